Source: an optimization exercise on an open RTL-to-GDS flow (aim: small area). Production flows keep margins and buffers that such runs may drop. At most, simulation tests tie the RTL to the original design; equivalence was not proved. The runs stand in the order in which they began. Some may have run side by side, so a run need not build on the results above it, and the first need not be the original design. The series may have gaps, and a smaller design here may also do less where the tests do not look. The RTL of run 5 was laid out without a check of its function. The clock port is modelled as an ideal driver; clocking choices that lean on that would not hold on a real chip. No activity file was given, so power comes from the tool's default toggle rates.

### flow/design.v
`timescale 1ns / 1ps
module SelectionOfAvatar(
	input [1:0] mode,
	input [5:0] userID,
	input [1:0] candidate,  
	input CLK,
	input rst,  
	output reg [1:0] ballotBoxId,
	output reg [5:0] numberOfRegisteredVoters,
	output reg [5:0] numberOfVotesWinner,  
	output reg [1:0] WinnerId,
	output reg AlreadyRegistered,
	output reg AlreadyVoted,
	output reg NotRegistered,
	output reg VotingHasNotStarted,
	output reg RegistrationHasEnded
	);
    reg [5:0] registered [0:63];
    reg [5:0] voted [0:63];
    integer i, clock, registeredNum, votedNum;
    integer airV, fireV, waterV, earthV;
	always @(posedge CLK)
	begin
	if (rst) begin
        clock = 0;
		registeredNum = 0;
		votedNum = 0;
		airV = 0;
		fireV = 0;
		waterV = 0;
		earthV = 0;
		for(i=0; i<64; i = i+1) begin
            registered[i]=6'b000000;
            voted[i]=6'b000000;
        end
        ballotBoxId =0;
        numberOfRegisteredVoters=0;
        numberOfVotesWinner=0;
        WinnerId=0;
        AlreadyRegistered=0;
        AlreadyVoted=0;
        NotRegistered=0;
        VotingHasNotStarted=0;
        RegistrationHasEnded=0;
	end
	else begin
		clock=clock+1;
        ballotBoxId =0;
        numberOfRegisteredVoters=0;
        numberOfVotesWinner=0;
        WinnerId=0;
        AlreadyRegistered=0;
        AlreadyVoted=0;
        NotRegistered=0;
        VotingHasNotStarted=0;
        RegistrationHasEnded=0;
        if(clock<=100) begin
            ballotBoxId=userID[5:4];
            if(mode==1) begin
                VotingHasNotStarted=1;
            end
            if(mode==0) begin
                if(registered[userID]==0) begin
                    registered[userID]=1;
                    ballotBoxId=userID[5:4];
                    registeredNum=registeredNum+1;
                end
                else begin 
                    AlreadyRegistered=1;
                    ballotBoxId=userID[5:4];
                end
            end
            numberOfRegisteredVoters=registeredNum;
        end
        else if(clock<=200) begin
            ballotBoxId=userID[5:4];
            numberOfRegisteredVoters=registeredNum;
            if(mode==0) begin
                RegistrationHasEnded=1;
            end
            if(mode==1) begin
                if(registered[userID]==1) begin
                    if(voted[userID]==0)begin
                        voted[userID]=1;
                        if(candidate==0)begin
                            airV=airV+1;
                        end
                        if(candidate==1)begin
                            fireV=fireV+1;
                        end
                        if(candidate==2)begin
                            waterV=waterV+1;
                        end
                        if(candidate==3)begin
                            earthV=earthV+1;
                        end
                    end 
                    else begin
                        AlreadyVoted=1;
                    end   
                end
                else begin
                    NotRegistered=1;
                end
            end    
        end
        else if(clock>200) begin
            numberOfRegisteredVoters=registeredNum;
            numberOfVotesWinner=airV;
            WinnerId=2'b0;
            if (fireV > numberOfVotesWinner) begin
				numberOfVotesWinner = fireV;
				WinnerId = 2'b01;
			end
			if (waterV > numberOfVotesWinner) begin
				numberOfVotesWinner = waterV;
				WinnerId = 2'b10;
			end
			if (earthV> numberOfVotesWinner) begin
				numberOfVotesWinner = earthV;
				WinnerId = 2'b11;
			end
        end
	end
	end
endmodule
### flow/run.sh
#!/bin/bash
# synth_recipe.tcl (not shown) runs the flow's synth.tcl, then flattens the netlist and writes it again
# the make line also repeats each setting of config.mk as NAME=value (left out here)
make -C /OpenROAD-flow-scripts/flow DESIGN_CONFIG=/design/flow/config.mk WORK_HOME=/design/flow/orfs CLKGATE_MAP_FILE= SYNTH_SCRIPT=/design/flow/synth_recipe.tcl finish
### flow/config.mk
export PLATFORM = sky130hd
export DESIGN_NAME = SelectionOfAvatar
export DESIGN_NICKNAME = SelectionOfAvatar
export VERILOG_FILES = /design/flow/design.v
export SDC_FILE = /design/flow/constraint.sdc
export NUM_CORES = 4
export LEC_CHECK = 0
export CAP_MARGIN = 20
export CORE_MARGIN = 2
export CORE_UTILIZATION = 40
export SLEW_MARGIN = 20
### flow/constraint.sdc
create_clock -name core_clock -period 6.0 [get_ports {CLK}]
set_input_delay 1.2000 -clock core_clock [delete_from_list [all_inputs] [get_ports {CLK}]]
set_output_delay 1.2000 -clock core_clock [all_outputs]
set_load 0.01 [all_outputs]
==> results of run 1 <==
==> placed cells by master (no fill, tap or decap), types with 19 or more instances in the layout <==
cell type and n:
nand4_1 44, xnor2_1 19, or4_1 45, o31ai_1 34, mux2_2 30, a21oi_1 43, ha_1 25, inv_1 59
dfxtp_1 289, nor3_1 22, clkbuf_16 37, nand2_1 201, o2bb2ai_1 63, or2_2 37, o311ai_0 22, and3_1 24
buf_4 31, nor2_1 129, o211ai_1 35, nor4_1 47, nor2b_1 34, o41ai_1 60, clkdlybuf4s50_1 31, nand3_1 69
mux2i_1 27
==> worst max-delay path, cell delays in order (launching register included) <==
cell	delay (ns)
dfxtp_1	0.38
inv_1	0.09
ha_1	0.29
nor2b_1	0.12
o21ai_0	0.09
a21oi_1	0.18
a211oi_1	0.08
o21ai_2	0.37
mux2_2	0.41
inv_1	0.06
ha_1	0.23
nor2b_1	0.13
o21a_1	0.16
o21ai_0	0.19
nand2b_1	0.08
a211oi_1	0.29
o21ai_2	0.20
mux2i_1	0.26
ha_1	0.29
nor2b_1	0.14
o21a_1	0.16
o21a_1	0.15
o21ai_0	0.15
nand2b_1	0.08
a21oi_1	0.14
o21ai_1	0.27
or2_2	0.37
a21oi_1	0.13
==> power groups by stage <==
stage / clock network (uW) / logic (uW) / registers [uW]
after floorplan: 0 / 136 / 1970
after global placement: 0 / 213 / 1970
after detailed placement: 0 / 214 / 1970
after CTS: 2250 / 214 / 1930
after global routing: 2310 / 233 / 1930
final: 2200 / 216 / 1930
==> cells by family after synthesis <==
group                    synth area share
AND/OR/NAND/NOR                     0.266
AO/OA/AOI/OAI                       0.204
flip-flops                          0.386
buffers and inverters              0.0573
multiplexers                       0.0466
XOR/XNOR                           0.0187
adder cells (fa/ha/maj)            0.0209
==> sequential cells by signal (all words and copies together), names as in the netlist <==
| signal | cells |
|---|---|
| NotRegistered | 1 |
| WinnerId | 2 |
| numberOfRegisteredVoters | 6 |
| registeredNum | 6 |
| earthV | 32 |
| AlreadyRegistered | 1 |
| RegistrationHasEnded | 1 |
| ballotBoxId | 2 |
| voted | 64 |
| registered | 64 |
| waterV | 32 |
| fireV | 32 |
| VotingHasNotStarted | 1 |
| airV | 6 |
| clock | 32 |
| numberOfVotesWinner | 6 |
| AlreadyVoted | 1 |
==> cell type report <==
cell class | instances | area, um2 | area share
inverters | 60 | 230 | 0.0137
multi-input cells | 1264 | 8340 | 0.497
flip-flops and latches | 289 | 5790 | 0.345
clock buffers | 55 | 1090 | 0.0651
repair buffers | 67 | 643 | 0.0383
well taps | 468 | 586 | 0.0349
clock inverters | 6 | 105 | 0.00626
==> worst max-delay path by stage <==
stage                        endpoint
6_report       numberOfVotesWinner[1]
5_1_grt        numberOfVotesWinner[4]
4_1_cts        numberOfVotesWinner[1]
3_5_place_dp   numberOfVotesWinner[0]
3_3_place_gp   numberOfVotesWinner[0]
2_1_floorplan  numberOfVotesWinner[1]
==> synthesized netlist by cell type, types with 15 or more instances <==
master | count | area share
nor2_1 | 129 | 0.032
nand2_1 | 201 | 0.050
and3_1 | 24 | 0.010
nand3_1 | 69 | 0.023
inv_1 | 59 | 0.015
o211ai_1 | 35 | 0.018
a21oi_1 | 43 | 0.014
nor4_1 | 47 | 0.020
mux2_2 | 30 | 0.023
o2bb2ai_1 | 63 | 0.037
buf_2 | 16 | 0.0053
o311ai_0 | 22 | 0.013
o21ai_0 | 19 | 0.0063
xnor2_1 | 19 | 0.011
o41ai_1 | 60 | 0.035
or4_1 | 46 | 0.023
nor3_1 | 22 | 0.0074
clkbuf_1 | 122 | 0.031
mux2i_1 | 27 | 0.018
or3_1 | 19 | 0.0079
nand4_1 | 44 | 0.018
o31ai_1 | 34 | 0.017
ha_1 | 25 | 0.021
and4_1 | 15 | 0.0088
nor2b_1 | 34 | 0.014
or2_2 | 37 | 0.015
dfxtp_1 | 289 | 0.39
==> metal layers <==
metal  global-route usage  part of all wire  wire length, um  up-vias
li1                     -                 -                -     6553
met1                0.290              0.48            19300     6451
met2                0.330              0.45            18300      299
met3               0.0314             0.049             2000       71
met4               0.0632             0.025             1010        0
met5                    0                 0                0        -
==> stage by stage <==
step	total power [uW]	util	hold WS, ns	cell area, um2	setup TNS [ns]
after floorplan	2100	-	0.411	15000	0
after global placement	2180	0.424	0.427	15600	0
after detailed placement	2180	0.424	0.430	15600	-0.461
after CTS	4390	0.456	0.448	16800	0
after global routing	4470	0.456	0.471	16800	0
final	4340	0.456	0.449	16800	0
==> timing repair <==
| action | in CTS | in global routing |
|---|---|---|
| pin swaps | 0 | 1 |
| gates resized for setup | 1 | 2 |
| gates cloned | 0 | 0 |
| setup endpoints to repair | 6 | 8 |
==> run summary, run 1 <==
- Via/cell ratio: 6.05
- Synth-to-layout area growth: 12.1%
- First-pass detailed-route iteration total: 6
- First-pass GRT wire length: 67300 um
- Die height: 198 um
- Crit Reg-Reg Endpoint: numberOfVotesWinner[1]
- Width of the die: 198 um
- Total CTS buffers: 35
- Die footprint: 39000 um2
- Cells on Worst Hold Path: 2
- DRT antenna net count: 0
- Largest net degree at the start of global routing: 118
- Worst-Skew Late Latency: 0.52 ns
- Async set-or-reset flop fraction in the synthesized netlist: 0
- Req. time, crit path: 6.44 ns
- R2r worst-path depth: 27
- Logic pwr share: 0.050
- Synth Net Count: 1805
- Clock Tree Buf Depth: 3
- Clk network pwr share: 0.506
- Ys flop type: dfxtp_1
- Final setup margin: 0.426 ns
- Hold EP: voted[34][0]
- Fin cells: 2209
- Pwr per Cell Area: 259 nW/um2
- Fin crit period: 5.57 ns
- Reg clk slew, reported paths: 0.06 ns
- # IOs: 33
- Pre-CTS worst setup slack: -0.106 ns
- Row cnt: 70
- Synthesized area per cell: 8.47 um2
- Post-CTS Hold Fix Bufs: 0
- FF+latch count, synth: 289
- Hold crit path type: reg2reg
- Total GRT Usage: 0.208
- WP data arrival: 6.01 ns
- Vias post-DR: 13400
- Port Buf Inserts: 32
- Worst vdd ir: 197 uV
- Lkg Pwr: 0.00572 uW
- Core Area: 36800 um2
- Cell Area, Synth: 15000 um2
- Fillers: 3567
- Avg WL per Cell: 18.4 um
- Dpl hpwl: 25800 um
- Switching share of power: 0.227
- Vias in the first global route: 12700
- Placed insts: 2148
- HP Start: voted[34][0]
- Int Pwr: 3360 uW
- Initial Utilization: 0.407
- EDFF count, synth: 0
- Post-CTS setup repair buffer count: 0
- Root buffer cell: clkbuf_16
- Share of layout cells above drive strength 1: 0.103
- Initial DRC Count: 953
- Setup Crit Path Kind: reg2reg
- Worst setup SP type: register
- Syn Inst Count: 1768
- MaxCap Viol Count: 0
- R2R setup slack: 0.43 ns
- Htree depth: 2
- Clk sinks: 289
- Grt total ovfl: 0
- Post-Route WL: 40700 um
- Antenna violations before repair: 0
- Crit. End Element: register
- Reg2reg start: airV[1]
- Setup violations, final: 0
- Sequential fraction of design power: 0.444
- DRC errors left: 0
- CP max FO: 13
- Slew margin rel.: 0.270
- Pins Over Slew Limit: 0
- Max Freq: 179 MHz
- CP startpoint: airV[1]
- Warnings from Yosys: 3
- CTS tree: built
- Synth cell types: 79
- Final hold viol count: 0
- Worst-margin pin slew: 1.10 ns
- Outcome: complete, no violations
- Post-Route Skew: 0.0292 ns
- Final #Nets: 1754
- GP Congestion: 0.848
- RSZ-0062 raised after global routing: no
- Switching power: 985 uW
- Sequential area share after synthesis: 0.386
- ANT cells: 0
- Final period util: 0.929
==> inputs of run 2 (changes only) <==
==> flow/design.v (replaced) <==
`timescale 1ns / 1ps
module SelectionOfAvatar(
	input [1:0] mode,
	input [5:0] userID,
	input [1:0] candidate,
	input CLK,
	input rst,  
	output reg [1:0] ballotBoxId,
	output reg [5:0] numberOfRegisteredVoters,
	output reg [5:0] numberOfVotesWinner,
	output reg [1:0] WinnerId,
	output reg AlreadyRegistered,
	output reg AlreadyVoted,
	output reg NotRegistered,
	output reg VotingHasNotStarted,
	output reg RegistrationHasEnded
	);
    reg [63:0] registered;
    reg [63:0] voted;
    reg [6:0] cnt;       
    reg [1:0] ph;        
    reg [6:0] v0, v1, v2, v3;
    wire last = (cnt == 7'd100);
    wire inReg  = (ph == 2'd0) & ~last;
    wire inVote = ((ph == 2'd0) & last) | ((ph == 2'd1) & ~last);
    wire inRes  = ~inReg & ~inVote;
    wire isReg = registered[userID];
    wire isVoted = voted[userID];
    wire doReg  = inReg & (mode == 2'd0) & ~isReg;
    wire doVote = inVote & (mode == 2'd1) & isReg & ~isVoted;
    wire        g01 = v1 > v0;
    wire [6:0]  m01 = g01 ? v1 : v0;
    wire        g23 = v3 > v2;
    wire [6:0]  m23 = g23 ? v3 : v2;
    wire        gf  = m23 > m01;
    wire [6:0]  wv  = gf ? m23 : m01;
    wire [1:0]  wid = gf ? {1'b1, g23} : {1'b0, g01};
    always @(posedge CLK) begin
        if (rst) begin
            registered <= 64'd0;
            voted <= 64'd0;
            cnt <= 7'd0;
            ph <= 2'd0;
            v0 <= 7'd0; v1 <= 7'd0; v2 <= 7'd0; v3 <= 7'd0;
            ballotBoxId <= 2'd0;
            numberOfRegisteredVoters <= 6'd0;
            numberOfVotesWinner <= 6'd0;
            WinnerId <= 2'd0;
            AlreadyRegistered <= 1'b0;
            AlreadyVoted <= 1'b0;
            NotRegistered <= 1'b0;
            VotingHasNotStarted <= 1'b0;
            RegistrationHasEnded <= 1'b0;
        end else begin
            cnt <= last ? 7'd1 : cnt + 7'd1;
            if (inVote) ph <= 2'd1;
            if (inRes) ph <= 2'd2;
            if (doReg) begin
                registered[userID] <= 1'b1;
                numberOfRegisteredVoters <= numberOfRegisteredVoters + 6'd1;
            end
            if (doVote) begin
                voted[userID] <= 1'b1;
                case (candidate)
                    2'd0: v0 <= v0 + 7'd1;
                    2'd1: v1 <= v1 + 7'd1;
                    2'd2: v2 <= v2 + 7'd1;
                    2'd3: v3 <= v3 + 7'd1;
                endcase
            end
            ballotBoxId <= inRes ? 2'd0 : userID[5:4];
            VotingHasNotStarted <= inReg & (mode == 2'd1);
            AlreadyRegistered <= inReg & (mode == 2'd0) & isReg;
            RegistrationHasEnded <= inVote & (mode == 2'd0);
            NotRegistered <= inVote & (mode == 2'd1) & ~isReg;
            AlreadyVoted <= inVote & (mode == 2'd1) & isReg & isVoted;
            numberOfVotesWinner <= inRes ? wv[5:0] : 6'd0;
            WinnerId <= inRes ? wid : 2'd0;
        end
    end
endmodule
==> run summary, run 2 <==
- Outcome: complete, no violations (unchanged)
- Synth-to-layout area growth: 12.3% (was 12.1%)
- Worst-margin pin slew: 1.07 ns (was 1.10 ns)
- Yosys top cell by area: dfxtp_1 (unchanged)
- Synth cell types: 67 (was 79)
- Reg clk slew, reported paths: 0.07 ns (was 0.06 ns)
- Synthesized area per cell: 8.96 um2 (was 8.47 um2)
- GR Util met2: 0.322 (was 0.330)
- Die height: 155 um (was 198 um)
- Met3 GRT Util: 0.0333 (was 0.0314)
- Htree depth: 4 (was 2)
- First-pass GRT wire length: 39600 um (was 67300 um)
- Post-Route Skew: 0.0152 ns (was 0.0292 ns)
- Req. time, crit path: 6.33 ns (was 6.44 ns)
- Hold WS: 0.456 ns (was 0.449 ns)
- Post-synth top cells: dfxtp_1, inv_1, nor2_1, o22ai_1, a31oi_1 (was dfxtp_1, nand2_1, nor2_1, clkbuf_1, nand3_1)
- Antenna violations before repair: 0 (unchanged)
- Cell Area, Synth: 9080 um2 (was 15000 um2)
- Warnings from Yosys: 1 (was 3)
- Share of layout cells above drive strength 1: 0.0938 (was 0.103)
- Fin crit period: 4.75 ns (was 5.57 ns)
- # IOs: 33 (unchanged)
- Initial DRC Count: 495 (was 953)
- Fillers: 2200 (was 3567)
- Post-CTS Hold Fix Bufs: 0 (unchanged)
- CP peak stage delay: 0.80 ns (was 0.41 ns)
- Design Area, Final: 10200 um2 (was 16800 um2)
- Avg WL per Cell: 18.8 um (was 18.4 um)
- Cells along the critical path: clkdlybuf4s50_1 > or3b_1 > o221ai_1 > a21oi_1 > a2111oi_4 > a22o_1 > buf_4 > nand3_2 > o41ai_1
- Post-route setup TNS: 0 ns (unchanged)
- Pins Over Slew Limit: 0 (unchanged)
- CP startpoint: userID[1] (was airV[1])
- Total GRT Usage: 0.209 (was 0.208)
- Dpl hpwl: 16900 um (was 25800 um)
- DRC errors left: 0 (unchanged)
- Async set-or-reset flop fraction in the synthesized netlist: 0 (unchanged)
- Largest net degree at the start of global routing: 80 (was 118)
- Worst setup SP type: input pin (was register)
- Final period util: 0.792 (was 0.929)
- Pre-CTS worst setup slack: 0.852 ns (was -0.106 ns)
- Final hold viol count: 0 (unchanged)
- WP data arrival: 5.08 ns (was 6.01 ns)
- Pwr per Cell Area: 252 nW/um2 (was 259 nW/um2)
- Sequential area share after synthesis: 0.410 (was 0.386)
- Post-Route WL: 24600 um (was 40700 um)
- First-pass detailed-route iteration total: 5 (was 6)
- Setup Crit Path Kind: in2reg (was reg2reg)
- DRT antenna net count: 0 (unchanged)
- Area contributors post-synth: dfxtp_1, mux4_2, ha_1, inv_1, nor2_1 (was dfxtp_1, nand2_1, o2bb2ai_1, o41ai_1, nor2_1)
- Setup violations, final: 0 (unchanged)
- Synth Net Count: 1058 (was 1805)
- Slew margin rel.: 0.284 (was 0.270)
- Worst path slowest cell: clkdlybuf4s50_1 (was mux2_2)
- Worst vdd ir: 177 uV (was 197 uV)
- Post-CTS setup repair buffer count: 0 (unchanged)
- Final setup margin: 1.25 ns (was 0.426 ns)
- CP max FO: 23 (was 13)
- EDFF count, synth: 0 (unchanged)
- ANT cells: 0 (unchanged)
- FF+latch count, synth: 186 (was 289)
- Port Buf Inserts: 32 (unchanged)
- Most common cell after layout, fill and taps aside: dfxtp_1 (unchanged)
- Final design utilization: 0.455 (was 0.456)
- CTS tree: built (unchanged)
- Syn Inst Count: 1014 (was 1768)
- Ys flop type: dfxtp_1 (unchanged)
- Root buffer cell: clkbuf_16 (unchanged)
- Max Freq: 210 MHz (was 179 MHz)
- Crit path buf inv count: 2 (unchanged)
- Combined area of the multi-input logic cells: 4660 um2 (was 8340 um2)
- Worst-Skew Late Latency: 0.44 ns (was 0.52 ns)
- Clk sinks: 186 (was 289)
- Grt total ovfl: 0 (unchanged)
- MaxCap Viol Count: 0 (unchanged)
- Post-CTS sizing: 0 (was 1)
- Reg area: 3720 um2 (was 5790 um2)
- Width of the die: 155 um (was 198 um)
- Post-synth top area share: 0.410 (was 0.386)
- Reg2reg start: v2[4] (was airV[1])
- Initial Utilization: 0.405 (was 0.407)
- Crit. End Element: register (unchanged)
- Vias post-DR: 7655 (was 13400)
- Total CTS buffers: 17 (was 35)
- Clock Tree Buf Depth: 2 (was 3)
- Vias in the first global route: 7181 (was 12700)
- Row cnt: 55 (was 70)
- Via/cell ratio: 5.85 (was 6.05)
- Lkg Pwr: 0.00360 uW (was 0.00572 uW)
- Placed cell areas: 9590 um2 (was 15600 um2)
- M1 GR Usage: 0.288 (was 0.290)
- HP Start: voted[47] (was voted[34][0])
- RSZ-0062 raised after global routing: no (unchanged)
- Cell family with most CP delay: compound AO/OA/AOI/OAI gates (unchanged)
- Top-count cell post-synth: dfxtp_1 (unchanged)
- Commonest cells after routing, fill and taps aside: dfxtp_1, inv_1, nor2_1 (was dfxtp_1, nand2_1, nor2_1)
- Core Area: 22400 um2 (was 36800 um2)
- GP Congestion: 0.919 (was 0.848)
- Final #Nets: 1054 (was 1754)
- Hold crit path type: reg2reg (unchanged)
- GR peak layer: met2 (unchanged)
- Die footprint: 23900 um2 (was 39000 um2)
## run 2: worst paths after layout
path / endpoint / slack, ns / cells past startpoint
worst max-delay path: voted[60] / 1.25 / 9
worst min-delay path: voted[47] / 0.46 / 2
worst max register to register: WinnerId[0] / 2.16 / 16
worst min register to register: voted[47] / 0.46 / 2
## run 2: where the power goes
group / total, uW / switching [uW] / internal (uW)
Combinational: 178 / 125 / 52.8
Clock: 1150 / 553 / 599
Sequential: 1240 / 3.90 / 1240
## run 2: layout make-up
class,count,area share
Sequential cell,186,0.365
Timing Repair Buffer,52,0.0458
Inverter,102,0.0375
Multi-Input combinational cell,651,0.457
Clock inverter,14,0.0174
Tap cell,285,0.0350
Clock buffer,18,0.0421
## run 2: metal layers
| layer | up-vias | wire, um |
|---|---|---|
| met3 | 57 | 1180 |
| met2 | 229 | 11200 |
| met4 | 0 | 932 |
| li1 | 3683 | - |
| met5 | - | 0 |
| met1 | 3686 | 11300 |
## run 2: through the flow
stage,power (uW),std cells
after floorplan,1390,1014
after global placement,1450,1276
after detailed placement,1450,1276
after CTS,2590,1308
after global routing,2650,1308
final,2570,1308
## run 2: cells by family after synthesis
group,after synthesis,synth area share
and+or+nand+nor,298,0.170
AOI/OAI and AO/OA,247,0.187
DFF,186,0.410
buffers and inverters,177,0.0767
muxes,62,0.101
adders and majority gates,32,0.0441
xor gates and xnor gates,12,0.0116
## run 2: tightest hold or removal path, stage by stage (launching register included)
cell     delay (ns)
dfxtp_1        0.31
inv_1          0.05
o32ai_1        0.05
==> inputs of run 3 (changes only) <==
==> flow/design.v (replaced) <==
`timescale 1ns / 1ps
module SelectionOfAvatar(
	input [1:0] mode,
	input [5:0] userID,
	input [1:0] candidate,
	input CLK,
	input rst,  
	output reg [1:0] ballotBoxId,
	output reg [5:0] numberOfRegisteredVoters,
	output [5:0] numberOfVotesWinner,
	output [1:0] WinnerId,
	output reg AlreadyRegistered,
	output reg AlreadyVoted,
	output reg NotRegistered,
	output reg VotingHasNotStarted,
	output reg RegistrationHasEnded
	);
    reg [63:0] registered;
    reg [63:0] voted;
    reg [6:0] lfsr;
    reg pv, pr;
    reg [5:0] v0, v1, v2, v3;
    reg [1:0] lead;
    wire last = (lfsr == 7'd22);    
    wire inReg  = ~pv & ~last;
    wire inVote = (~pv & last) | (pv & ~pr & ~last);
    wire inRes  = pr | (pv & last);
    wire isReg = registered[userID];
    wire isVoted = voted[userID];
    wire doReg  = inReg & (mode == 2'd0) & ~isReg;
    wire doVote = inVote & (mode == 2'd1) & isReg & ~isVoted;
    reg [5:0] vsel, vlead;
    always @* case (candidate)
        2'd0: vsel = v0;
        2'd1: vsel = v1;
        2'd2: vsel = v2;
        default: vsel = v3;
    endcase
    always @* case (lead)
        2'd0: vlead = v0;
        2'd1: vlead = v1;
        2'd2: vlead = v2;
        default: vlead = v3;
    endcase
    wire [5:0] vinc = vsel + 6'd1;
    wire take = {vinc, candidate < lead} > {vlead, 1'b0};
    assign numberOfVotesWinner = pr ? vlead : 6'd0;
    assign WinnerId = pr ? lead : 2'd0;
    wire nrst = ~rst;
    wire [7:0] col = 8'd1 << userID[2:0];
    wire [7:0] row = 8'd1 << userID[5:3];
    wire setR = nrst & inReg & (mode == 2'd0);
    wire setV = nrst & inVote & (mode == 2'd1);
    wire [7:0] rowR = row & {8{setR}};
    wire [7:0] rowV = row & {8{setV}};
    genvar gi;
    generate for (gi = 0; gi < 64; gi = gi + 1) begin : tbl
        always @(posedge CLK) begin
            registered[gi] <= (registered[gi] & nrst) | (rowR[gi/8] & col[gi%8]);
            voted[gi] <= (voted[gi] & nrst) | (rowV[gi/8] & col[gi%8]);
        end
    end endgenerate
    always @(posedge CLK) begin
        if (rst) begin
            lfsr <= 7'd0;
            pv <= 1'b0;
            pr <= 1'b0;
            v0 <= 6'd0; v1 <= 6'd0; v2 <= 6'd0; v3 <= 6'd0;
            lead <= 2'd0;
            ballotBoxId <= 2'd0;
            numberOfRegisteredVoters <= 6'd0;
            AlreadyRegistered <= 1'b0;
            AlreadyVoted <= 1'b0;
            NotRegistered <= 1'b0;
            VotingHasNotStarted <= 1'b0;
            RegistrationHasEnded <= 1'b0;
        end else begin
            lfsr <= last ? 7'd1 : {lfsr[5:0], ~(lfsr[6] ^ lfsr[5])};
            if (last) pv <= 1'b1;
            if (inRes) pr <= 1'b1;
            if (doReg) begin
                numberOfRegisteredVoters <= numberOfRegisteredVoters + 6'd1;
            end
            if (doVote) begin
                if (take) lead <= candidate;
                case (candidate)
                    2'd0: v0 <= vinc;
                    2'd1: v1 <= vinc;
                    2'd2: v2 <= vinc;
                    2'd3: v3 <= vinc;
                endcase
            end
            ballotBoxId <= inRes ? 2'd0 : userID[5:4];
            VotingHasNotStarted <= inReg & (mode == 2'd1);
            AlreadyRegistered <= inReg & (mode == 2'd0) & isReg;
            RegistrationHasEnded <= inVote & (mode == 2'd0);
            NotRegistered <= inVote & (mode == 2'd1) & ~isReg;
            AlreadyVoted <= inVote & (mode == 2'd1) & isReg & isVoted;
        end
    end
endmodule
==> run summary, run 3 <==
- Outcome: complete, no violations (unchanged)
- Lkg Pwr: 0.00302 uW (was 0.00360 uW)
- Post-route setup TNS: 0 ns (unchanged)
- Clk network pwr share: 0.465 (was 0.448)
- R2R setup slack: 3.20 ns (was 2.16 ns)
- Slew margin rel.: 0.304 (was 0.284)
- Cell Area, Synth: 7670 um2 (was 9080 um2)
- CTS tree: built (unchanged)
- Die footprint: 20300 um2 (was 23900 um2)
- Die height: 142 um (was 155 um)
- Area contributors post-synth: dfxtp_1, mux4_2, o22ai_1, inv_1, mux2i_1 (was dfxtp_1, mux4_2, ha_1, inv_1, nor2_1)
- Commonest cells after routing, fill and taps aside: dfxtp_1, inv_1, o22ai_1 (was dfxtp_1, inv_1, nor2_1)
- Crit Reg-Reg Endpoint: lead[1] (was WinnerId[0])
- Initial DRC Count: 455 (was 495)
- HP Start: lfsr[1] (was voted[47])
- Warnings from Yosys: 1 (unchanged)
- Clock Tree Buf Depth: 2 (unchanged)
- First-pass GRT wire length: 29100 um (was 39600 um)
- Post-Route WL: 17900 um (was 24600 um)
- Synth Net Count: 800 (was 1058)
- Most common cell after layout, fill and taps aside: dfxtp_1 (unchanged)
- Setup Crit Path Kind: in2reg (unchanged)
- Final period util: 0.704 (was 0.792)
- Core Area: 18800 um2 (was 22400 um2)
- Worst-Skew Late Latency: 0.43 ns (was 0.44 ns)
- CP peak stage delay: 0.89 ns (was 0.80 ns)
- Yosys top cell by area: dfxtp_1 (unchanged)
- Via/cell ratio: 5.39 (was 5.85)
- Row cnt: 50 (was 55)
- Final setup margin: 1.78 ns (was 1.25 ns)
- Final hold viol count: 0 (unchanged)
- Share of layout cells above drive strength 1: 0.111 (was 0.0938)
- Total CTS buffers: 17 (unchanged)
- First-pass detailed-route iteration total: 5 (unchanged)
- Fillers: 1839 (was 2200)
- Post-CTS Hold Fix Bufs: 0 (unchanged)
- EDFF count, synth: 0 (unchanged)
- Initial Utilization: 0.409 (was 0.405)
- Post-Route Skew: 0.00836 ns (was 0.0152 ns)
- Dpl hpwl: 10900 um (was 16900 um)
- Max Freq: 237 MHz (was 210 MHz)
- Post-synth top cells: dfxtp_1, inv_1, o22ai_1, mux2i_1, nand2b_1 (was dfxtp_1, inv_1, nor2_1, o22ai_1, a31oi_1)
- Post-synth top area share: 0.459 (was 0.410)
- Avg WL per Cell: 17.4 um (was 18.8 um)
- Sequential area share after synthesis: 0.459 (was 0.410)
- Ys flop type: dfxtp_1 (unchanged)
- Switching share of power: 0.237 (was 0.265)
- Worst vdd ir: 191 uV (was 177 uV)
- MaxCap Viol Count: 0 (unchanged)
- Worst setup SP type: input pin (unchanged)
- Grt total ovfl: 0 (unchanged)
- CP max FO: 12 (was 23)
- Worst-margin pin slew: 1.04 ns (was 1.07 ns)
- RSZ-0062 raised after global routing: no (unchanged)
- Pre-CTS worst setup slack: 1.32 ns (was 0.852 ns)
- Reg clk slew, reported paths: 0.07 ns (about the same)
- # IOs: 33 (unchanged)
- Design Area, Final: 8670 um2 (was 10200 um2)
- Post-CTS sizing: 0 (unchanged)
- WP data arrival: 4.54 ns (was 5.08 ns)
- Req. time, crit path: 6.32 ns (was 6.33 ns)
- Hold EP: lfsr[2] (was voted[47])
- GP Congestion: 0.772 (was 0.919)
- Hold crit path type: reg2reg (unchanged)
- Switching power: 573 uW (was 683 uW)
- Largest net degree at the start of global routing: 105 (was 80)
- R2r worst-path depth: 10 (was 16)
- Reg2reg start: lead[0] (was v2[4])
- Fin crit period: 4.22 ns (was 4.75 ns)
- Port Buf Inserts: 32 (unchanged)
- Crit. End Element: register (unchanged)
- Pins Over Slew Limit: 0 (unchanged)
- Syn Inst Count: 779 (was 1014)
- Cells on Worst Hold Path: 1 (was 2)
- Synth-to-layout area growth: 13.0% (was 12.3%)
- Synthesized area per cell: 9.84 um2 (was 8.96 um2)
- DRT antenna net count: 0 (unchanged)
- Antenna violations before repair: 0 (unchanged)
- Htree depth: 4 (unchanged)
- Setup violations, final: 0 (unchanged)
- Worst path slowest cell: clkdlybuf4s50_1 (unchanged)
- Async set-or-reset flop fraction in the synthesized netlist: 0 (unchanged)
- Vias post-DR: 5537 (was 7655)
- Cell mode on critical path: o21a_1
- Vias in the first global route: 5336 (was 7181)
- FF+latch count, synth: 176 (was 186)
- DRC errors left: 0 (unchanged)
- Top-count cell post-synth: dfxtp_1 (unchanged)
- Int Pwr: 1850 uW (was 1890 uW)
- Synth cell types: 51 (was 67)
- Final #Nets: 802 (was 1054)
- ANT cells: 0 (unchanged)
- Cells along the critical path: clkdlybuf4s50_1 > mux4_2 > ha_1 > ha_1 > nor2b_1 > o21a_1 > o21a_1 > o21a_1 > o21a_1 > o211a_1 > mux2i_1 (was clkdlybuf4s50_1 > or3b_1 > o221ai_1 > a21oi_1 > a2111oi_4 > a22o_1 > buf_4 > nand3_2 > o41ai_1)
- Total GRT Usage: 0.185 (was 0.209)
- Placed cell areas: 8070 um2 (was 9590 um2)
- Sequential fraction of design power: 0.486 (was 0.483)
- Pwr per Cell Area: 279 nW/um2 (was 252 nW/um2)
- Post-CTS setup repair buffer count: 0 (unchanged)
- Width of the die: 142 um (was 155 um)
- Root buffer cell: clkbuf_16 (unchanged)
- Clk sinks: 176 (was 186)
- Logic pwr share: 0.049 (was 0.069)
## run 3: per-stage QoR
step / utilization / hold WS, ns / instances / total power (uW)
final: 0.462 / 0.446 / 1028 / 2420
after global placement: 0.430 / 0.429 / 996 / 1320
after detailed placement: 0.430 / 0.437 / 996 / 1320
after global routing: 0.462 / 0.475 / 1028 / 2500
after CTS: 0.461 / 0.448 / 1028 / 2440
after floorplan: - / 0.421 / 779 / 1280
## run 3: worst max path at each step
stage                     slack (ns)    startpoint  endpoint
after floorplan                 2.06  candidate[0]   lead[0]
after global placement          1.33  candidate[0]   lead[0]
after detailed placement        1.32  candidate[0]   lead[1]
after CTS                       1.75  candidate[0]   lead[1]
after global routing            1.58  candidate[0]   lead[1]
final                           1.78  candidate[0]   lead[1]
## run 3: area by class of cell
class	count	area [um2]	area share
Clock buffer	19	443	0.0511
Sequential cell	176	3520	0.407
Tap cell	234	293	0.0338
Multi-Input combinational cell	415	3410	0.394
Timing Repair Buffer	35	330	0.0381
Inverter	136	510	0.0589
Clock inverter	13	153	0.0176
## run 3: power groups by stage
stage	registers, uW	clock network (uW)	logic, uW
floorplan	1200	0	81.5
global placement	1200	0	120
detailed placement	1200	0	120
CTS	1180	1140	120
global route	1180	1190	129
finish	1180	1130	120
## run 3: cell families after synthesis
logic type	synth area share
simple gates	0.112
buf+inv	0.0961
compound gates	0.136
mux	0.172
flops	0.459
xor+xnor	0.00914
fa+ha+maj	0.0147
## run 3: critical path, delay by kind of cell
| family | cells | cell delay, ns |
|---|---|---|
| mux | 2 | 0.77 |
| buf+inv | 1 | 0.89 |
| simple gates | 1 | 0.13 |
| fa+ha+maj | 2 | 0.65 |
| compound gates | 5 | 0.90 |
## run 3: layer usage
layer / wire length, um / up-vias / GRT usage
met5: 0 / - / 0
met4: 157 / 0 / 0.0537
met3: 752 / 14 / 0.0326
met2: 8430 / 130 / 0.293
met1: 8550 / 2657 / 0.260
li1: - / 2736 / -
==> inputs of run 4 (changes only) <==
--- a/flow/design.v
+++ b/flow/design.v
@@ -15,8 +15,8 @@
 	output reg VotingHasNotStarted,
 	output reg RegistrationHasEnded
 	);
-    reg [63:0] registered;
-    reg [63:0] voted;
+    reg [63:0] nregistered;
+    reg [63:0] nvoted;
     reg [6:0] lfsr;
     reg pv, pr;
     reg [5:0] v0, v1, v2, v3;
@@ -25,8 +25,8 @@
     wire inReg  = ~pv & ~last;
     wire inVote = (~pv & last) | (pv & ~pr & ~last);
     wire inRes  = pr | (pv & last);
-    wire isReg = registered[userID];
-    wire isVoted = voted[userID];
+    wire isReg = ~nregistered[userID];
+    wire isVoted = ~nvoted[userID];
     wire doReg  = inReg & (mode == 2'd0) & ~isReg;
     wire doVote = inVote & (mode == 2'd1) & isReg & ~isVoted;
     reg [5:0] vsel, vlead;
@@ -56,8 +56,8 @@
     genvar gi;
     generate for (gi = 0; gi < 64; gi = gi + 1) begin : tbl
         always @(posedge CLK) begin
-            registered[gi] <= (registered[gi] & nrst) | (rowR[gi/8] & col[gi%8]);
-            voted[gi] <= (voted[gi] & nrst) | (rowV[gi/8] & col[gi%8]);
+            nregistered[gi] <= (nregistered[gi] | rst) & ~(rowR[gi/8] & col[gi%8]);
+            nvoted[gi] <= (nvoted[gi] | rst) & ~(rowV[gi/8] & col[gi%8]);
         end
     end endgenerate
     always @(posedge CLK) begin
==> flow/flow/run.sh (new file) <==
#!/bin/bash
# Layout flow: the standard ORFS flow (standard.sh) with changes that only
# affect cell area:
#  - synthesis maps the logic with an area-oriented ABC script (flow/abc.script)
#    instead of ORFS's delay-oriented one; everything else in synthesis,
#    including the registers, is the standard synthesis;
#  - the port buffers are buf_1 cells;
#  - clock tree synthesis uses clkbuf_8 buffers and no dummy loads.
# Each tool's output is in standard.log and in ORFS's own logs under orfs/logs.
set -euo pipefail
W=$(pwd)
rm -rf "$W/scripts_abc"
cp -r "$FLOW_HOME/scripts" "$W/scripts_abc"
cp "$W/flow/abc.script" "$W/scripts_abc/abc_speed.script"
bash "$W/standard.sh" \
  "SCRIPTS_DIR=$W/scripts_abc" \
  "BUFFER_PORTS_ARGS=-buffer_cell sky130_fd_sc_hd__buf_1" \
  "CTS_ARGS=-sink_clustering_enable -repair_clock_nets -dont_use_dummy_load -buf_list sky130_fd_sc_hd__clkbuf_8" \
  finish > "$W/standard.log" 2>&1
==> flow/flow/abc.script (new file) <==
&get -n
&st
&deepsyn -T 60
&dch -f
&nf -R 1000
&put
==> flow/standard.sh (new file) <==
#!/bin/bash
# synth_recipe.tcl (not shown) runs the flow's synth.tcl, then flattens the netlist and writes it again
# the make line also repeats each setting of config.mk as NAME=value (left out here)
make -C /OpenROAD-flow-scripts/flow DESIGN_CONFIG=/design/flow/config.mk WORK_HOME=/design/flow/orfs CLKGATE_MAP_FILE= SYNTH_SCRIPT=/design/flow/synth_recipe.tcl "${@:-finish}"
removed: flow/run.sh
==> run summary, run 4 <==
- Final hold viol count: 0 (unchanged)
- Pins Over Slew Limit: 0 (unchanged)
- Post-route setup TNS: 0 ns (unchanged)
- Vias in the first global route: 5773 (was 5336)
- Synth Net Count: 735 (was 800)
- Commonest cells after routing, fill and taps aside: dfxtp_1, nor2_1, a21oi_1 (was dfxtp_1, inv_1, o22ai_1)
- Clock Tree Buf Depth: 2 (unchanged)
- Setup violations, final: 0 (unchanged)
- Max Freq: 222 MHz (was 237 MHz)
- ANT cells: 0 (unchanged)
- Post-CTS Hold Fix Bufs: 0 (unchanged)
- Syn Inst Count: 714 (was 779)
- DRC errors left: 0 (unchanged)
- Total CTS buffers: 17 (unchanged)
- Antenna violations before repair: 0 (unchanged)
- Most common cell after layout, fill and taps aside: dfxtp_1 (unchanged)
- Dpl hpwl: 12300 um (was 10900 um)
- Post-CTS sizing: 0 (unchanged)
- Worst vdd ir: 130 uV (was 191 uV)
- Largest net degree at the start of global routing: 78 (was 105)
- Synthesized area per cell: 9.43 um2 (was 9.84 um2)
- CP max FO: 10 (was 12)
- Hold EP: lfsr[2] (unchanged)
- Row cnt: 47 (was 50)
- Clk sinks: 176 (unchanged)
- Root buffer cell: clkbuf_8 (was clkbuf_16)
- Ys flop type: dfxtp_1 (unchanged)
- RSZ-0062 raised after global routing: no (unchanged)
- Post-synth top area share: 0.523 (was 0.459)
- Vias post-DR: 5917 (was 5537)
- WP data arrival: 4.83 ns (was 4.54 ns)
- First-pass GRT wire length: 29700 um (was 29100 um)
- Avg WL per Cell: 18.8 um (was 17.4 um)
- Initial DRC Count: 665 (was 455)
- Area contributors post-synth: dfxtp_1, o22a_1, nor2_1, a21oi_1, a222oi_1 (was dfxtp_1, mux4_2, o22ai_1, inv_1, mux2i_1)
- EDFF count, synth: 0 (unchanged)
- DRT antenna net count: 0 (unchanged)
- Synth-to-layout area growth: 10.3% (was 13.0%)
- Fin crit period: 4.50 ns (was 4.22 ns)
- Worst path slowest cell: nor2b_1 (was clkdlybuf4s50_1)
- Pwr per Cell Area: 258 nW/um2 (was 279 nW/um2)
- Reg clk slew, reported paths: 0.09 ns (was 0.07 ns)
- GP Congestion: 0.876 (was 0.772)
- Reg2reg start: v1[0] (was lead[0])
- Top-count cell post-synth: dfxtp_1 (unchanged)
- FF+latch count, synth: 176 (unchanged)
- Slew margin rel.: 0.279 (was 0.304)
- Initial Utilization: 0.408 (was 0.409)
- Yosys top cell by area: dfxtp_1 (unchanged)
- Pre-CTS worst setup slack: 1.06 ns (was 1.32 ns)
- CP peak stage delay: 0.84 ns (was 0.89 ns)
- Outcome: complete, no violations (unchanged)
- R2r worst-path depth: 15 (was 10)
- HP Start: lfsr[1] (unchanged)
- Post-synth top cells: dfxtp_1, nor2_1, a21oi_1, o22a_1, nand2_1 (was dfxtp_1, inv_1, o22ai_1, mux2i_1, nand2b_1)
- Req. time, crit path: 6.33 ns (was 6.32 ns)
- Htree depth: 4 (unchanged)
- Post-Route WL: 18600 um (was 17900 um)
- Setup Crit Path Kind: in2reg (unchanged)
- Worst-margin pin slew: 1.07 ns (was 1.04 ns)
- First-pass detailed-route iteration total: 7 (was 5)
- Hold crit path type: reg2reg (unchanged)
- Cells on Worst Hold Path: 1 (unchanged)
- # IOs: 33 (unchanged)
- Final #Nets: 794 (was 802)
- Post-Route Skew: 0.0275 ns (was 0.00836 ns)
- Crit Reg-Reg Endpoint: lead[1] (unchanged)
- Worst setup SP type: input pin (unchanged)
- Final setup margin: 1.50 ns (was 1.78 ns)
- Total GRT Usage: 0.210 (was 0.185)
- MaxCap Viol Count: 0 (unchanged)
- Async set-or-reset flop fraction in the synthesized netlist: 0 (unchanged)
- Die footprint: 17900 um2 (was 20300 um2)
- CTS tree: built (unchanged)
- R2R setup slack: 2.40 ns (was 3.20 ns)
- Worst-Skew Late Latency: 0.46 ns (was 0.43 ns)
- Crit. End Element: register (unchanged)
- Synth cell types: 39 (was 51)
- Core Area: 16500 um2 (was 18800 um2)
- Grt total ovfl: 0 (unchanged)
- Sequential area share after synthesis: 0.523 (was 0.459)
- Post-CTS setup repair buffer count: 0 (unchanged)
- Cells along the critical path: buf_1 > nor2b_1 > buf_4 > a222oi_1 > and3_1 > a21oi_1 > nand4_1 > a31oi_1 > buf_4 > nor2b_1 > and2_0 > and4_1 > and3_1 > nor3_1 (was clkdlybuf4s50_1 > mux4_2 > ha_1 > ha_1 > nor2b_1 > o21a_1 > o21a_1 > o21a_1 > o21a_1 > o211a_1 > mux2i_1)
- Warnings from Yosys: 1 (unchanged)
- Final period util: 0.751 (was 0.704)
- Lkg Pwr: 0.00255 uW (was 0.00302 uW)
- Via/cell ratio: 5.97 (was 5.39)
- Share of layout cells above drive strength 1: 0.0337 (was 0.111)
- Cell Area, Synth: 6740 um2 (was 7670 um2)
- Port Buf Inserts: 32 (unchanged)
- Width of the die: 134 um (was 142 um)
- Die height: 134 um (was 142 um)
-- run 4: changes by cell type in the layout (fill, tap and decap cells not counted), sizes merged, moves of 20 or more --
cell,previous run,this run
nand2b,40,11
a21oi,5,86
o22a,1,64
nor2,19,121
a222oi,0,20
buf,6,39
mux2i,43,3
clkdlybuf4s50,29,0
mux4,37,0
inv,142,0
o21ai,3,30
o22ai,128,23
-- run 4: cells by family (layout without fill, tap and decap cells) --
| group | count (synthesis) | in the layout | synth area share |
|---|---|---|---|
| buffers and inverters | 8 | 65 | 0.00446 |
| multiplexers | 7 | 7 | 0.0111 |
| AND/OR/NAND/NOR | 246 | 246 | 0.169 |
| XOR/XNOR | 5 | 5 | 0.00650 |
| adder cells (fa/ha/maj) | 9 | 9 | 0.0167 |
| AO/OA/AOI/OAI | 263 | 263 | 0.269 |
| flip-flops | 176 | 176 | 0.523 |
-- run 4: worst max path at each step --
| stage | start | endpoint | slack, ns | cells past startpoint |
|---|---|---|---|---|
| floorplan | candidate[0] | lead[0] | 1.70 | 16 |
| global placement | userID[1] | numberOfRegisteredVoters[5] | 1.11 | 14 |
| detailed placement | userID[0] | numberOfRegisteredVoters[5] | 1.06 | 16 |
| CTS | userID[0] | numberOfRegisteredVoters[5] | 1.56 | 16 |
| global route | userID[3] | numberOfRegisteredVoters[5] | 1.19 | 16 |
| finish | userID[1] | numberOfRegisteredVoters[5] | 1.50 | 14 |
-- run 4: per-stage QoR --
step                      cell area, um2  hold WS, ns   util  total power [uW]  cells
after floorplan                     6740        0.422      -              1260    714
after global placement              7200        0.433  0.435              1330    974
after detailed placement            7200        0.448  0.435              1330    974
after CTS                           7430        0.469  0.450              1930    991
after global routing                7430        0.486  0.450              1990    991
final                               7430        0.473  0.450              1920    991
-- run 4: layer usage --
layer / vias up / track usage / share of wire
met5: - / 0 / 0
met4: 0 / 0.0910 / 0.019
met1: 2881 / 0.266 / 0.44
li1: 2806 / - / -
met3: 29 / 0.0446 / 0.052
met2: 201 / 0.348 / 0.49
-- run 4: power by group --
part | switching, uW | internal [uW]
Sequential | 2.78 | 1170
Clock | 364 | 251
Combinational | 93.9 | 34.0
Total | 461 | 1460
-- run 4: layout make-up --
cell class	instances	area [um2]
fillers	1603	9090
flip-flops and latches	176	3520
multi-input cells	530	3180
well taps	220	275
clock buffers	17	234
repair buffers	40	184
inverters	8	30.0
-- run 4: worst max-delay path: cells and delay by family --
family | cells | cell delay, ns
AOI/OAI and AO/OA | 3 | 0.54
buffers and inverters | 3 | 0.76
and+or+nand+nor | 8 | 2.31
==> inputs of run 5 (changes only) <==
--- a/flow/design.v
+++ b/flow/design.v
@@ -25,8 +25,16 @@
     wire inReg  = ~pv & ~last;
     wire inVote = (~pv & last) | (pv & ~pr & ~last);
     wire inRes  = pr | (pv & last);
-    wire isReg = ~nregistered[userID];
-    wire isVoted = ~nvoted[userID];
+    wire [7:0] colr = 8'd1 << userID[2:0];
+    wire [7:0] rowr = 8'd1 << userID[5:3];
+    wire [7:0] rr, vr;
+    genvar gr;
+    generate for (gr = 0; gr < 8; gr = gr + 1) begin : rd
+        assign rr[gr] = |(~nregistered[gr*8 +: 8] & colr);
+        assign vr[gr] = |(~nvoted[gr*8 +: 8] & colr);
+    end endgenerate
+    wire isReg = |(rr & rowr);
+    wire isVoted = |(vr & rowr);
     wire doReg  = inReg & (mode == 2'd0) & ~isReg;
     wire doVote = inVote & (mode == 2'd1) & isReg & ~isVoted;
     reg [5:0] vsel, vlead;
==> run summary, run 5 <==
- Post-route setup TNS: 0 ns (unchanged)
- Req. time, crit path: 6.37 ns (was 6.33 ns)
- Crit. End Element: register (unchanged)
- Async set-or-reset flop fraction in the synthesized netlist: 0 (unchanged)
- Clk sinks: 176 (unchanged)
- Crit Reg-Reg Endpoint: lead[0] (was lead[1])
- DRT antenna net count: 0 (unchanged)
- Initial DRC Count: 536 (was 665)
- Final hold viol count: 0 (unchanged)
- Worst-Skew Late Latency: 0.46 ns (about the same)
- Vias in the first global route: 5051 (was 5773)
- Clk network pwr share: 0.325 (was 0.320)
- Row cnt: 46 (was 47)
- GP Congestion: 0.896 (was 0.876)
- Setup Crit Path Kind: in2reg (unchanged)
- Cell Area, Synth: 6590 um2 (was 6740 um2)
- Area contributors post-synth: dfxtp_1, o22a_1, o22ai_1, nand2_1, ha_1 (was dfxtp_1, o22a_1, nor2_1, a21oi_1, a222oi_1)
- Lkg Pwr: 0.00235 uW (was 0.00255 uW)
- Avg WL per Cell: 17.9 um (was 18.8 um)
- Worst-margin pin slew: 0.932 ns (was 1.07 ns)
- Setup violations, final: 0 (unchanged)
- R2r worst-path depth: 14 (was 15)
- Post-CTS Hold Fix Bufs: 0 (unchanged)
- WP data arrival: 4.91 ns (was 4.83 ns)
- Via/cell ratio: 6.08 (was 5.97)
- Top Metal Used: met4 (unchanged)
- Syn Inst Count: 624 (was 714)
- Commonest cells after routing, fill and taps aside: dfxtp_1, o22a_1, o22ai_1 (was dfxtp_1, nor2_1, a21oi_1)
- Post-synth top cells: dfxtp_1, o22a_1, o22ai_1, nand2_1, nor2_1 (was dfxtp_1, nor2_1, a21oi_1, o22a_1, nand2_1)
- Synth cell types: 42 (was 39)
- Switching share of power: 0.225 (was 0.240)
- First-pass GRT wire length: 26300 um (was 29700 um)
- Final period util: 0.757 (was 0.751)
- Post-CTS setup repair buffer count: 0 (unchanged)
- Total GRT Usage: 0.188 (was 0.210)
- Wl on met1: 7470 um (was 8200 um)
- Post-synth top area share: 0.535 (was 0.523)
- Pwr per Cell Area: 255 nW/um2 (was 258 nW/um2)
- EDFF count, synth: 0 (unchanged)
- Design Area, Final: 7320 um2 (was 7430 um2)
- R2R setup slack: 2.72 ns (was 2.40 ns)
- CP max FO: 19 (was 10)
- RSZ-0062 raised after global routing: no (unchanged)
- Sequential area share after synthesis: 0.535 (was 0.523)
- Vias post-DR: 5486 (was 5917)
- Width of the die: 132 um (was 134 um)
- Dpl hpwl: 10600 um (was 12300 um)
- Post-CTS sizing: 0 (unchanged)
- Worst vdd ir: 151 uV (was 130 uV)
- Overall power: 1860 uW (was 1920 uW)
- Synthesized area per cell: 10.6 um2 (was 9.43 um2)
- Antenna violations before repair: 0 (unchanged)
- Hold crit path type: reg2reg (unchanged)
- Max Freq: 220 MHz (was 222 MHz)
- Pins Over Slew Limit: 0 (unchanged)
- Warnings from Yosys: 1 (unchanged)
- Crit path capture: v3[1] (was numberOfRegisteredVoters[5])
- Fin crit period: 4.54 ns (was 4.50 ns)
- Reg2reg start: v2[1] (was v1[0])
- # IOs: 33 (unchanged)
- Slew margin rel.: 0.379 (was 0.279)
- Metal3 WL: 685 um (was 970 um)
- Int Pwr: 1440 uW (was 1460 uW)
- FF+latch count, synth: 176 (unchanged)
- Logic pwr share: 0.045 (was 0.067)
- Root buffer cell: clkbuf_8 (unchanged)
- Htree depth: 4 (unchanged)
- CP startpoint: userID[2] (was userID[1])
- CTS tree: built (unchanged)
- Die height: 132 um (was 134 um)
- Ys flop type: dfxtp_1 (unchanged)
- Synth Net Count: 644 (was 735)
- Most common cell after layout, fill and taps aside: dfxtp_1 (unchanged)
- Post-Route Skew: 0.0248 ns (was 0.0275 ns)
- Clock Tree Buf Depth: 2 (unchanged)
- Total CTS buffers: 17 (unchanged)
- Initial Utilization: 0.412 (was 0.408)
- Synth-to-layout area growth: 11.0% (was 10.3%)
- Post-Route WL: 16100 um (was 18600 um)
- Placed cell areas: 7080 um2 (was 7200 um2)
- Outcome: complete, no violations (unchanged)
- MaxCap Viol Count: 0 (unchanged)
- DRC errors left: 0 (unchanged)
- Yosys top cell by area: dfxtp_1 (unchanged)
- First-pass detailed-route iteration total: 9 (was 7)
- Worst setup SP type: input pin (unchanged)
- Sequential fraction of design power: 0.631 (was 0.613)
- Final #Nets: 708 (was 794)
- Die footprint: 17500 um2 (was 17900 um2)
- Reg clk slew, reported paths: 0.08 ns (was 0.09 ns)
- Grt total ovfl: 0 (unchanged)
- Core Area: 16000 um2 (was 16500 um2)
- Port Buf Inserts: 32 (unchanged)
- Switching power: 420 uW (was 461 uW)
- Detail Route met2 WL: 7620 um (was 9070 um)
- Share of layout cells above drive strength 1: 0.0452 (was 0.0337)
- Largest net degree at the start of global routing: 72 (was 78)
- ANT cells: 0 (unchanged)
- Top-count cell post-synth: dfxtp_1 (unchanged)
==> run 5: how the worst min path moves through the flow <==
stage	cells past startpoint	start	slack (ns)	end
CTS	1	lfsr[2]	0.46	lfsr[3]
finish	1	lfsr[2]	0.46	lfsr[3]
detailed placement	1	lfsr[2]	0.45	lfsr[3]
global route	1	lfsr[3]	0.49	lfsr[4]
global placement	1	lfsr[1]	0.43	lfsr[2]
floorplan	1	lfsr[1]	0.42	lfsr[2]
==> run 5: metrics by stage <==
| step | util | worst slack (ns) | instances | hold slack (ns) |
|---|---|---|---|---|
| final | 0.457 | 1.46 | 902 | 0.457 |
| after global routing | 0.457 | 1.10 | 902 | 0.494 |
| after CTS | 0.457 | 1.45 | 902 | 0.460 |
| after detailed placement | 0.443 | 0.990 | 885 | 0.449 |
| after global placement | 0.443 | 1.05 | 885 | 0.434 |
| after floorplan | - | 1.98 | 624 | 0.422 |
==> run 5: power groups by stage <==
stage          Combinational [uW]  Clock, uW  Sequential [uW]
2_1_floorplan                36.1          0             1200
3_3_place_gp                 81.0          0             1200
3_5_place_dp                 83.0          0             1200
4_1_cts                      83.1        624             1170
5_1_grt                      91.4        672             1180
6_report                     83.3        605             1170
==> run 5: cell families after synthesis <==
kind of cell               synth area share
muxes                               0.00304
buffers and inverters               0.00512
adders and majority gates            0.0152
xor gates and xnor gates            0.00532
AOI/OAI and AO/OA                     0.312
and+or+nand+nor                       0.125
DFF                                   0.535
==> run 5: critical path: stages <==
cell	delay (ns)
buf_1	0.22
or3b_1	0.70
buf_4	0.35
o22ai_1	0.10
nor4_1	0.52
o22ai_1	0.17
or3_1	0.50
nand3_1	0.17
clkinv_1	0.20
and2_0	0.25
nor2_1	0.33
nand2_1	0.09
o21ai_0	0.09
==> run 5: final cells by class <==
class / instances / area [um2]
Clock buffer: 17 / 234
Fill cell: 1579 / 8680
Inverter: 9 / 33.8
Multi-Input combinational cell: 439 / 3030
Sequential cell: 176 / 3520
Tap cell: 216 / 270
Timing Repair Buffer: 45 / 221
==> run 5: routing by layer <==
layer,up-vias,GRT usage
li1,2629,-
met1,2682,0.248
met2,149,0.300
met3,26,0.0434
met4,0,0.0717
met5,-,0
==> inputs of run 6 (changes only) <==
==> flow/design.v (replaced) <==
`timescale 1ns / 1ps
module SelectionOfAvatar(
	input [1:0] mode,
	input [5:0] userID,
	input [1:0] candidate,  
	input CLK,
	input rst,  
	output reg [1:0] ballotBoxId,
	output reg [5:0] numberOfRegisteredVoters,
	output [5:0] numberOfVotesWinner,  
	output [1:0] WinnerId,
	output reg AlreadyRegistered,
	output reg AlreadyVoted,
	output reg NotRegistered,
	output reg VotingHasNotStarted,
	output reg RegistrationHasEnded
	);
    wire nrst = ~rst;
    reg [6:0] lfsr;
    reg pv, pr;
    wire last = (lfsr == 7'd22);
    wire inReg  = ~pv & ~last;
    wire inVote = (~pv & last) | (pv & ~pr & ~last);
    wire inRes  = pr | (pv & last);
    wire [6:0] lfsr_step = {lfsr[5:0], ~(lfsr[6] ^ lfsr[5])};
    always @(posedge CLK) begin
        lfsr <= {7{nrst}} & (last ? 7'd1 : lfsr_step);
        pv <= nrst & (pv | last);
        pr <= nrst & inRes;
    end
    reg [63:0] nregistered;
    reg [63:0] nvoted;
    wire [7:0] col = 8'd1 << userID[2:0];
    wire [7:0] row = 8'd1 << userID[5:3];
    wire [7:0] rr, vr;
    genvar gr;
    generate for (gr = 0; gr < 8; gr = gr + 1) begin : rd
        assign rr[gr] = |(~nregistered[gr*8 +: 8] & col);
        assign vr[gr] = |(~nvoted[gr*8 +: 8] & col);
    end endgenerate
    wire isReg = |(rr & row);
    wire isVoted = |(vr & row);
    wire m0 = (mode == 2'd0);
    wire m1 = (mode == 2'd1);
    wire doReg  = inReg & m0 & ~isReg;
    wire doVote = inVote & m1 & isReg & ~isVoted;
    wire [7:0] rowR = row & {8{nrst & inReg & m0}};
    wire [7:0] rowV = row & {8{nrst & inVote & m1}};
    genvar gi;
    generate for (gi = 0; gi < 64; gi = gi + 1) begin : tbl
        always @(posedge CLK) begin
            nregistered[gi] <= (nregistered[gi] | rst) & ~(rowR[gi/8] & col[gi%8]);
            nvoted[gi] <= (nvoted[gi] | rst) & ~(rowV[gi/8] & col[gi%8]);
        end
    end endgenerate
    wire [5:0] rt = {rt[4:0] & numberOfRegisteredVoters[4:0], doReg};
    always @(posedge CLK)
        numberOfRegisteredVoters <= {6{nrst}} & (numberOfRegisteredVoters ^ rt);
    reg [5:0] v0, v1, v2, v3;
    reg [1:0] lead;
    wire [3:0] ch = 4'd1 << candidate;
    wire [3:0] lh = 4'd1 << lead;
    wire [5:0] vsel = ({6{ch[0]}} & v0) | ({6{ch[1]}} & v1) | ({6{ch[2]}} & v2) | ({6{ch[3]}} & v3);
    wire [5:0] vlead = ({6{lh[0]}} & v0) | ({6{lh[1]}} & v1) | ({6{lh[2]}} & v2) | ({6{lh[3]}} & v3);
    wire [5:0] vc = {vc[4:0] & vsel[4:0], 1'b1};
    wire [5:0] vinc = vsel ^ vc;
    wire take = {vinc, candidate < lead} > {vlead, 1'b0};
    wire [3:0] vwe = {4{nrst & doVote}} & ch;
    wire [3:0] vkeep = {4{nrst}} & ~vwe;
    wire lwe = nrst & doVote & take;
    wire lkeep = nrst & ~lwe;
    always @(posedge CLK) begin
        v0 <= (v0 & {6{vkeep[0]}}) | (vinc & {6{vwe[0]}});
        v1 <= (v1 & {6{vkeep[1]}}) | (vinc & {6{vwe[1]}});
        v2 <= (v2 & {6{vkeep[2]}}) | (vinc & {6{vwe[2]}});
        v3 <= (v3 & {6{vkeep[3]}}) | (vinc & {6{vwe[3]}});
        lead <= (lead & {2{lkeep}}) | (candidate & {2{lwe}});
    end
    assign numberOfVotesWinner = {6{pr}} & vlead;
    assign WinnerId = {2{pr}} & lead;
    always @(posedge CLK) begin
        ballotBoxId <= {2{nrst & ~inRes}} & userID[5:4];
        VotingHasNotStarted <= nrst & inReg & m1;
        AlreadyRegistered <= nrst & inReg & m0 & isReg;
        RegistrationHasEnded <= nrst & inVote & m0;
        NotRegistered <= nrst & inVote & m1 & ~isReg;
        AlreadyVoted <= nrst & inVote & m1 & isReg & isVoted;
    end
endmodule
==> flow/flow/abc.script (replaced) <==
&get -n
&st
&dch -f
&nf -R 1000
&put
==> run summary, run 6 <==
- Fin crit period: 4.77 ns (was 4.54 ns)
- Share of layout cells above drive strength 1: 0.0613 (was 0.0452)
- Post-CTS sizing: 0 (unchanged)
- Design Area, Final: 7280 um2 (was 7320 um2)
- Hold crit path type: reg2reg (unchanged)
- Worst-Skew Late Latency: 0.45 ns (was 0.46 ns)
- Yosys top cell by area: dfxtp_1 (unchanged)
- Ys flop type: dfxtp_1 (unchanged)
- Hold EP: lfsr[1] (was lfsr[3])
- Dpl hpwl: 10400 um (was 10600 um)
- Logic pwr share: 0.045 (about the same)
- Final period util: 0.795 (was 0.757)
- Pins Over Slew Limit: 0 (unchanged)
- Final setup margin: 1.23 ns (was 1.46 ns)
- Initial DRC Count: 496 (was 536)
- Clock Tree Buf Depth: 2 (unchanged)
- Area contributors post-synth: dfxtp_1, o22a_1, o22ai_1, a22o_1, ha_1 (was dfxtp_1, o22a_1, o22ai_1, nand2_1, ha_1)
- Initial Utilization: 0.409 (was 0.412)
- R2r worst-path depth: 14 (unchanged)
- Vias post-DR: 5277 (was 5486)
- Worst path slowest cell: a21boi_0 (was or3b_1)
- Die height: 131 um (was 132 um)
- GP Congestion: 0.909 (was 0.896)
- Setup violations, final: 0 (unchanged)
- RSZ-0062 raised after global routing: no (unchanged)
- Pwr per Cell Area: 256 nW/um2 (was 255 nW/um2)
- Cells along the critical path: buf_1 > nor2_1 > a222oi_1 > a21boi_0 > clkinv_1 > ha_1 > ha_1 > ha_1 > ha_1 > xor2_1 > ha_1 > nand2_1 > nor3_1 > nor3_1 > nor2_1 > a22o_1 (was buf_1 > or3b_1 > buf_4 > o22ai_1 > nor4_1 > o22ai_1 > or3_1 > nand3_1 > clkinv_1 > and2_0 > nor2_1 > nand2_1 > o21ai_0)
- Req. time, crit path: 6.32 ns (was 6.37 ns)
- Vias in the first global route: 5057 (was 5051)
- Post-CTS Hold Fix Bufs: 0 (unchanged)
- Warnings from Yosys: 1 (unchanged)
- R2R setup slack: 2.22 ns (was 2.72 ns)
- Largest net degree at the start of global routing: 67 (was 72)
- HP Start: lfsr[0] (was lfsr[2])
- Total CTS buffers: 17 (unchanged)
- Synth cell types: 34 (was 42)
- Placed cell areas: 7050 um2 (was 7080 um2)
- MaxCap Viol Count: 0 (unchanged)
- # IOs: 33 (unchanged)
- WP data arrival: 5.09 ns (was 4.91 ns)
- Width of the die: 131 um (was 132 um)
- FF+latch count, synth: 176 (unchanged)
- Max Freq: 210 MHz (was 220 MHz)
- Pre-CTS worst setup slack: 0.842 ns (was 0.990 ns)
- Htree depth: 4 (unchanged)
- Root buffer cell: clkbuf_8 (unchanged)
- Post-route setup TNS: 0 ns (unchanged)
- Clk network pwr share: 0.324 (was 0.325)
- Antenna violations before repair: 0 (unchanged)
- Cells on Worst Hold Path: 1 (unchanged)
- Post-synth top area share: 0.542 (was 0.535)
- Post-Route WL: 15500 um (was 16100 um)
- EDFF count, synth: 0 (unchanged)
- Top-count cell post-synth: dfxtp_1 (unchanged)
- Async set-or-reset flop fraction in the synthesized netlist: 0 (unchanged)
- Commonest cells after routing, fill and taps aside: dfxtp_1, o22a_1, o22ai_1 (unchanged)
- ANT cells: 0 (unchanged)
- Worst setup SP type: input pin (unchanged)
- Synthesized area per cell: 11.1 um2 (was 10.6 um2)
- CP max FO: 10 (was 19)
- Hold WS: 0.466 ns (was 0.457 ns)
- Synth-to-layout area growth: 12.1% (was 11.0%)
- Sequential fraction of design power: 0.631 (about the same)
- Switching power: 417 uW (was 420 uW)
- Row cnt: 46 (unchanged)
- Setup Crit Path Kind: in2reg (unchanged)
- Cell family with most CP delay: adder cells (was simple AND/OR/NAND/NOR gates)
- First-pass detailed-route iteration total: 8 (was 9)
- Post-synth top cells: dfxtp_1, o22a_1, o22ai_1, nand2_1 (was dfxtp_1, o22a_1, o22ai_1, nand2_1, nor2_1)
- Post-CTS setup repair buffer count: 0 (unchanged)
- Cell Area, Synth: 6500 um2 (was 6590 um2)
- Clk sinks: 176 (unchanged)
- Crit Reg-Reg Endpoint: lead[0] (unchanged)
- Core Area: 15900 um2 (was 16000 um2)
- Die footprint: 17300 um2 (was 17500 um2)
- Outcome: complete, no violations (unchanged)
- Final hold viol count: 0 (unchanged)
- Int Pwr: 1440 uW (about the same)
- Switching share of power: 0.224 (was 0.225)
- Avg WL per Cell: 17.8 um (was 17.9 um)
- Reg clk slew, reported paths: 0.07 ns (was 0.08 ns)
- Synth Net Count: 611 (was 644)
- Final #Nets: 683 (was 708)
- Most common cell after layout, fill and taps aside: dfxtp_1 (unchanged)
- Syn Inst Count: 583 (was 624)
- Worst vdd ir: 146 uV (was 151 uV)
- Sequential area share after synthesis: 0.542 (was 0.535)
- Lkg Pwr: 0.00241 uW (was 0.00235 uW)
- Fillers: 1530 (was 1579)
- First-pass GRT wire length: 25600 um (was 26300 um)
- Reg2reg start: v0[0] (was v2[1])
- Via/cell ratio: 6.07 (was 6.08)
- Crit. End Element: register (unchanged)
- DRT antenna net count: 0 (unchanged)
- DRC errors left: 0 (unchanged)
- Total GRT Usage: 0.183 (was 0.188)
- Grt total ovfl: 0 (unchanged)
- Crit path buf inv count: 2 (was 3)
- Port Buf Inserts: 32 (unchanged)
- CP peak stage delay: 0.52 ns (was 0.70 ns)
- Slew margin rel.: 0.518 (was 0.379)
- Post-Route Skew: 0.0207 ns (was 0.0248 ns)
- CTS tree: built (unchanged)
- Worst-margin pin slew: 0.722 ns (was 0.932 ns)
- Cell mode on critical path: ha_1 (was o22ai_1)
## run 6: metal layers
metal  GRT usage  share of wire
met5           0              0
met2       0.291           0.46
met4      0.0586          0.014
met1       0.243           0.47
met3      0.0455          0.051
## run 6: power by group through the flow
stage          Clock (uW)  Combinational [uW]  Sequential (uW)
2_1_floorplan           0                34.6             1200
3_3_place_gp            0                80.9             1200
3_5_place_dp            0                83.0             1200
4_1_cts               627                83.1             1170
5_1_grt               677                91.1             1180
6_report              604                83.6             1170
## run 6: worst max path at each step
stage	from	to	cells past startpoint
final	candidate[1]	lead[0]	16
after CTS	candidate[1]	lead[0]	16
after detailed placement	candidate[1]	lead[0]	16
after global routing	candidate[1]	lead[1]	16
after global placement	userID[2]	numberOfRegisteredVoters[4]	14
after floorplan	candidate[0]	lead[0]	15
## run 6: area by class of cell
cell class | count | area, um2 | area share
flip-flops and latches | 176 | 3520 | 0.484
multi-input cells | 404 | 2960 | 0.407
repair buffers | 53 | 282 | 0.0386
well taps | 216 | 270 | 0.0371
clock buffers | 17 | 234 | 0.0321
inverters | 3 | 11.3 | 0.00155
## run 6: cell families after synthesis
logic type	count (synthesis)	share of synthesized area
AOI/OAI and AO/OA	254	0.314
xor gates and xnor gates	3	0.00404
adders and majority gates	16	0.0308
buffers and inverters	3	0.00173
DFF	176	0.542
and+or+nand+nor	131	0.107
## run 6: stage by stage
stage | power (uW) | util | std cells
floorplan | 1240 | - | 583
global placement | 1280 | 0.444 | 852
detailed placement | 1280 | 0.444 | 852
CTS | 1880 | 0.459 | 869
global route | 1940 | 0.459 | 869
finish | 1860 | 0.459 | 869
==> inputs of run 7 (changes only) <==
==> flow/flow/run.sh (replaced) <==
#!/bin/bash
# Layout flow: the standard ORFS flow (standard.sh) with changes that only
# affect cell area:
#  - synthesis maps the logic with an area-oriented ABC script (flow/abc.script)
#    instead of ORFS's delay-oriented one; everything else in synthesis,
#    including the registers, is the standard synthesis;
#  - the port buffers are buf_1 cells;
#  - clock tree synthesis uses clkbuf_4 buffers and no dummy loads; after it,
#    flow/cts_fix.tcl upsizes to clkbuf_8 the buffers whose flip-flops would
#    see a slow clock edge.
# Each tool's output is in standard_cts.log, cts_fix.log and standard.log, and
# in ORFS's own logs under orfs/logs.
set -euo pipefail
W=$(pwd)
rm -rf "$W/scripts_abc"
cp -r "$FLOW_HOME/scripts" "$W/scripts_abc"
cp "$W/flow/abc.script" "$W/scripts_abc/abc_speed.script"
ARGS=(
  "SCRIPTS_DIR=$W/scripts_abc"
  "BUFFER_PORTS_ARGS=-buffer_cell sky130_fd_sc_hd__buf_1"
  "CTS_ARGS=-sink_clustering_enable -repair_clock_nets -dont_use_dummy_load -buf_list sky130_fd_sc_hd__clkbuf_4"
)
bash "$W/standard.sh" "${ARGS[@]}" cts > "$W/standard_cts.log" 2>&1
RESULTS="$W/orfs/results/sky130hd/SelectionOfAvatar/base" openroad -no_init -exit "$W/flow/cts_fix.tcl" > "$W/cts_fix.log" 2>&1
bash "$W/standard.sh" "${ARGS[@]}" finish > "$W/standard.log" 2>&1
==> flow/flow/cts_fix.tcl (new file) <==
# Upsize the clock-tree buffers (clkbuf_4) whose flip-flop clock pins see an
# edge slower than the threshold to clkbuf_8, then legalize the placement.
set plat $::env(FLOW_HOME)/platforms/sky130hd
set res $::env(RESULTS)
read_liberty $plat/lib/sky130_fd_sc_hd__tt_025C_1v80.lib
read_db $res/4_cts.odb
read_sdc $res/4_cts.sdc
source $plat/setRC.tcl
estimate_parasitics -placement

proc worst_clk_slew {} {
  set worst 0
  foreach pin [get_pins -hierarchical */CLK] {
    set s [get_property $pin slew_max]
    if {$s > $worst} { set worst $s }
  }
  return $worst
}
puts "worst flip-flop clock slew before: [worst_clk_slew]"
set n 0
foreach inst [get_cells -hierarchical *] {
  if {![string match "*__clkbuf_4" [get_property $inst ref_name]]} continue
  set out [get_pins -of_objects $inst -filter "direction==output"]
  set w 0
  foreach p [get_pins -of_objects [get_nets -of_objects $out] -filter "direction==input"] {
    if {[string match "*/CLK" [get_full_name $p]]} {
      set s [get_property $p slew_max]
      if {$s > $w} { set w $s }
    }
  }
  if {$w > 0.11} {
    replace_cell $inst sky130_fd_sc_hd__clkbuf_8
    incr n
  }
}
puts "upsized $n clock buffers"
detailed_placement
check_placement
estimate_parasitics -placement
puts "worst flip-flop clock slew after: [worst_clk_slew]"
write_db $res/4_cts.odb
==> run summary, run 7 <==
- Post-synth top cells: dfxtp_1, o22a_1, o22ai_1, nand2_1 (unchanged)
- Setup Crit Path Kind: in2reg (unchanged)
- EDFF count, synth: 0 (unchanged)
- Async set-or-reset flop fraction in the synthesized netlist: 0 (unchanged)
- Yosys top cell by area: dfxtp_1 (unchanged)
- Total GRT Usage: 0.184 (was 0.183)
- RSZ-0062 raised after global routing: no (unchanged)
- Post-CTS setup repair buffer count: 0 (unchanged)
- Synth Net Count: 611 (unchanged)
- Combined area of the multi-input logic cells: 2960 um2 (unchanged)
- MaxCap Viol Count: 0 (unchanged)
- Dpl hpwl: 10400 um (unchanged)
- Synth-to-layout area growth: 11.6% (was 12.1%)
- Initial Utilization: 0.409 (unchanged)
- Synth cell types: 34 (unchanged)
- Worst path slowest cell: a21boi_0 (unchanged)
- Pwr per Cell Area: 250 nW/um2 (was 256 nW/um2)
- Warnings from Yosys: 1 (unchanged)
- Core Area: 15900 um2 (unchanged)
- Cell mode on critical path: ha_1 (unchanged)
- Post-CTS Hold Fix Bufs: 0 (unchanged)
- First-pass detailed-route iteration total: 9 (was 8)
- Slew margin rel.: 0.517 (was 0.518)
- Max Freq: 217 MHz (was 210 MHz)
- Total CTS buffers: 17 (unchanged)
- Via/cell ratio: 6.03 (was 6.07)
- Worst-margin pin slew: 0.724 ns (was 0.722 ns)
- Initial DRC Count: 463 (was 496)
- Worst vdd ir: 136 uV (was 146 uV)
- CTS tree: built (unchanged)
- Avg WL per Cell: 17.9 um (was 17.8 um)
- Fillers: 1534 (was 1530)
- Reg area: 3520 um2 (unchanged)
- Post-Route WL: 15500 um (about the same)
- Commonest cells after routing, fill and taps aside: dfxtp_1, o22a_1, o22ai_1 (unchanged)
- Final #Nets: 683 (unchanged)
- Area contributors post-synth: dfxtp_1, o22a_1, o22ai_1, a22o_1, ha_1 (unchanged)
- CP peak stage delay: 0.53 ns (was 0.52 ns)
- Crit path buf inv count: 2 (unchanged)
- Cell Area, Synth: 6500 um2 (unchanged)
- Fin cells: 870 (was 869)
- Placed insts: 852 (unchanged)
- Die footprint: 17300 um2 (unchanged)
- Cell family with most CP delay: adder cells (unchanged)
- Synthesized area per cell: 11.1 um2 (unchanged)
- Vias post-DR: 5249 (was 5277)
- DRT antenna net count: 0 (unchanged)
- Top-count cell post-synth: dfxtp_1 (unchanged)
- Root buffer cell: clkbuf_4 (was clkbuf_8)
- Pins Over Slew Limit: 0 (unchanged)
- Grt total ovfl: 0 (unchanged)
- Cells along the critical path: buf_1 > nor2_1 > a222oi_1 > a21boi_0 > clkinv_1 > ha_1 > ha_1 > ha_1 > ha_1 > xor2_1 > ha_1 > nand2_1 > nor3_1 > nor3_1 > nor2_1 > a22o_1 (unchanged)
- CP max FO: 10 (unchanged)
- Width of the die: 131 um (unchanged)
- Lkg Pwr: 0.00239 uW (was 0.00241 uW)
- Clock Tree Buf Depth: 2 (unchanged)
- Pre-CTS worst setup slack: 0.842 ns (unchanged)
- Most common cell after layout, fill and taps aside: dfxtp_1 (unchanged)
- Hold crit path type: reg2reg (unchanged)
- Antenna violations before repair: 1 (was 0)
- DRC errors left: 0 (unchanged)
- Row cnt: 46 (unchanged)
- # IOs: 33 (unchanged)
- Syn Inst Count: 583 (unchanged)
- Sequential area share after synthesis: 0.542 (unchanged)
- Vias in the first global route: 5091 (was 5057)
- Ys flop type: dfxtp_1 (unchanged)
- Reg clk slew, reported paths: 0.09 ns (was 0.07 ns)
- FF+latch count, synth: 176 (unchanged)
- First-pass GRT wire length: 25700 um (was 25600 um)
- Post-CTS sizing: 0 (unchanged)
- GP Congestion: 0.909 (unchanged)
- Final hold viol count: 0 (unchanged)
- Port Buf Inserts: 32 (unchanged)
- Post-Route Skew: 0.0372 ns (was 0.0207 ns)
- Largest net degree at the start of global routing: 67 (unchanged)
- Outcome: complete, no violations (unchanged)
- Final setup margin: 1.39 ns (was 1.23 ns)
- Setup violations, final: 0 (unchanged)
- WP data arrival: 5.10 ns (was 5.09 ns)
- Htree depth: 4 (unchanged)
- Post-route setup TNS: 0 ns (unchanged)
- Fin crit period: 4.61 ns (was 4.77 ns)
- Clk sinks: 176 (unchanged)
- Crit. End Element: register (unchanged)
- Worst-Skew Late Latency: 0.59 ns (was 0.45 ns)
- Final period util: 0.769 (was 0.795)
- Die height: 131 um (unchanged)
- Req. time, crit path: 6.48 ns (was 6.32 ns)
- Worst setup SP type: input pin (unchanged)
- Post-synth top area share: 0.542 (unchanged)
- Share of layout cells above drive strength 1: 0.0613 (unchanged)
[run 7: cell counts after synthesis]
No cell type changed its count.
[run 7: logic make-up (layout without fill, tap and decap cells)]
family          after synthesis  in the layout  synth area share
fa+ha+maj                    16             16            0.0308
buf+inv                       3             73           0.00173
xor+xnor                      3              3           0.00404
other cells                   0              1                 0
simple gates                131            131             0.107
compound gates              254            254             0.314
flops                       176            176             0.542
[run 7: path summary, 6_finish.rpt]
check                                   from  endpoint  slack (ns)  cells after the start
worst max-delay path            candidate[1]   lead[0]        1.39                     16
worst min-delay path                 lfsr[0]   lfsr[1]        0.47                      1
worst max register to register         v0[0]   lead[0]        2.19                     14
worst min register to register       lfsr[0]   lfsr[1]        0.47                      1
[run 7: stage by stage]
stage	utilization	power, uW	hold WS [ns]	instance area, um2
finish	0.456	1810	0.466	7250
floorplan	-	1240	0.430	6500
detailed placement	0.444	1280	0.457	7050
CTS	0.452	1750	0.475	7180
global placement	0.444	1280	0.444	7050
global route	0.456	1890	0.489	7250
[run 7: where the power goes]
| part | total [uW] | switching, uW | leakage, uW | internal, uW |
|---|---|---|---|---|
| Combinational | 83.5 | 61.6 | 0.000861 | 21.9 |
| Sequential | 1170 | 2.27 | 0.00142 | 1170 |
| Clock | 553 | 347 | 0.000107 | 206 |
| Total | 1810 | 411 | 0.00239 | 1400 |
[run 7: metal layers]
layer	part of all wire	track usage
met1	0.48	0.244
met2	0.46	0.292
met3	0.047	0.0467
met4	0.014	0.0610
met5	0	0
[run 7: cell type report]
| cell class | instances | area share |
|---|---|---|
| Inverter | 3 | 0.00155 |
| Multi-Input combinational cell | 404 | 0.409 |
| Antenna cell | 1 | 0.000345 |
| Timing Repair Buffer | 53 | 0.0388 |
| Clock buffer | 17 | 0.0271 |
| Sequential cell | 176 | 0.486 |
| Tap cell | 216 | 0.0373 |
==> inputs of run 8 (changes only) <==
--- a/flow/design.v
+++ b/flow/design.v
@@ -44,13 +44,13 @@
     wire m1 = (mode == 2'd1);
     wire doReg  = inReg & m0 & ~isReg;
     wire doVote = inVote & m1 & isReg & ~isVoted;
-    wire [7:0] rowR = row & {8{nrst & inReg & m0}};
-    wire [7:0] rowV = row & {8{nrst & inVote & m1}};
+    wire [7:0] colR = col & {8{nrst & inReg & m0}};
+    wire [7:0] colV = col & {8{nrst & inVote & m1}};
     genvar gi;
     generate for (gi = 0; gi < 64; gi = gi + 1) begin : tbl
         always @(posedge CLK) begin
-            nregistered[gi] <= (nregistered[gi] | rst) & ~(rowR[gi/8] & col[gi%8]);
-            nvoted[gi] <= (nvoted[gi] | rst) & ~(rowV[gi/8] & col[gi%8]);
+            nregistered[gi] <= (nregistered[gi] | rst) & ~(row[gi/8] & colR[gi%8]);
+            nvoted[gi] <= (nvoted[gi] | rst) & ~(row[gi/8] & colV[gi%8]);
         end
     end endgenerate
     wire [5:0] rt = {rt[4:0] & numberOfRegisteredVoters[4:0], doReg};
==> run summary, run 8 <==
- Slew margin rel.: 0.390 (was 0.517)
- Setup violations, final: 0 (unchanged)
- Htree depth: 4 (unchanged)
- Sequential fraction of design power: 0.648 (about the same)
- Vias in the first global route: 4989 (was 5091)
- Async set-or-reset flop fraction in the synthesized netlist: 0 (unchanged)
- Synth-to-layout area growth: 10.1% (was 11.6%)
- Post-synth top area share: 0.540 (was 0.542)
- Yosys top cell by area: dfxtp_1 (unchanged)
- Area contributors post-synth: dfxtp_1, o22a_1, o22ai_1, ha_1, a22o_1 (was dfxtp_1, o22a_1, o22ai_1, a22o_1, ha_1)
- Sequential area share after synthesis: 0.540 (was 0.542)
- Pins Over Slew Limit: 0 (unchanged)
- GP Congestion: 0.906 (was 0.909)
- Post-CTS sizing: 0 (unchanged)
- Post-synthesis simple-gate area fraction: 0.114 (was 0.107)
- Final #Nets: 669 (was 683)
- Adder-cell area share of the yosys netlist: 0.0307 (was 0.0308)
- Share of layout cells above drive strength 1: 0.0438 (was 0.0613)
- Logic pwr share: 0.045 (was 0.046)
- Int Pwr: 1390 uW (was 1400 uW)
- Dpl hpwl: 11100 um (was 10400 um)
- MaxCap Viol Count: 0 (unchanged)
- Synthesized area per cell: 11.3 um2 (was 11.1 um2)
- First-pass GRT wire length: 27000 um (was 25700 um)
- Post-synthesis compound-gate area fraction: 0.310 (was 0.314)
- Cell Area, Synth: 6530 um2 (was 6500 um2)
- Antenna violations before repair: 1 (unchanged)
- Clock Tree Buf Depth: 2 (unchanged)
- Crit. End Element: register (unchanged)
- Commonest cells after routing, fill and taps aside: dfxtp_1, o22a_1, o22ai_1 (unchanged)
- Overall power: 1810 uW (about the same)
- Pwr per Cell Area: 252 nW/um2 (was 250 nW/um2)
- Reg2reg start: v0[0] (unchanged)
- Syn Inst Count: 580 (was 583)
- Hold crit path type: reg2reg (unchanged)
- Initial Utilization: 0.409 (about the same)
- Post-Route Skew: 0.0352 ns (was 0.0372 ns)
- Core Area: 15900 um2 (about the same)
- DRC errors left: 0 (unchanged)
- Top-count cell post-synth: dfxtp_1 (unchanged)
- # IOs: 33 (unchanged)
- Via/cell ratio: 6.26 (was 6.03)
- DRT antenna net count: 0 (unchanged)
- Req. time, crit path: 6.49 ns (was 6.48 ns)
- Die footprint: 17400 um2 (was 17300 um2)
- Total GRT Usage: 0.194 (was 0.184)
- Synth cell types: 33 (was 34)
- Width of the die: 132 um (was 131 um)
- R2R setup slack: 2.51 ns (was 2.19 ns)
- Post-synth top cells: dfxtp_1, o22a_1, o22ai_1, a22o_1, nor2_1 (was dfxtp_1, o22a_1, o22ai_1, nand2_1)
- Worst vdd ir: 136 uV (about the same)
- Warnings from Yosys: 1 (unchanged)
- Switching power: 421 uW (was 411 uW)
- HP Start: lfsr[0] (unchanged)
- Ys flop type: dfxtp_1 (unchanged)
- Port Buf Inserts: 32 (unchanged)
- FF+latch count, synth: 176 (unchanged)
- Fin crit period: 4.49 ns (was 4.61 ns)
- Grt total ovfl: 0 (unchanged)
- CP max FO: 18 (was 10)
- Crit Reg-Reg Endpoint: lead[1] (was lead[0])
- Die height: 132 um (was 131 um)
- Setup Crit Path Kind: in2reg (unchanged)
- Hold EP: lfsr[1] (unchanged)
- Worst-margin pin slew: 0.914 ns (was 0.724 ns)
- Switching share of power: 0.232 (was 0.227)
- Synth Net Count: 608 (was 611)
- Post-route setup TNS: 0 ns (unchanged)
- Largest net degree at the start of global routing: 93 (was 67)
- WP data arrival: 4.98 ns (was 5.10 ns)
- Total CTS buffers: 17 (unchanged)
- Main combinational cell family by area after synthesis: compound AO/OA/AOI/OAI gates (unchanged)
- Max Freq: 223 MHz (was 217 MHz)
- RSZ-0062 raised after global routing: no (unchanged)
- R2r worst-path depth: 13 (was 14)
- Worst setup SP type: input pin (unchanged)
- EDFF count, synth: 0 (unchanged)
- Final hold viol count: 0 (unchanged)
- Initial DRC Count: 693 (was 463)
- Avg WL per Cell: 19.5 um (was 17.9 um)
- Reg clk slew, reported paths: 0.11 ns (was 0.09 ns)
- Post-Synth XOR/XNOR Area: 0.00403 (was 0.00404)
- Vias post-DR: 5361 (was 5249)
- Worst-Skew Late Latency: 0.59 ns (about the same)
- Outcome: complete, no violations (unchanged)
- Root buffer cell: clkbuf_4 (unchanged)
- Clk network pwr share: 0.307 (was 0.306)
- Post-CTS Hold Fix Bufs: 0 (unchanged)
- Cells on Worst Hold Path: 1 (unchanged)
- Post-Route WL: 16700 um (was 15500 um)
- Final period util: 0.749 (was 0.769)
- CTS tree: built (unchanged)
- Clk sinks: 176 (unchanged)
- Row cnt: 46 (unchanged)
- First-pass detailed-route iteration total: 8 (was 9)
- Most common cell after layout, fill and taps aside: dfxtp_1 (unchanged)
- Lkg Pwr: 0.00231 uW (was 0.00239 uW)
- Post-CTS setup repair buffer count: 0 (unchanged)
- Fraction of synthesized area in multiplexers: 0 (unchanged)
-- run 8: cell count changes after synthesis, moves of 6 or more --
cell      change
nand2_1      -12
nand2b_1     +12
o41ai_1       -8
a22o_1        -6
nor2_1        -6
nor3_1        +6
o221ai_1      +6
o22a_1        +6
-- run 8: worst max-delay path by stage --
stage,cells after the start,endpoint,from,slack [ns]
after detailed placement,14,numberOfRegisteredVoters[4],userID[2],0.97
after global placement,10,v3[0],userID[2],1.00
after CTS,10,v3[0],userID[2],1.57
final,10,v3[0],userID[2],1.51
after floorplan,14,lead[0],candidate[0],1.97
after global routing,15,lead[1],candidate[1],1.36
-- run 8: power groups by stage --
stage | Sequential (uW) | Combinational [uW] | Clock (uW)
after floorplan | 1200 | 35.2 | 0
after global placement | 1200 | 78.6 | 0
after detailed placement | 1200 | 80.0 | 0
after CTS | 1180 | 80.3 | 493
after global routing | 1180 | 87.8 | 621
final | 1170 | 81.0 | 556
-- run 8: area by class of cell --
type	count	area, um2
antenna	1	2.50
clock buffer	17	190
fill	1528	8750
inverter	2	7.51
multi-input combinational	402	3000
sequential	176	3520
tap	216	270
timing repair buffer	42	199
-- run 8: cells by family (layout without fill, tap and decap cells) --
group,Yosys count,count (layout)
adders and majority gates,16,16
buffers and inverters,2,61
xor gates and xnor gates,3,3
and+or+nand+nor,134,134
DFF,176,176
AOI/OAI and AO/OA,249,249
other,0,1
-- run 8: through the flow --
| step | cells | hold slack, ns | utilization | setup WS (ns) | instance area [um2] |
|---|---|---|---|---|---|
| finish | 856 | 0.469 | 0.451 | 1.51 | 7190 |
| global route | 856 | 0.492 | 0.451 | 1.36 | 7190 |
| CTS | 855 | 0.479 | 0.447 | 1.57 | 7120 |
| detailed placement | 838 | 0.461 | 0.439 | 0.970 | 7000 |
| global placement | 838 | 0.447 | 0.439 | 1.00 | 7000 |
| floorplan | 580 | 0.430 | - | 1.97 | 6530 |
-- run 8: worst max-delay path: stages --
cell and delay [ns]:
buf_1 0.27, nand3b_1 0.69, o22ai_1 0.26, nor4_1 0.34
o22ai_1 0.12, or4_1 0.67, nand3b_1 0.33, nor2_1 0.53
nor2_1 0.28, a32o_1 0.29
-- run 8: per-layer routing --
metal  part of all wire  GRT usage  wire length (um)  vias to the layer above
li1                   -          -                 -                     2506
met4              0.011     0.0477               178                        0
met2               0.45      0.298              7490                      214
met1               0.48      0.274              7970                     2622
met5                  0          0                 0                        -
met3              0.064     0.0473              1070                       19
==> inputs of run 9 (changes only) <==
--- a/flow/design.v
+++ b/flow/design.v
@@ -7,8 +7,8 @@
 	input rst,  
 	output reg [1:0] ballotBoxId,
 	output reg [5:0] numberOfRegisteredVoters,
-	output [5:0] numberOfVotesWinner,  
-	output [1:0] WinnerId,
+	output reg [5:0] numberOfVotesWinner,  
+	output reg [1:0] WinnerId,
 	output reg AlreadyRegistered,
 	output reg AlreadyVoted,
 	output reg NotRegistered,
@@ -76,8 +76,10 @@
         v3 <= (v3 & {6{vkeep[3]}}) | (vinc & {6{vwe[3]}});
         lead <= (lead & {2{lkeep}}) | (candidate & {2{lwe}});
     end
-    assign numberOfVotesWinner = {6{pr}} & vlead;
-    assign WinnerId = {2{pr}} & lead;
+    always @(posedge CLK) begin
+        numberOfVotesWinner <= {6{nrst & inRes}} & vlead;
+        WinnerId <= {2{nrst & inRes}} & lead;
+    end
     always @(posedge CLK) begin
         ballotBoxId <= {2{nrst & ~inRes}} & userID[5:4];
         VotingHasNotStarted <= nrst & inReg & m1;
==> run summary, run 9 <==
- Share of layout cells above drive strength 1: 0.0415 (was 0.0438)
- Core Area: 16500 um2 (was 15900 um2)
- Worst path slowest cell: or4_1 (was nand3b_1)
- Clock Tree Buf Depth: 2 (unchanged)
- Syn Inst Count: 593 (was 580)
- Top-count cell post-synth: dfxtp_1 (unchanged)
- Worst vdd ir: 138 uV (was 136 uV)
- Antenna violations before repair: 1 (unchanged)
- First-pass detailed-route iteration total: 6 (was 8)
- EDFF count, synth: 0 (unchanged)
- Die height: 133 um (was 132 um)
- First-pass GRT wire length: 27400 um (was 27000 um)
- Grt total ovfl: 0 (unchanged)
- Cell Area, Synth: 6700 um2 (was 6530 um2)
- Dpl hpwl: 11300 um (was 11100 um)
- Sequential area share after synthesis: 0.550 (was 0.540)
- GP Congestion: 0.809 (was 0.906)
- RSZ-0062 raised after global routing: no (unchanged)
- Pins Over Slew Limit: 0 (unchanged)
- Final design utilization: 0.447 (was 0.451)
- Async set-or-reset flop fraction in the synthesized netlist: 0 (unchanged)
- Post-route setup TNS: 0 ns (unchanged)
- Setup Crit Path Kind: in2reg (unchanged)
- Fillers: 1567 (was 1528)
- Post-Route WL: 16700 um (about the same)
- Initial DRC Count: 379 (was 693)
- Port Buf Inserts: 32 (unchanged)
- Largest net degree at the start of global routing: 86 (was 93)
- Placed cell areas: 7170 um2 (was 7000 um2)
- Synthesized area per cell: 11.3 um2 (about the same)
- Worst-margin pin slew: 0.947 ns (was 0.914 ns)
- MaxCap Viol Count: 0 (unchanged)
- Hold crit path type: reg2reg (unchanged)
- Setup violations, final: 0 (unchanged)
- Initial Utilization: 0.407 (was 0.409)
- Max Freq: 225 MHz (was 223 MHz)
- Req. time, crit path: 6.41 ns (was 6.49 ns)
- Post-synth top area share: 0.550 (was 0.540)
- Final #Nets: 681 (was 669)
- Post-Route Skew: 0.0331 ns (was 0.0352 ns)
- Most common cell after layout, fill and taps aside: dfxtp_1 (unchanged)
- Total CTS buffers: 17 (unchanged)
- CP max FO: 18 (unchanged)
- Area contributors post-synth: dfxtp_1, o22a_1, o22ai_1, ha_1, a22o_1 (unchanged)
- Avg WL per Cell: 19.2 um (was 19.5 um)
- Reg clk slew, reported paths: 0.09 ns (was 0.11 ns)
- Design Area, Final: 7360 um2 (was 7190 um2)
- Root buffer cell: clkbuf_4 (unchanged)
- FF+latch count, synth: 184 (was 176)
- Reg area: 3680 um2 (was 3520 um2)
- Cells along the critical path: buf_1 > nand3b_1 > o22a_1 > o221ai_1 > nor3_1 > o22ai_1 > or4_1 > nor4_1 > ha_1 > ha_1 > ha_1 > ha_1 > ha_1 > nor2b_1 (was buf_1 > nand3b_1 > o22ai_1 > nor4_1 > o22ai_1 > or4_1 > nand3b_1 > nor2_1 > nor2_1 > a32o_1)
- Synth-to-layout area growth: 9.84% (was 10.1%)
- Vias in the first global route: 5380 (was 4989)
- CTS tree: built (unchanged)
- # IOs: 33 (unchanged)
- Fin crit period: 4.45 ns (was 4.49 ns)
- Worst-Skew Late Latency: 0.58 ns (was 0.59 ns)
- Worst setup SP type: input pin (unchanged)
- Placed insts: 854 (was 838)
- Row cnt: 47 (was 46)
- Post-CTS Hold Fix Bufs: 0 (unchanged)
- Crit path buf inv count: 1 (unchanged)
- Clk sinks: 184 (was 176)
- Post-CTS setup repair buffer count: 0 (unchanged)
- Final period util: 0.741 (was 0.749)
- Post-synth top cells: dfxtp_1, o22a_1, o22ai_1, nor2_1, a22o_1 (was dfxtp_1, o22a_1, o22ai_1, a22o_1, nor2_1)
- Warnings from Yosys: 1 (unchanged)
- Outcome: complete, no violations (unchanged)
- CP peak stage delay: 0.71 ns (was 0.69 ns)
- Post-CTS sizing: 0 (unchanged)
- Lkg Pwr: 0.00237 uW (was 0.00231 uW)
- Die footprint: 17800 um2 (was 17400 um2)
- Final hold viol count: 0 (unchanged)
- DRC errors left: 0 (unchanged)
- Total GRT Usage: 0.193 (was 0.194)
- Ys flop type: dfxtp_1 (unchanged)
- Width of the die: 133 um (was 132 um)
- Fin cells: 872 (was 856)
- Cell mode on critical path: ha_1
- Commonest cells after routing, fill and taps aside: dfxtp_1, o22a_1, o22ai_1 (unchanged)
- Synth cell types: 34 (was 33)
- DRT antenna net count: 0 (unchanged)
- Yosys top cell by area: dfxtp_1 (unchanged)
- Vias post-DR: 5382 (was 5361)
- Cell family with most CP delay: simple AND/OR/NAND/NOR gates (unchanged)
- Synth Net Count: 621 (was 608)
- Slew margin rel.: 0.367 (was 0.390)
- Crit. End Element: register (unchanged)
- Pwr per Cell Area: 253 nW/um2 (was 252 nW/um2)
- Combined area of the multi-input logic cells: 2990 um2 (was 3000 um2)
- WP data arrival: 4.86 ns (was 4.98 ns)
- Htree depth: 4 (unchanged)
- Via/cell ratio: 6.17 (was 6.26)
==> run 9: cell count changes after synthesis, sizes merged <==
cell,delta
a21oi,-1
clkinv,+6
o21bai,+1
nand3,+1
a31oi,+5
nor2,+1
dfxtp,+8
and2,-2
nand2,-1
a21boi,-5
==> run 9: path summary, 6_finish.rpt <==
check / to / depth (start not counted) / slack, ns / startpoint
hold reg to reg: lfsr[4] / 1 / 0.46 / lfsr[3]
hold / removal: lfsr[4] / 1 / 0.46 / lfsr[3]
setup reg to reg: lead[1] / 13 / 2.57 / v0[0]
setup / recovery: numberOfRegisteredVoters[4] / 14 / 1.55 / userID[2]
==> run 9: report_power, final <==
part / internal [uW] / switching [uW]
Combinational: 18.6 / 60.5
Clock: 200 / 356
Sequential: 1230 / 2.45
==> run 9: routing by layer <==
layer  vias up  share of wire  global-route usage
met5         -              0                   0
li1       2542              -                   -
met3        23          0.037              0.0434
met2       113           0.51               0.335
met1      2704           0.43               0.236
met4         0          0.021              0.0686
==> run 9: per-stage QoR <==
step | power [uW] | setup slack, ns | hold slack (ns)
4_1_cts | 1800 | 1.61 | 0.473
3_5_place_dp | 1330 | 1.00 | 0.450
3_3_place_gp | 1330 | 1.16 | 0.451
2_1_floorplan | 1290 | 1.97 | 0.430
6_report | 1860 | 1.55 | 0.463
5_1_grt | 1940 | 1.28 | 0.478
==> run 9: logic make-up after synthesis <==
| family | after synthesis | synth area share |
|---|---|---|
| xor+xnor | 3 | 0.00392 |
| buf+inv | 8 | 0.00448 |
| simple gates | 133 | 0.110 |
| flops | 184 | 0.550 |
| fa+ha+maj | 16 | 0.0299 |
| compound gates | 249 | 0.302 |
==> run 9: cell type report <==
| type | instances | area share |
|---|---|---|
| diodes | 1 | 0.000340 |
| clock buffers | 17 | 0.0258 |
| inverters | 8 | 0.00408 |
| multi-input cells | 401 | 0.406 |
| flip-flops and latches | 184 | 0.501 |
| well taps | 220 | 0.0374 |
| repair buffers | 41 | 0.0260 |
==> inputs of run 10 (changes only) <==
--- a/flow/design.v
+++ b/flow/design.v
@@ -7,8 +7,8 @@
 	input rst,  
 	output reg [1:0] ballotBoxId,
 	output reg [5:0] numberOfRegisteredVoters,
-	output reg [5:0] numberOfVotesWinner,  
-	output reg [1:0] WinnerId,
+	output [5:0] numberOfVotesWinner,  
+	output [1:0] WinnerId,
 	output reg AlreadyRegistered,
 	output reg AlreadyVoted,
 	output reg NotRegistered,
@@ -76,10 +76,8 @@
         v3 <= (v3 & {6{vkeep[3]}}) | (vinc & {6{vwe[3]}});
         lead <= (lead & {2{lkeep}}) | (candidate & {2{lwe}});
     end
-    always @(posedge CLK) begin
-        numberOfVotesWinner <= {6{nrst & inRes}} & vlead;
-        WinnerId <= {2{nrst & inRes}} & lead;
-    end
+    assign numberOfVotesWinner = {6{pr}} & vlead;
+    assign WinnerId = {2{pr}} & lead;
     always @(posedge CLK) begin
         ballotBoxId <= {2{nrst & ~inRes}} & userID[5:4];
         VotingHasNotStarted <= nrst & inReg & m1;
--- a/flow/config.mk
+++ b/flow/config.mk
@@ -5,7 +5,7 @@
 export SDC_FILE = /design/flow/constraint.sdc
 export NUM_CORES = 4
 export LEC_CHECK = 0
-export CAP_MARGIN = 20
+export CAP_MARGIN = 0
 export CORE_MARGIN = 2
 export CORE_UTILIZATION = 40
-export SLEW_MARGIN = 20
+export SLEW_MARGIN = 0
==> run summary, run 10 <==
- MaxCap Viol Count: 0 (unchanged)
- Setup Crit Path Kind: in2reg (unchanged)
- CTS tree: built (unchanged)
- Ys flop type: dfxtp_1 (unchanged)
- Total CTS buffers: 17 (unchanged)
- Hold crit path type: reg2reg (unchanged)
- Avg WL per Cell: 19.5 um (was 19.2 um)
- Port Buf Inserts: 32 (unchanged)
- Pwr per Cell Area: 252 nW/um2 (was 253 nW/um2)
- Synth Net Count: 608 (was 621)
- Pins Over Slew Limit: 0 (unchanged)
- Core Area: 15900 um2 (was 16500 um2)
- Worst vdd ir: 136 uV (was 138 uV)
- DRC errors left: 0 (unchanged)
- Slew margin rel.: 0.390 (was 0.367)
- Via/cell ratio: 6.26 (was 6.17)
- Grt total ovfl: 0 (unchanged)
- First-pass detailed-route iteration total: 8 (was 6)
- Share of layout cells above drive strength 1: 0.0438 (was 0.0415)
- Fillers: 1528 (was 1567)
- Largest net degree at the start of global routing: 93 (was 86)
- Post-synth top area share: 0.540 (was 0.550)
- Die footprint: 17400 um2 (was 17800 um2)
- Die height: 132 um (was 133 um)
- DRT antenna net count: 0 (unchanged)
- Dpl hpwl: 11100 um (was 11300 um)
- Sequential area share after synthesis: 0.540 (was 0.550)
- Htree depth: 4 (unchanged)
- Worst setup SP type: input pin (unchanged)
- Placed insts: 838 (was 854)
- Total GRT Usage: 0.194 (was 0.193)
- Syn Inst Count: 580 (was 593)
- Cell Area, Synth: 6530 um2 (was 6700 um2)
- Clk sinks: 176 (was 184)
- Top-count cell post-synth: dfxtp_1 (unchanged)
- Setup violations, final: 0 (unchanged)
- Area contributors post-synth: dfxtp_1, o22a_1, o22ai_1, ha_1, a22o_1 (unchanged)
- Vias post-DR: 5361 (was 5382)
- Initial DRC Count: 693 (was 379)
- First-pass GRT wire length: 27000 um (was 27400 um)
- Final setup margin: 1.51 ns (was 1.55 ns)
- GP Congestion: 0.906 (was 0.809)
- Worst-margin pin slew: 0.914 ns (was 0.947 ns)
- Fin crit period: 4.49 ns (was 4.45 ns)
- Root buffer cell: clkbuf_4 (unchanged)
- Reg area: 3520 um2 (was 3680 um2)
- Commonest cells after routing, fill and taps aside: dfxtp_1, o22a_1, o22ai_1 (unchanged)
- Clock Tree Buf Depth: 2 (unchanged)
- Row cnt: 46 (was 47)
- Final period util: 0.749 (was 0.741)
- Most common cell after layout, fill and taps aside: dfxtp_1 (unchanged)
- Synth-to-layout area growth: 10.1% (was 9.84%)
- EDFF count, synth: 0 (unchanged)
- Lkg Pwr: 0.00231 uW (was 0.00237 uW)
- Yosys top cell by area: dfxtp_1 (unchanged)
- Warnings from Yosys: 1 (unchanged)
- Outcome: complete, no violations (unchanged)
- Post-route setup TNS: 0 ns (unchanged)
- Initial Utilization: 0.409 (was 0.407)
- Max Freq: 223 MHz (was 225 MHz)
- Crit. End Element: register (unchanged)
- Post-synth top cells: dfxtp_1, o22a_1, o22ai_1, a22o_1, nor2_1 (was dfxtp_1, o22a_1, o22ai_1, nor2_1, a22o_1)
- Post-CTS setup repair buffer count: 0 (unchanged)
- Vias in the first global route: 4989 (was 5380)
- Post-Route Skew: 0.0352 ns (was 0.0331 ns)
- Synth cell types: 33 (was 34)
- Post-CTS Hold Fix Bufs: 0 (unchanged)
- Width of the die: 132 um (was 133 um)
- FF+latch count, synth: 176 (was 184)
- RSZ-0062 raised after global routing: no (unchanged)
- Reg clk slew, reported paths: 0.11 ns (was 0.09 ns)
- WP data arrival: 4.98 ns (was 4.86 ns)
- Post-CTS sizing: 0 (unchanged)
- CP max FO: 18 (unchanged)
- Req. time, crit path: 6.49 ns (was 6.41 ns)
- Final #Nets: 669 (was 681)
- Worst-Skew Late Latency: 0.59 ns (was 0.58 ns)
- Antenna violations before repair: 1 (unchanged)
- Pre-CTS worst setup slack: 0.970 ns (was 1.00 ns)
- Combined area of the multi-input logic cells: 3000 um2 (was 2990 um2)
- # IOs: 33 (unchanged)
- Synthesized area per cell: 11.3 um2 (about the same)
- Async set-or-reset flop fraction in the synthesized netlist: 0 (unchanged)
- Final hold viol count: 0 (unchanged)
- Fin cells: 856 (was 872)
- Post-Route WL: 16700 um (about the same)
- Hold WS: 0.469 ns (was 0.463 ns)
## run 10: changes by cell type after synthesis, moves of 2 or more
cell | previous run | this run
a31oi_1 | 5 | 0
a21boi_0 | 0 | 5
and2_0 | 3 | 5
dfxtp_1 | 184 | 176
clkinv_1 | 8 | 2
## run 10: cell type report
cell class,count,area share
inverter,2,0.00104
clock buffer,17,0.0265
antenna,1,0.000348
multi-input combinational,402,0.417
timing repair buffer,42,0.0277
sequential,176,0.490
tap,216,0.0376
## run 10: final timing paths
path | start | to | slack, ns | cells past startpoint
min reg2reg | lfsr[0] | lfsr[1] | 0.47 | 1
max | userID[2] | v3[0] | 1.51 | 10
min | lfsr[0] | lfsr[1] | 0.47 | 1
max reg2reg | v0[0] | lead[1] | 2.51 | 13
## run 10: per-layer routing
| layer | global-route usage | wire (um) | up-vias |
|---|---|---|---|
| li1 | - | - | 2506 |
| met1 | 0.274 | 7970 | 2622 |
| met2 | 0.298 | 7490 | 214 |
| met3 | 0.0473 | 1070 | 19 |
| met4 | 0.0477 | 178 | 0 |
| met5 | 0 | 0 | - |
## run 10: worst max-delay path: stages
cell	delay, ns
buf_1	0.27
nand3b_1	0.69
o22ai_1	0.26
nor4_1	0.34
o22ai_1	0.12
or4_1	0.67
nand3b_1	0.33
nor2_1	0.53
nor2_1	0.28
a32o_1	0.29
## run 10: where the power goes
group | switching, uW | total, uW | internal (uW) | leakage [uW]
registers | 2.31 | 1170 | 1170 | 0.00142
logic | 62.1 | 81.0 | 18.9 | 0.000786
clock network | 357 | 556 | 199 | 0.000104
total | 421 | 1810 | 1390 | 0.00231
## run 10: stage by stage
| stage | area, um2 | total power (uW) | utilization |
|---|---|---|---|
| 2_1_floorplan | 6530 | 1240 | - |
| 3_3_place_gp | 7000 | 1280 | 0.439 |
| 6_report | 7190 | 1810 | 0.451 |
| 5_1_grt | 7190 | 1880 | 0.451 |
| 3_5_place_dp | 7000 | 1280 | 0.439 |
| 4_1_cts | 7120 | 1750 | 0.447 |
## run 10: kinds of logic after synthesis
| group | Yosys count | share of synthesized area |
|---|---|---|
| buffers and inverters | 2 | 0.00115 |
| xor gates and xnor gates | 3 | 0.00403 |
| adders and majority gates | 16 | 0.0307 |
| DFF | 176 | 0.540 |
| and+or+nand+nor | 134 | 0.114 |
| AOI/OAI and AO/OA | 249 | 0.310 |
==> inputs of run 11 (changes only) <==
--- a/flow/config.mk
+++ b/flow/config.mk
@@ -8,4 +8,5 @@
 export CAP_MARGIN = 0
 export CORE_MARGIN = 2
 export CORE_UTILIZATION = 40
+export GPL_TIMING_DRIVEN = 0
 export SLEW_MARGIN = 0
==> run summary, run 11 <==
- Int Pwr: 1400 uW (was 1390 uW)
- Sequential area share after synthesis: 0.540 (unchanged)
- Outcome: complete, no violations (unchanged)
- Vias post-DR: 5211 (was 5361)
- Post-synthesis simple-gate area fraction: 0.114 (unchanged)
- Core Area: 15900 um2 (unchanged)
- Cell family with most CP delay: simple AND/OR/NAND/NOR gates (unchanged)
- Most common cell after layout, fill and taps aside: dfxtp_1 (unchanged)
- Initial Utilization: 0.409 (unchanged)
- Avg WL per Cell: 18.6 um (was 19.5 um)
- Clock Tree Buf Depth: 2 (unchanged)
- Clk network pwr share: 0.307 (about the same)
- Post-CTS Hold Fix Bufs: 0 (unchanged)
- Total GRT Usage: 0.183 (was 0.194)
- Area contributors post-synth: dfxtp_1, o22a_1, o22ai_1, ha_1, a22o_1 (unchanged)
- Hold crit path type: reg2reg (unchanged)
- Switching share of power: 0.228 (was 0.232)
- RSZ-0062 raised after global routing: no (unchanged)
- Antenna violations before repair: 1 (unchanged)
- CP max FO: 18 (unchanged)
- MaxCap Viol Count: 0 (unchanged)
- Lkg Pwr: 0.00229 uW (was 0.00231 uW)
- Pins Over Slew Limit: 0 (unchanged)
- Design Area, Final: 7170 um2 (was 7190 um2)
- Crit. End Element: register (unchanged)
- Via/cell ratio: 6.14 (was 6.26)
- Adder-cell area share of the yosys netlist: 0.0307 (unchanged)
- Pwr per Cell Area: 253 nW/um2 (was 252 nW/um2)
- Worst-Skew Late Latency: 0.59 ns (about the same)
- Hold EP: lfsr[4] (was lfsr[1])
- Dpl hpwl: 10800 um (was 11100 um)
- R2R setup slack: 1.41 ns (was 2.51 ns)
- Placed cell areas: 6970 um2 (was 7000 um2)
- EDFF count, synth: 0 (unchanged)
- CTS tree: built (unchanged)
- Worst vdd ir: 113 uV (was 136 uV)
- Synth cell types: 33 (unchanged)
- Worst-margin pin slew: 1.36 ns (was 0.914 ns)
- Fin crit period: 4.71 ns (was 4.49 ns)
- Logic pwr share: 0.044 (was 0.045)
- Commonest cells after routing, fill and taps aside: dfxtp_1, o22a_1, o22ai_1 (unchanged)
- Row cnt: 46 (unchanged)
- HP Start: lfsr[3] (was lfsr[0])
- Final hold viol count: 0 (unchanged)
- Port Buf Inserts: 32 (unchanged)
- DRT antenna net count: 0 (unchanged)
- Post-Route WL: 15800 um (was 16700 um)
- Switching power: 413 uW (was 421 uW)
- Hold WS: 0.473 ns (was 0.469 ns)
- Vias in the first global route: 4934 (was 4989)
- Share of layout cells above drive strength 1: 0.0333 (was 0.0438)
- FF+latch count, synth: 176 (unchanged)
- Max Freq: 212 MHz (was 223 MHz)
- Async set-or-reset flop fraction in the synthesized netlist: 0 (unchanged)
- Final period util: 0.785 (was 0.749)
- Cell Area, Synth: 6530 um2 (unchanged)
- DRC errors left: 0 (unchanged)
- Post-synth top area share: 0.540 (unchanged)
- Post-synthesis compound-gate area fraction: 0.310 (unchanged)
- Synthesized area per cell: 11.3 um2 (unchanged)
- Largest net degree at the start of global routing: 59 (was 93)
- Width of the die: 132 um (unchanged)
- Grt total ovfl: 0 (unchanged)
- Die footprint: 17400 um2 (unchanged)
- Warnings from Yosys: 1 (unchanged)
- Main combinational cell family by area after synthesis: compound AO/OA/AOI/OAI gates (unchanged)
- Post-synth top cells: dfxtp_1, o22a_1, o22ai_1, a22o_1, nor2_1 (unchanged)
- # IOs: 33 (unchanged)
- Crit path buf inv count: 1 (unchanged)
- Reg2reg start: lfsr[5] (was v0[0])
- Total CTS buffers: 17 (unchanged)
- Sequential fraction of design power: 0.649 (was 0.648)
- Fin cells: 849 (was 856)
- Post-Synth XOR/XNOR Area: 0.00403 (unchanged)
- R2r worst-path depth: 9 (was 13)
- First-pass detailed-route iteration total: 8 (unchanged)
- Top-count cell post-synth: dfxtp_1 (unchanged)
- Initial DRC Count: 454 (was 693)
- Setup violations, final: 0 (unchanged)
- Final design utilization: 0.450 (was 0.451)
- Syn Inst Count: 580 (unchanged)
- Crit Reg-Reg Endpoint: v2[0] (was lead[1])
- Setup Crit Path Kind: in2reg (unchanged)
- Root buffer cell: clkbuf_4 (unchanged)
- Placed insts: 830 (was 838)
- Fraction of synthesized area in multiplexers: 0 (unchanged)
- Clk sinks: 176 (unchanged)
- Post-CTS setup repair buffer count: 0 (unchanged)
- Post-Route Skew: 0.0475 ns (was 0.0352 ns)
- Cells on Worst Hold Path: 1 (unchanged)
- Worst setup SP type: input pin (unchanged)
- Req. time, crit path: 6.48 ns (was 6.49 ns)
- Final #Nets: 661 (was 669)
- First-pass GRT wire length: 25700 um (was 27000 um)
- Ys flop type: dfxtp_1 (unchanged)
- Htree depth: 4 (unchanged)
- Synth-to-layout area growth: 9.79% (was 10.1%)
- Die height: 132 um (unchanged)
- Cells along the critical path: buf_1 > nand3b_1 > o22ai_1 > nor4_1 > o22ai_1 > or4_1 > nand3b_1 > nor3b_1 > nor2_1 > a32o_1 (was buf_1 > nand3b_1 > o22ai_1 > nor4_1 > o22ai_1 > or4_1 > nand3b_1 > nor2_1 > nor2_1 > a32o_1)
- Post-CTS sizing: 0 (unchanged)
- Slew margin rel.: 0.0847 (was 0.390)
- Yosys top cell by area: dfxtp_1 (unchanged)
- GP Congestion: 0.810 (was 0.906)
- Worst path slowest cell: nor3b_1 (was nand3b_1)
- Synth Net Count: 608 (unchanged)
- WP data arrival: 5.19 ns (was 4.98 ns)
- Reg clk slew, reported paths: 0.10 ns (was 0.11 ns)
- CP peak stage delay: 0.86 ns (was 0.69 ns)
-- run 11: layout make-up --
class,count,area (um2)
antenna,2,5.00
clock buffer,17,196
fill,1534,8780
inverter,2,7.51
multi-input combinational,402,3000
sequential,176,3520
tap,216,270
timing repair buffer,34,161
-- run 11: worst max-delay path by stage --
stage	to	depth (start not counted)	slack (ns)	start
5_1_grt	v2[0]	10	0.96	userID[2]
3_3_place_gp	v1[1]	6	-2.44	rst
4_1_cts	v2[0]	10	1.23	userID[2]
2_1_floorplan	lead[0]	14	1.97	candidate[0]
6_report	v2[0]	10	1.29	userID[2]
3_5_place_dp	v2[0]	10	0.65	userID[2]
-- run 11: stage by stage --
| step | setup slack (ns) | TNS (ns) | power (uW) |
|---|---|---|---|
| finish | 1.29 | 0 | 1810 |
| global route | 0.965 | 0 | 1890 |
| CTS | 1.23 | 0 | 1740 |
| detailed placement | 0.651 | 0 | 1280 |
| global placement | -2.44 | -291.10 | 1280 |
| floorplan | 1.97 | 0 | 1240 |
-- run 11: metal layers --
| metal | global-route usage | wire length (um) |
|---|---|---|
| met1 | 0.260 | 7810 |
| met4 | 0.0453 | 141 |
| met2 | 0.278 | 7060 |
| met3 | 0.0461 | 767 |
| met5 | 0 | 0 |
-- run 11: power by group through the flow --
stage	combinational (uW)	clock [uW]	sequential [uW]
2_1_floorplan	35.2	0	1200
3_3_place_gp	74.3	0	1200
3_5_place_dp	79.4	0	1200
4_1_cts	79.5	487	1180
5_1_grt	87.1	624	1180
6_report	79.8	556	1170
-- run 11: cells by family (layout without fill, tap and decap cells) --
| kind of cell | after synthesis | in the layout |
|---|---|---|
| AO/OA/AOI/OAI | 249 | 249 |
| AND/OR/NAND/NOR | 134 | 134 |
| flip-flops | 176 | 176 |
| adder cells (fa/ha/maj) | 16 | 16 |
| buffers and inverters | 2 | 53 |
| XOR/XNOR | 3 | 3 |
| other | 0 | 2 |
-- run 11: worst reg2reg max path: stages, from the launching register on --
cell	delay (ns)
dfxtp_1	0.33
or4b_1	0.51
nor3_1	0.48
a21oi_1	0.08
or2_0	0.25
nor3_1	1.04
nand3b_1	0.38
nor3b_1	0.86
nor2_1	0.30
a32o_1	0.29

==> re-timing with driven ports <==
Ports are ideal in the flow. The routed layouts listed here were re-timed in OpenROAD.
Step 1 (the two cells are an assumption about what drives the block):
set clk [get_ports {CLK}]
set_driving_cell -lib_cell sky130_fd_sc_hd__clkbuf_16 $clk
set_driving_cell -lib_cell sky130_fd_sc_hd__buf_2 [delete_from_list [all_inputs] $clk]
Step 2, shift: input delay + t, output delay - t, t = (earliest + latest rising clock arrival at the registers) / 2. This alone moves slack from input paths to output paths.
Slacks: ideal ports / drivers / drivers and shift; pairs: ideal ports / drivers.
run | t, ns | slack for setup (ns) | worst setup path at the end | clock arrival spread, ns | worst register clock-pin slew, ns
run 1 | 0.561 | 0.426 / 0.426 / 0.426 | register to register | 0.029 / 0.029 | 0.06 / 0.06
run 2 | 0.475 | 1.248 / 1.271 / 0.796 | input to register | 0.015 / 0.015 | 0.08 / 0.08
run 3 | 0.473 | 1.775 / 1.795 / 1.323 | input to register | 0.009 / 0.009 | 0.07 / 0.07
run 4 | 0.485 | 1.497 / 1.509 / 1.024 | input to register | 0.028 / 0.027 | 0.09 / 0.09
run 5 | 0.485 | 1.460 / 1.470 / 0.984 | input to register | 0.026 / 0.025 | 0.09 / 0.09
run 6 | 0.471 | 1.230 / 1.240 / 0.769 | input to register | 0.020 / 0.020 | 0.09 / 0.09
run 7 | 0.609 | 1.386 / 1.396 / 0.788 | input to register | 0.037 / 0.037 | 0.10 / 0.10
run 8 | 0.603 | 1.508 / 1.519 / 0.915 | input to register | 0.035 / 0.035 | 0.11 / 0.11
run 9 | 0.594 | 1.554 / 1.552 / 0.958 | input to register | 0.036 / 0.036 | 0.11 / 0.11
run 10 | 0.603 | 1.508 / 1.519 / 0.915 | input to register | 0.035 / 0.035 | 0.11 / 0.11
run 11 | 0.607 | 1.292 / 1.304 / 0.696 | input to register | 0.048 / 0.047 | 0.12 / 0.12
After both steps every run listed still meets setup and hold. For run 7, which loses most, drivers alone change the setup slack by +0.010 ns; drivers and shift together by -0.598 ns.
